Background: an optimization exercise with open tools, aiming at small area. Do not read the settings as production practice. In this exercise RTL edits were held to simulation tests only and were not proved equivalent to the original. The runs stand in the order in which they began. Some may have run side by side, so a run need not build on the results above it, and the first need not be the original design. Not every run is shown, and edits may drop behaviour that the tests do not exercise. Power and IR drop assume default switching activity.

## run.sh

```bash
#!/bin/bash
# synth_recipe.tcl (not shown) runs the flow's synth.tcl, then flattens the netlist and writes it again
# the make line also repeats each setting of config.mk as NAME=value (left out here)
make -C /OpenROAD-flow-scripts/flow DESIGN_CONFIG=/design/flow/config.mk WORK_HOME=/design/flow/orfs CLKGATE_MAP_FILE= SYNTH_SCRIPT=/design/flow/synth_recipe.tcl finish
```

## design.v

```verilog
typedef struct packed {
    logic hsync_n;
    logic vsync_n;
    logic blank_n;           
    logic next_line_visible;     
    logic end_of_line;           
    logic end_of_visible_line;   
    logic end_of_frame;      
    logic valid;
} VGA_Timing;
`default_nettype none
module VGA_Timing_Generator #(
    CLK_DIV
)(
    clk_i,
    rst_i,
    timing_o
);
input clk_i;
input rst_i;
output VGA_Timing timing_o;
localparam H_VISIBLE = 640;
localparam H_FRONT_PORCH = 16;
localparam H_BACK_PORCH = 44;
localparam H_TOTAL = H_VISIBLE + H_FRONT_PORCH + 96 + H_BACK_PORCH;
localparam V_VISIBLE = 480;
localparam V_FRONT_PORCH = 10;
localparam V_BACK_PORCH = 31;
localparam V_TOTAL = V_VISIBLE + V_FRONT_PORCH + 2 + V_BACK_PORCH;
logic[$clog2(CLK_DIV)-1:0] prescaler;
logic clk_en;            
reg[$clog2(V_TOTAL)-1:0] scanline;
reg[$clog2(V_TOTAL)-1:0] next_scanline;      
/*verilator lint_off UNUSED*/
reg[$clog2(H_TOTAL)-1:0] i;
/*verilator lint_on UNUSED*/
reg[$clog2(H_TOTAL)-1:0] next_i;
reg is_picture_line;
always_ff @ (posedge clk_i) begin
    if (rst_i) begin
        prescaler <= '0;
        clk_en <= '0;
    end else begin
        if (prescaler == '0) begin
            prescaler <= CLK_DIV - 1;
            clk_en <= '1;
        end else begin
            prescaler <= prescaler - 1;
            clk_en <= '0;
        end
    end
end
always @ (posedge clk_i) begin
    if (rst_i) begin
        scanline <= 0;
        next_scanline <= 0;
        i <= 0;
        next_i <= 0;
        is_picture_line <= 1'b0;
    end else if (clk_en) begin
        if (next_i == 0) begin
            if (next_scanline == 0) begin
                is_picture_line <= 1'b1;
            end
            if (next_scanline == V_VISIBLE) begin
                is_picture_line <= 1'b0;
            end
        end
        i <= next_i;
        scanline <= next_scanline;
        if (next_i < H_TOTAL-1) begin
            next_i <= next_i + 1'b1;
        end else begin
            next_i <= '0;
            if (scanline < V_TOTAL-1) begin
                next_scanline <= scanline + 1'b1;
            end else begin
                next_scanline <= 0;
            end
        end
    end
end
localparam H_SYNC_BEGIN =   H_VISIBLE + H_FRONT_PORCH;
localparam H_SYNC_END =     H_TOTAL - H_BACK_PORCH;
localparam V_SYNC_BEGIN =   V_VISIBLE + V_FRONT_PORCH;
localparam V_SYNC_END =     V_TOTAL - V_BACK_PORCH;
always @ (posedge clk_i) begin
    if (rst_i) begin
        timing_o.hsync_n <= 1'b1;
        timing_o.vsync_n <= 1'b1;
    end else if (clk_en) begin
        if (next_i == H_SYNC_BEGIN) begin
            timing_o.hsync_n <= 1'b0;
        end else if (next_i == H_SYNC_END) begin
            timing_o.hsync_n <= 1'b1;
        end
        if (next_i == 0 && next_scanline == V_SYNC_BEGIN) begin
            timing_o.vsync_n <= 1'b0;
        end else if (next_i == 0 && next_scanline == V_SYNC_END) begin
            timing_o.vsync_n <= 1'b1;
        end
        if (next_i < H_VISIBLE && next_scanline < V_VISIBLE) begin
            timing_o.blank_n <= 1'b1;
        end else begin
            timing_o.blank_n <= 1'b0;
        end
    end
    timing_o.next_line_visible <= (scanline + 1'b1 < V_VISIBLE || scanline == V_TOTAL-1);
end
always @ (posedge clk_i) begin
    if (clk_en && next_i == H_VISIBLE) begin
        timing_o.end_of_line <= 1'b1;
    end else begin
        timing_o.end_of_line <= 1'b0;
    end
    if (clk_en && is_picture_line && next_i == H_VISIBLE) begin
        timing_o.end_of_visible_line <= 1'b1;
    end else begin
        timing_o.end_of_visible_line <= 1'b0;
    end
end
always @ (posedge clk_i) begin
    if (clk_en && is_picture_line && next_i == H_VISIBLE && next_scanline == V_VISIBLE - 1) begin
        timing_o.end_of_frame <= 1'b1;
    end else begin
        timing_o.end_of_frame <= 1'b0;
    end
end
always_ff @ (posedge clk_i) begin
    if (rst_i) begin
        timing_o.valid <= '0;
    end else begin
        timing_o.valid <= clk_en;
    end
end
endmodule
`default_nettype none
module Video_Ctrl(
  clk_i,
  rst_i,
  fb_en_i,
  sdram_cmd_valid,
  sdram_cmd_ready,
  sdram_rdy,
  sdram_ack,
  sdram_addr_x16,
  sdram_resp_valid,
  sdram_resp_last,
  sdram_rdata,
  timing_i,
  timing_o,
  rgb_o
);
input             clk_i;
input             rst_i;
input             fb_en_i;
output reg        sdram_cmd_valid;
input             sdram_cmd_ready;
input             sdram_rdy;
output reg        sdram_ack;
output reg[23:0]  sdram_addr_x16;      
input             sdram_resp_valid;
input             sdram_resp_last;
input[15:0]       sdram_rdata;
input VGA_Timing  timing_i;
output VGA_Timing timing_o;
output reg[23:0]  rgb_o;
wire[5:0] fb_page = 6'h20;             
reg[15:0] line_buffer[0:319];       
reg[15:0] line_read_data;
reg[9:0] line_write_ptr;
reg[9:0] line_no;
localparam DISPLAY_W = 320;
localparam DISPLAY_H = 240;
localparam BURST_LEN = 64;
localparam BURST_BITS = 6;
always @ (posedge clk_i) begin
  sdram_ack <= 1'b0;
  if (sdram_cmd_valid && sdram_cmd_ready) begin
    sdram_cmd_valid <= '0;
  end
  if (rst_i) begin
    sdram_cmd_valid <= '0;
    sdram_addr_x16 <= 0;
    line_write_ptr <= 10'd0;
    line_no <= '0;
  end else begin
    if (timing_i.end_of_visible_line) begin
    end
    if (timing_i.end_of_line && timing_i.next_line_visible) begin
      line_write_ptr <= 10'd0;
      if (fb_en_i && line_no < DISPLAY_H) begin
        sdram_cmd_valid <= '1;
      end
    end
    if (sdram_ack) begin
      sdram_ack <= 1'b0;
      if (line_write_ptr < DISPLAY_W) begin
        sdram_cmd_valid <= '1;
      end
    end else if (sdram_resp_valid) begin
      if (line_write_ptr[BURST_BITS-1:0] == BURST_LEN - 1) begin
        sdram_ack <= 1'b1;
        sdram_addr_x16[17:0] <= sdram_addr_x16[17:0] + BURST_LEN;
      end
      if (line_write_ptr < DISPLAY_W)
        line_buffer[line_write_ptr[8:0]] <= sdram_rdata;
      line_write_ptr <= line_write_ptr + 1'b1;
    end
    if (timing_i.end_of_visible_line) begin
      line_no <= line_no + 1;
    end
    if (timing_i.end_of_frame) begin
      sdram_addr_x16[17:0] <= 18'h00000;
      line_no <= '0;
    end
  end
  sdram_addr_x16[23:18] <= fb_page;
end
reg[9:0] line_read_ptr;
always_ff @ (posedge clk_i) begin
  if (rst_i) begin
    line_read_ptr <= 10'd0;
  end else begin
    if (timing_i.end_of_visible_line) begin
      line_read_ptr <= 10'd0;
    end else if (timing_i.valid && timing_i.blank_n == '1) begin
      line_read_ptr <= line_read_ptr + 1'b1;
    end
  end
end
always_comb begin
  line_read_data = (line_read_ptr < DISPLAY_W) ? line_buffer[line_read_ptr[8:0]] : 16'h0000;
end
always_ff @ (posedge clk_i) begin
  if (rst_i) begin
    rgb_o <= 24'h000000;
  end else begin
    if (fb_en_i) begin
      if (line_no < DISPLAY_H && line_read_ptr < DISPLAY_W) begin
        rgb_o <= {line_read_data[15:11], line_read_data[15:13],  
                  line_read_data[10:5], line_read_data[10:9],    
                  line_read_data[4:0], line_read_data[2:0]};     
      end else begin
        rgb_o <= 24'h000000;
      end
    end else begin
      rgb_o <= 24'hFF00FF;
    end
  end
  timing_o <= timing_i;
end
endmodule
`default_nettype none
module Poly94_Video(
    input  wire        clk_i,
    input  wire        rst_i,
    input  wire        fb_en_i,
    output wire        sdram_cmd_valid_o,
    input  wire        sdram_cmd_ready_i,
    output wire [23:0] sdram_addr_x16_o,
    input  wire        sdram_resp_valid_i,
    input  wire        sdram_resp_last_i,
    input  wire [15:0] sdram_rdata_i,
    output wire        sdram_ack_o,
    output wire        hsync_n_o,
    output wire        vsync_n_o,
    output wire        blank_n_o,
    output wire        pixel_valid_o,
    output wire        end_of_visible_line_o,
    output wire        end_of_frame_o,
    output wire [23:0] vga_color_o
);
    wire VGA_Timing timing0;
    wire VGA_Timing timing1;
    VGA_Timing_Generator #(.CLK_DIV(2)) vgatm(
        .clk_i(clk_i),
        .rst_i(rst_i),
        .timing_o(timing0)
    );
    Video_Ctrl video_inst(
        .clk_i(clk_i),
        .rst_i(rst_i),
        .fb_en_i(fb_en_i),
        .sdram_cmd_valid(sdram_cmd_valid_o),
        .sdram_cmd_ready(sdram_cmd_ready_i),
        .sdram_rdy(1'b1),
        .sdram_ack(sdram_ack_o),
        .sdram_addr_x16(sdram_addr_x16_o),
        .sdram_resp_valid(sdram_resp_valid_i),
        .sdram_resp_last(sdram_resp_last_i),
        .sdram_rdata(sdram_rdata_i),
        .timing_i(timing0),
        .timing_o(timing1),
        .rgb_o(vga_color_o)
    );
    assign hsync_n_o = timing1.hsync_n;
    assign vsync_n_o = timing1.vsync_n;
    assign blank_n_o = timing1.blank_n;
    assign pixel_valid_o = timing1.valid;
    assign end_of_visible_line_o = timing1.end_of_visible_line;
    assign end_of_frame_o = timing1.end_of_frame;
endmodule
```

## config.mk

```make
export PLATFORM = sky130hd
export DESIGN_NAME = Poly94_Video
export DESIGN_NICKNAME = Poly94_Video
export VERILOG_FILES = /design/flow/design.v
export SDC_FILE = /design/flow/constraint.sdc
export NUM_CORES = 4
export LEC_CHECK = 0
export CAP_MARGIN = 20
export CORE_MARGIN = 2
export CORE_UTILIZATION = 30
export PLACE_DENSITY = 0.42
export SLEW_MARGIN = 20
export SYNTH_MEMORY_MAX_BITS = 32768
```

## constraint.sdc

```tcl
create_clock -name core_clock -period 10.0 [get_ports {clk_i}]
set_input_delay 2.0000 -clock core_clock [delete_from_list [all_inputs] [get_ports {clk_i}]]
set_output_delay 2.0000 -clock core_clock [all_outputs]
set_load 0.01 [all_outputs]
```

==> flow_metrics.tcl, run 1 <==
set metrics [dict create \
    die_x_um 823 \
    drive_gt1_frac 0.283 \
    period_share 0.564 \
    drtPass1Iterations 5 \
    ys.flop_type "edfxtp_1" \
    yosys.area.top_type "edfxtp_1" \
    start_util 0.301 \
    setup_viol 0 \
    ys_seq_elements 5235 \
    hold_class "reg -> reg" \
    ir_drop_v 0.000168 \
    min_to "video_inst.timing_o[6]$_DFF_P_" \
    gr-total-overflow 0 \
    maxCapViolCount 0 \
    synth-xor-area-share 0.00213 \
    clkLatencyLatePin_ps 1080 \
    cts_sinks 5235 \
    synth_fa_ha_area_frac 0.000683 \
    portBuffers 64 \
    worst_pin_slew_ps 1250 \
    cts_root_buf "clkbuf_16" \
    drv_slew 0 \
    grt_usage 0.186 \
    reg2reg_slack_ps 4660 \
    post_cts_buffers 0 \
    core_area_mm2 0.668 \
    routedWlPerCell_um 34.3 \
    relSlewSlack 0.164 \
    synth_top_family_by_area "multiplexers" \
    worstPathRequired_ps 10670 \
    area_growth_pct 15.7 \
    vias_per_cell 5.18 \
    finalHoldViolations 0 \
    p_leak_nw 68.9 \
    synth_compound_area_frac 0.0217 \
    status "complete, no violations" \
    vias 98300 \
    synth_top_area_share 0.763 \
    die_height_um 823 \
    hp-start "vgatm.timing_o[6]$_SDFFE_PP1P_" \
    pin_count 78 \
    reg2reg_to "video_inst.rgb_o[13]$_SDFF_PP0_" \
    holdPathStages 0 \
    grt_max_degree 168 \
    drtIter0Drc 11600 \
    tns_ps 0 \
    syn_inst 9140 \
    synth.distinct_cells 79 \
    path_clk_slew_ps 60 \
    synthSimpleGateAreaFrac 0.0227 \
    cts_resized 0 \
    async_flop_share 0 \
    critPathMaxFanout 16 \
    cts-hold-fix-buffers 0 \
    synthTopCellsByArea "edfxtp_1 (76%), mux4_2 (15%), mux2i_1 (1.4%)" \
    rows 300 \
    place_hpwl_mm 399 \
    post-route-util 0.349 \
    syn_area_per_cell_um2 22.0 \
    gp_congestion 0.816 \
    grt_pass1_wl_mm 875 \
    seq_area_frac_synth 0.775 \
    worstSetupStartpointType "input port" \
    yosys_warnings 2 \
    synth_edf_count 5121 \
    cp_data_arrival_time_ps 6310 \
    drt.antenna.violating_nets 0 \
    dieArea_mm2 0.678 \
    skew_ps 65.5 \
    nets 9601 \
    post-route-min-period_ps 5640 \
    synthMuxAreaShare 0.163 \
    cts_tree "built" \
    synthesis.area_mm2 0.201 \
    clock.fmax_mhz 177 \
    drc 0 \
    cts_max_level 6 \
    rsz0062_at_grt "false" \
    routed_wl_mm 649 \
    cts_buffers 575 \
    antenna_found_initial 66 \
    power_density_mw_per_mm2 200 \
    path_class "in -> reg" \
    worstSetupEndpointType "register" \
    r2r_cells 8 \
    grt_pass1_vias 99800 \
    clk_path_buf_depth 4 \
]
-- Yosys cell counts (9+ instances only) --
master / count
o22ai_1: 93
ha_1: 11
clkbuf_1: 213
mux2i_1: 272
buf_4: 89
nor4_1: 22
nor2_1: 462
nor3_1: 46
a221oi_1: 29
and3_1: 20
o21ai_0: 73
o31ai_1: 17
a211oi_1: 26
a2111oi_0: 9
a21oi_1: 111
dfxtp_1: 114
inv_1: 14
xor2_1: 35
xnor2_1: 14
a22oi_1: 86
nand3_1: 80
nand2b_1: 15
nand2_1: 265
mux2_2: 24
and2_1: 19
a21o_1: 10
buf_2: 133
nor2b_1: 32
a31oi_1: 17
edfxtp_1: 5121
a22o_1: 25
mux4_2: 1321
buf_1: 46
o211ai_1: 19
nand4_1: 26
buf_6: 54
o221ai_1: 59
-- worst max-delay path, stage by stage --
cell and delay [ps]:
clkdlybuf4s50_1 510, nand2b_1 70, buf_4 180, or4_1 410, buf_4 210, nor3b_1 870
nand2_1 900, nor2_2 1140
-- flip-flops by register name, summed over array words and instances (netlist names), named ones only --
register,flops
vgatm.is_picture_line,1
video_inst.sdram_cmd_valid,1
video_inst.line_read_ptr,10
video_inst.sdram_addr_x16,12
video_inst.line_no,10
vgatm.timing_o,8
vgatm.next_scanline,10
video_inst.sdram_ack,1
vgatm.next_i,10
video_inst.line_write_ptr,10
video_inst.timing_o,6
video_inst.rgb_o,16
video_inst.line_buffer,5120
vgatm.clk_en,1
vgatm.scanline,10
-- layout make-up --
cell class / instances / area, um^2
fill: 61900 / 435000
sequential: 5235 / 156000
multi-input combinational: 3356 / 43900
clock buffer: 734 / 15400
tap: 8909 / 11100
timing repair buffer: 385 / 3630
clock inverter: 299 / 2700
inverter: 15 / 72.6
antenna: 23 / 57.6
-- how the worst max path moves through the flow --
stage | to | depth (start not counted) | startpoint | slack (ps)
floorplan | video_inst.line_buffer[63][0]$_DFFE_PP_ | 4 | rst_i | 5160
global placement | video_inst.line_buffer[75][11]$_DFFE_PP_ | 8 | sdram_resp_valid_i | 3230
detailed placement | video_inst.line_buffer[121][3]$_DFFE_PP_ | 9 | sdram_resp_valid_i | 3150
CTS | video_inst.line_buffer[121][14]$_DFFE_PP_ | 9 | sdram_resp_valid_i | 4300
global route | video_inst.line_buffer[105][4]$_DFFE_PP_ | 8 | sdram_resp_valid_i | 4180
finish | video_inst.line_buffer[96][3]$_DFFE_PP_ | 8 | sdram_resp_valid_i | 4360
-- power by group --
| part | switching, mW | internal [mW] | leakage, nW |
|---|---|---|---|
| clock | 8.80 | 11.9 | 8.84 |
| combinational | 1.14 | 0.605 | 13.1 |
| sequential | 0.0293 | 24.1 | 46.9 |
-- metal layers --
metal | part of all wire | global-route usage | vias up
met3 | 0.068 | 0.0341 | 728
met1 | 0.43 | 0.261 | 54500
li1 | - | - | 39500
met2 | 0.48 | 0.303 | 3537
met5 | 0.00014 | 0 | -
met4 | 0.025 | 0.0442 | 10
-- stage by stage --
| step | std cells | setup slack, ps | hold WS (ps) | instance area (um^2) | power (mW) |
|---|---|---|---|---|---|
| after floorplan | 9150 | 5160 | 324 | 201000 | 25.5 |
| after global placement | 17900 | 3230 | 378 | 214000 | 26.3 |
| after detailed placement | 17900 | 3150 | 372 | 214000 | 26.4 |
| after CTS | 18900 | 4300 | 388 | 233000 | 47.0 |
| after global routing | 18900 | 4180 | 399 | 233000 | 47.9 |
| final | 19000 | 4360 | 380 | 233000 | 46.5 |
-- cells in the final DEF, fill, tap and decap left out, drive strengths merged, types with 73 or more instances in the layout --
master and count:
buf 336, a22oi 86, edfxtp 5121, o21ai 73, nand3 80, a21oi 111, mux2i 272, o22ai 93
mux4 1321, nand2 265, nor2 462, dfxtp 114, clkbuf 736, clkinv 229
-- kinds of logic after synthesis --
group,Yosys count
AND/OR/NAND/NOR,1036
AO/OA/AOI/OAI,631
XOR/XNOR,49
buffers and inverters,559
multiplexers,1617
flip-flops,5235
adder cells (fa/ha/maj),11
other,2
==> inputs of run 2 (changes only) <==
==> design.v (replaced) <==
`default_nettype none
module VGA_Timing_Generator(
    input  wire       clk_i,
    input  wire       rst_i,
    output wire       hsync_n_o,
    output wire       vsync_n_o,
    output wire       blank_n_o,
    output wire       valid_o,
    output wire       end_of_visible_line_o,
    output wire       end_of_frame_o,
    output wire       left_o,        
    output wire       top_o,         
    output wire       line0_o        
);
reg       ph;            
reg [9:0] px;            
reg [9:0] v;             
always @(posedge clk_i) begin
    if (rst_i) begin
        ph <= 1'b1;
        px <= 10'd794;
        v  <= 10'd522;
    end else begin
        ph <= ~ph;
        if (ph) begin
            if (px == 10'd795) begin
                px <= 10'd0;
                v  <= (v == 10'd522) ? 10'd0 : v + 1'b1;
            end else begin
                px <= px + 1'b1;
            end
        end
    end
end
wire vis_line = (v < 10'd480);
wire eol      = ~ph & (px == 10'd640);
assign valid_o               = ~ph;
assign blank_n_o             = (px < 10'd640) & vis_line;
assign hsync_n_o             = ~((px >= 10'd656) & (px < 10'd752));
assign vsync_n_o             = ~((v == 10'd490) | (v == 10'd491));
assign end_of_visible_line_o = eol & vis_line;
assign end_of_frame_o        = eol & (v == 10'd479);
assign left_o  = (px < 10'd320);
assign top_o   = (v < 10'd240);
assign line0_o = (v == 10'd0);
endmodule
`default_nettype none
module Video_Ctrl #(
  parameter DEPTH     = 48,
  parameter REQ_LEVEL = 29
)(
  input  wire        clk_i,
  input  wire        rst_i,
  input  wire        fb_en_i,
  output wire        sdram_cmd_valid,
  input  wire        sdram_cmd_ready,
  output wire        sdram_ack,
  output wire [23:0] sdram_addr_x16,
  input  wire        sdram_resp_valid,
  input  wire        sdram_resp_last,
  input  wire [15:0] sdram_rdata,
  input  wire        valid_i,
  input  wire        left_i,
  input  wire        top_i,
  input  wire        line0_i,
  input  wire        end_of_frame_i,
  output wire [23:0] rgb_o
);
localparam LW = $clog2(DEPTH + 1);
reg [15:0]   fifo [1:DEPTH];    
reg [LW-1:0] level;
reg [16:0]   addr;
reg          first_frame;       
reg          req;               
reg          busy;              
reg          cap;               
wire show = left_i & top_i;
wire pop  = valid_i & show & ~(first_frame & line0_i);
wire full = (level == DEPTH);
wire push = sdram_resp_valid & cap & (~full | pop);
wire ack  = sdram_resp_valid & sdram_resp_last;
wire want = (level <= REQ_LEVEL);
assign sdram_cmd_valid = req;
assign sdram_ack       = ack;
assign sdram_addr_x16  = {6'h20, 1'b0, addr};
integer k;
always @(posedge clk_i) begin
  if (push) begin
    fifo[1] <= sdram_rdata;
    for (k = 2; k <= DEPTH; k = k + 1)
      fifo[k] <= fifo[k-1];
  end
end
always @(posedge clk_i) begin
  if (rst_i) begin
    level       <= '0;
    addr        <= '0;
    first_frame <= 1'b1;
    req         <= 1'b0;
    busy        <= 1'b0;
    cap         <= 1'b0;
  end else begin
    if (push & ~pop)
      level <= level + 1'b1;
    else if (pop & ~push)
      level <= level - 1'b1;
    if (push)
      addr <= addr + 1'b1;
    if (sdram_resp_valid & ~push)
      cap <= 1'b0;
    if (req) begin
      if (sdram_cmd_ready) begin
        req  <= 1'b0;
        busy <= 1'b1;
        cap  <= 1'b1;
      end
    end else if (busy) begin
      if (ack) begin
        busy <= 1'b0;
        req  <= want;
      end
    end else begin
      req <= want;
    end
    if (end_of_frame_i) begin
      level       <= '0;
      addr        <= '0;
      first_frame <= 1'b0;
    end
  end
end
wire [15:0] d = fifo[level];
assign rgb_o = ~fb_en_i ? 24'hFF00FF :
               ~show    ? 24'h000000 :
               {d[15:11], d[15:13], d[10:5], d[10:9], d[4:0], d[2:0]};
endmodule
`default_nettype none
module Poly94_Video(
    input  wire        clk_i,
    input  wire        rst_i,
    input  wire        fb_en_i,
    output wire        sdram_cmd_valid_o,
    input  wire        sdram_cmd_ready_i,
    output wire [23:0] sdram_addr_x16_o,
    input  wire        sdram_resp_valid_i,
    input  wire        sdram_resp_last_i,
    input  wire [15:0] sdram_rdata_i,
    output wire        sdram_ack_o,
    output wire        hsync_n_o,
    output wire        vsync_n_o,
    output wire        blank_n_o,
    output wire        pixel_valid_o,
    output wire        end_of_visible_line_o,
    output wire        end_of_frame_o,
    output wire [23:0] vga_color_o
);
    wire valid, left, top, line0;
    VGA_Timing_Generator vgatm(
        .clk_i(clk_i),
        .rst_i(rst_i),
        .hsync_n_o(hsync_n_o),
        .vsync_n_o(vsync_n_o),
        .blank_n_o(blank_n_o),
        .valid_o(valid),
        .end_of_visible_line_o(end_of_visible_line_o),
        .end_of_frame_o(end_of_frame_o),
        .left_o(left),
        .top_o(top),
        .line0_o(line0)
    );
    assign pixel_valid_o = valid;
    Video_Ctrl video_inst(
        .clk_i(clk_i),
        .rst_i(rst_i),
        .fb_en_i(fb_en_i),
        .sdram_cmd_valid(sdram_cmd_valid_o),
        .sdram_cmd_ready(sdram_cmd_ready_i),
        .sdram_ack(sdram_ack_o),
        .sdram_addr_x16(sdram_addr_x16_o),
        .sdram_resp_valid(sdram_resp_valid_i),
        .sdram_resp_last(sdram_resp_last_i),
        .sdram_rdata(sdram_rdata_i),
        .valid_i(valid),
        .left_i(left),
        .top_i(top),
        .line0_i(line0),
        .end_of_frame_i(end_of_frame_o),
        .rgb_o(vga_color_o)
    );
endmodule
==> run 2 against run 1 <==
Cell area fell by 84%. Global-route usage rose by 1.1 points. Area after synthesis fell by 85%. Non-clock buffer count fell by 256. Utilization rose by 0.47 points. Fmax fell by 16%. Sequential share of layout area fell by 1.2 points. Via count fell by 80%. Total power fell by 84%. Register-to-register slack improved by 360 ps. Synthesized cell count fell by 79%. Critical endpoint is now vga_color_o[5].
==> flow_metrics.tcl, run 2 <==
set metrics [dict create \
    wl_met2_mm 49.3 \
    dp_slack_ps 3380 \
    ys.flop_type "edfxtp_1" \
    post-route-min-period_ps 6720 \
    setup_viol 0 \
    finalHoldViolations 0 \
    ir_drop_v 0.000111 \
    critPathSlowestCell "nand2b_1" \
    grt_pass1_vias 18700 \
    path_class "reg -> out" \
    p_total_mw 7.67 \
    clock.fmax_mhz 149 \
    r2r_cells 14 \
    pin_count 78 \
    synth_edf_count 768 \
    antenna_found_initial 7 \
    tns_ps 0 \
    relSlewSlack 0.136 \
    drt-met1-wl_mm 46.3 \
    clkLatencyLatePin_ps 680 \
    portBuffers 70 \
    core_area_mm2 0.103 \
    maxCapViolCount 0 \
    cts_max_level 3 \
    synth_top_area_share 0.739 \
    fill_cells 9835 \
    yosys_warnings 19 \
    synthesis.area_mm2 0.0312 \
    post-route-util 0.353 \
    critPathTopFamily "compound AO/OA/AOI/OAI gates" \
    critPathMaxFanout 15 \
    path_clk_slew_ps 60 \
    cts_tree "built" \
    routedWlPerCell_um 31.4 \
    cts_buffers 90 \
    cts_root_buf "clkbuf_16" \
    gp_congestion 0.802 \
    hold_slack_ps 416 \
    place_hpwl_mm 64.4 \
    p_leak_nw 11.7 \
    ys_seq_elements 816 \
    maxUsedRoutingLayer "met5" \
    worst_slack_ps 3280 \
    gr-total-overflow 0 \
    max_stage_delay_ps 870 \
    drv_slew 0 \
    holdPathStages 0 \
    vias_per_cell 5.59 \
    worstSetupStartpointType "register" \
    final_cell_mix "edfxtp_1 (768), a22oi_1 (284), clkbuf_16 (91)" \
    dieArea_mm2 0.107 \
    worstPathRequired_ps 8000 \
    post_cts_buffers 0 \
    routed_wl_mm 108 \
    drc 0 \
    drtPass1Iterations 5 \
    cp_data_arrival_time_ps 4720 \
    postLayoutCellArea_mm2 0.0365 \
    final_common_cell "edfxtp_1" \
    drt.antenna.violating_nets 0 \
    synth.distinct_cells 83 \
    async_flop_share 0 \
    cts-hold-fix-buffers 0 \
    status "complete, no violations" \
    start_util 0.302 \
    hold_class "reg -> reg" \
    power_density_mw_per_mm2 210 \
    largest_register_ff_count 768 \
    nets 2025 \
    clk_path_buf_depth 3 \
    die_x_um 326 \
    drive_gt1_frac 0.132 \
    dr_wl_met3_mm 9.08 \
    synthTopCellsByArea "edfxtp_1 (74%), a22oi_1 (6.8%), dfxtp_1 (3.1%)" \
    syn_inst 1874 \
    synth.most_common_cell "edfxtp_1" \
    grt_pass1_wl_mm 148 \
    path_depth 7 \
    rsz0062_at_grt "false" \
    worstSetupEndpointType "output port" \
    syn_area_per_cell_um2 16.6 \
    skew_ps 55.8 \
    area_growth_pct 17.1 \
    worst_pin_slew_ps 1290 \
    postPlaceCellArea_mm2 0.0336 \
    vias 19300 \
    yosys.area.top_type "edfxtp_1" \
    crit_chain "or2_1, buf_4, o32a_2, nand2b_1, o21ai_0, a31oi_1, clkdlybuf4s50_1" \
    netlist_top_cells_count "edfxtp_1 (768), a22oi_1 (284), nand2_1 (85), nor2_1 (70), and3_1 (65)" \
    grt_usage 0.197 \
    rows 118 \
    period_share 0.672 \
    seq_area_frac_synth 0.770 \
    grt_max_degree 191 \
    cts_resized 0 \
    cts_sinks 816 \
    layout.cells.non_filler 3442 \
    dp.cells 3279 \
    worst-path-buf-inv 2 \
    die_height_um 326 \
    drtIter0Drc 2768 \
]
## run 2: final cells by class
type | count | area (um^2) | area share
Tap cell | 1380 | 1730 | 0.0473
Multi-Input combinational cell | 935 | 6570 | 0.180
Antenna cell | 1 | 2.50 | 0.0000685
Timing Repair Buffer | 129 | 1200 | 0.0328
Clock inverter | 46 | 569 | 0.0156
Sequential cell | 816 | 24000 | 0.658
Clock buffer | 116 | 2370 | 0.0649
Inverter | 19 | 71.3 | 0.00195
## run 2: path summary, 6_finish.rpt
| kind | startpoint | endpoint | slack (ps) |
|---|---|---|---|
| max | video_inst.level[4]$_SDFFE_PP0P_ | vga_color_o[5] | 3280 |
| min | video_inst.fifo[33][6]$_DFFE_PP_ | video_inst.fifo[34][6]$_DFFE_PP_ | 420 |
| max reg2reg | video_inst.level[1]$_SDFFE_PP0P_ | video_inst.level[5]$_SDFFE_PP0P_ | 5020 |
| min reg2reg | video_inst.fifo[33][6]$_DFFE_PP_ | video_inst.fifo[34][6]$_DFFE_PP_ | 420 |
## run 2: layer usage
metal	vias to the layer above	global-route usage
li1	7873	-
met1	10200	0.278
met2	999	0.304
met3	180	0.0383
met4	2	0.0716
met5	-	0
## run 2: cell families (layout without fill, tap and decap cells)
family	count (synthesis)	in the layout	share of synthesized area
DFF	816	816	0.770
other	2	8	0.000241
AOI/OAI and AO/OA	422	422	0.102
and+or+nand+nor	458	458	0.0879
adders and majority gates	12	12	0.00505
xor gates and xnor gates	35	35	0.00983
muxes	1	1	0.000321
buffers and inverters	128	310	0.0248
## run 2: power by group
| group | switching, mW | internal [mW] | leakage (nW) |
|---|---|---|---|
| clock network | 1.41 | 1.97 | 1.43 |
| logic | 0.251 | 0.106 | 2.87 |
| registers | 0.0796 | 3.86 | 7.37 |
| total | 1.74 | 5.93 | 11.7 |
==> inputs of run 3 (changes only) <==
--- a/design.v
+++ b/design.v
@@ -46,7 +46,7 @@
 endmodule
 `default_nettype none
 module Video_Ctrl #(
-  parameter DEPTH     = 48,
+  parameter DEPTH     = 47,
   parameter REQ_LEVEL = 29
 )(
   input  wire        clk_i,
@@ -129,10 +129,51 @@
     end
   end
 end
-wire [15:0] d = fifo[level];
+localparam NG = (DEPTH + 2) / 3;
+wire [DEPTH+2:1] sel;
+wire [15:0]      ent [1:DEPTH+2];
+genvar g;
+generate
+  for (g = 1; g <= DEPTH + 2; g = g + 1) begin : g_sel
+    if (g <= DEPTH) begin : g_e
+      assign sel[g] = (level == g);
+      assign ent[g] = fifo[g];
+    end else begin : g_pad
+      assign sel[g] = 1'b0;
+      assign ent[g] = 16'h0000;
+    end
+  end
+endgenerate
+wire [15:0] grp_n [0:NG-1];
+generate
+  for (g = 0; g < NG; g = g + 1) begin : g_grp
+    Sel3_N u_sel (
+      .a0(ent[3*g+1]), .a1(ent[3*g+2]), .a2(ent[3*g+3]),
+      .s0(sel[3*g+1]), .s1(sel[3*g+2]), .s2(sel[3*g+3]),
+      .y_n(grp_n[g])
+    );
+  end
+endgenerate
+reg [15:0] d;
+always @(*) begin
+  d = 16'h0000;
+  for (k = 0; k < NG; k = k + 1)
+    d = d | ~grp_n[k];
+end
 assign rgb_o = ~fb_en_i ? 24'hFF00FF :
                ~show    ? 24'h000000 :
                {d[15:11], d[15:13], d[10:5], d[10:9], d[4:0], d[2:0]};
+endmodule
+module Sel3_N(
+  input  wire [15:0] a0,
+  input  wire [15:0] a1,
+  input  wire [15:0] a2,
+  input  wire        s0,
+  input  wire        s1,
+  input  wire        s2,
+  output wire [15:0] y_n
+);
+assign y_n = ~((a0 & {16{s0}}) | (a1 & {16{s1}}) | (a2 & {16{s2}}));
 endmodule
 `default_nettype none
 module Poly94_Video(
--- a/config.mk
+++ b/config.mk
@@ -10,4 +10,5 @@
 export CORE_UTILIZATION = 30
 export PLACE_DENSITY = 0.42
 export SLEW_MARGIN = 20
+export SYNTH_HIERARCHICAL = 1
 export SYNTH_MEMORY_MAX_BITS = 32768
==> run 3 against run 2 <==
Clock power down 12%. Still clean on timing, DRC and antenna. Cell area shrank 6.7%. Fmax increased by 2.1%. Critical endpoint is now vga_color_o[0].
==> flow_metrics.tcl, run 3 <==
set metrics [dict create \
    status "complete, no violations" \
    insertedDiodeCount 0 \
    skew_ps 32.2 \
    cts-hold-fix-buffers 0 \
    syn_inst 1566 \
    worstSetupStartpointType "register" \
    die_height_um 316 \
    grt_usage 0.140 \
    post-route-min-period_ps 6590 \
    die_x_um 316 \
    place_hpwl_mm 43.0 \
    synth_edf_count 752 \
    clk_path_buf_depth 3 \
    dieArea_mm2 0.100 \
    worst_slack_ps 3410 \
    cts_max_level 3 \
    drt.antenna.violating_nets 0 \
    ys_seq_elements 800 \
    finalHoldViolations 0 \
    grt_max_degree 201 \
    hold_class "reg -> reg" \
    path_clk_slew_ps 60 \
    tns_ps 0 \
    worst_pin_slew_ps 1230 \
    synth.distinct_cells 55 \
    start_util 0.302 \
    max_stage_delay_ps 700 \
    cts_sinks 800 \
    ir_drop_v 0.000119 \
    cp_data_arrival_time_ps 4590 \
    grt_pass1_vias 16100 \
    final_common_cell "edfxtp_1" \
    vias_per_cell 5.43 \
    clock.fmax_mhz 152 \
    drv_slew 0 \
    worst-path-buf-inv 1 \
    postLayoutCellArea_mm2 0.0341 \
    area_growth_pct 16.5 \
    gr-total-overflow 0 \
    crit_chain "nand2b_1, nor2_2, a222oi_1, nand4_1, nor4_1, o21ai_0, clkdlybuf4s50_1" \
    largest_register_ff_count 752 \
    vias 16600 \
    rows 114 \
    syn_area_per_cell_um2 18.7 \
    seq_area_frac_synth 0.805 \
    cts_root_buf "clkbuf_16" \
    relSlewSlack 0.178 \
    routedWlPerCell_um 23.6 \
    portBuffers 70 \
    grt_pass1_wl_mm 106 \
    synthesis.area_mm2 0.0293 \
    nets 1743 \
    drive_gt1_frac 0.120 \
    async_flop_share 0 \
    synthTopCellsByArea "edfxtp_1 (77%), a222oi_1 (8.8%), dfxtp_1 (3.3%)" \
    maxCapViolCount 0 \
    final_cell_mix "edfxtp_1 (752), a222oi_1 (256), clkbuf_16 (87)" \
    setup_viol 0 \
    netlist_top_cells_count "edfxtp_1 (752), a222oi_1 (256), nand4_1 (74), nor2_1 (74), dfxtp_1 (48)" \
    drtIter0Drc 2866 \
    postPlaceCellArea_mm2 0.0315 \
    critPathMaxFanout 16 \
    clkLatencyLatePin_ps 630 \
    cts_buffers 85 \
    critPathTopFamily "simple AND/OR/NAND/NOR gates" \
    antenna_found_initial 0 \
    worstPathRequired_ps 8000 \
    yosys_warnings 10 \
    worstSetupEndpointType "output port" \
    drtPass1Iterations 9 \
    period_share 0.659 \
    power_density_mw_per_mm2 208 \
    critPathSlowestCell "nand2b_1" \
    core_area_mm2 0.0967 \
    p_leak_nw 10.5 \
    post_cts_buffers 0 \
    ys.flop_type "edfxtp_1" \
    cts_resized 0 \
    cts_tree "built" \
    gp_congestion 0.805 \
    dp_slack_ps 3780 \
    rsz0062_at_grt "false" \
    pin_count 78 \
    path_class "reg -> out" \
    drc 0 \
    routed_wl_mm 72.1 \
    synth_top_area_share 0.772 \
    synth.most_common_cell "edfxtp_1" \
    yosys.area.top_type "edfxtp_1" \
    post-route-util 0.353 \
]
-- run 3: changes by cell type in the layout (fill, tap and decap cells not counted), moves of 14 or more --
cell | previous run | this run
nor2_4 | 17 | 3
and3_1 | 65 | 4
a2111oi_0 | 14 | 0
nand2_1 | 84 | 37
a222oi_1 | 1 | 256
nand4_1 | 52 | 74
a22oi_1 | 284 | 0
a22o_1 | 24 | 0
nand3_1 | 36 | 19
edfxtp_1 | 768 | 752
conb_1 | 7 | 30
-- run 3: worst reg2reg max path: stages (launching register included) --
cell and delay [ps]:
dfxtp_1 350, inv_1 100, ha_1 150, or4b_2 580
nor3b_1 260, nand2_1 170, a311oi_4 700, buf_6 250
nor2_4 60, buf_12 190, buf_12 950
-- run 3: logic make-up after synthesis --
family | synth area share
flops | 0.805
compound gates | 0.105
simple gates | 0.0550
buf+inv | 0.0248
xor+xnor | 0.00389
fa+ha+maj | 0.00513
mux | 0.00141
other cells | 0.000257
-- run 3: layout make-up --
type	count	area (um^2)
clock buffer	103	2240
clock inverter	48	365
fill	9109	62600
inverter	12	45.0
multi-input combinational	691	5210
sequential	800	23500
tap	1276	1600
timing repair buffer	119	1100
-- run 3: worst paths after layout --
| check | startpoint | end | slack, ps | depth (start not counted) |
|---|---|---|---|---|
| max reg2reg | vgatm.v[0]$_SDFFE_PP0P_ | video_inst.fifo[45][8]$_DFFE_PP_ | 5540 | 10 |
| min | video_inst.fifo[40][0]$_DFFE_PP_ | video_inst.fifo[41][0]$_DFFE_PP_ | 430 | 0 |
| min reg2reg | video_inst.fifo[40][0]$_DFFE_PP_ | video_inst.fifo[41][0]$_DFFE_PP_ | 430 | 0 |
| max | video_inst.level[5]$_SDFFE_PP0P_ | vga_color_o[0] | 3410 | 7 |
-- run 3: power breakdown --
group	total [mW]	switching, mW	internal, mW
Clock	2.99	1.30	1.70
Combinational	0.257	0.176	0.0813
Sequential	3.83	0.0658	3.77
Total	7.08	1.54	5.54
-- run 3: per-module statistics from Yosys (local to each module, per instance), excerpt --
| module | cells | copies in the design | flip-flops and latches |
|---|---|---|---|
| Video_Ctrl | 1114 | 1 | 779 |
| VGA_Timing_Generator | 148 | 1 | 21 |
| Sel3_N | 19 | 16 | 0 |
-- run 3: per-layer routing --
layer	global-route usage	part of all wire
met1	0.201	0.45
met4	0.0419	0.018
met2	0.215	0.45
met3	0.0293	0.078
met5	0	0
-- run 3: metrics by stage --
| step | std cells | power [mW] | hold slack, ps |
|---|---|---|---|
| finish | 3049 | 7.08 | 426 |
| global route | 3049 | 7.35 | 446 |
| CTS | 3048 | 7.19 | 426 |
| detailed placement | 2897 | 4.16 | 432 |
| global placement | 2897 | 4.15 | 429 |
| floorplan | 1594 | 4.08 | 426 |
==> inputs of run 4 (changes only) <==
--- a/config.mk
+++ b/config.mk
@@ -7,8 +7,11 @@
 export LEC_CHECK = 0
 export CAP_MARGIN = 20
 export CORE_MARGIN = 2
-export CORE_UTILIZATION = 30
-export PLACE_DENSITY = 0.42
+export CORE_UTILIZATION = 60
+export CTS_BUF_LIST = sky130_fd_sc_hd__clkbuf_8
+export CTS_CLUSTER_DIAMETER = 60
+export CTS_CLUSTER_SIZE = 18
+export PLACE_DENSITY = 0.7
 export SLEW_MARGIN = 20
 export SYNTH_HIERARCHICAL = 1
 export SYNTH_MEMORY_MAX_BITS = 32768
==> run 4 against run 3 <==
Final cell count decreased by 25%. Critical endpoint is now vga_color_o[16]. Clock skew decreased by 0.58 ps. Clock-buffer cell count down 50. Sequential power barely moved. Clock power fell by 49%. Non-clock buffer count is 34 lower. Sequential share of layout area up 6.0 points. Largest power group unchanged. Utilization up 30 points. Critical path depth is the same. Fmax decreased by 2.7%. Global-route usage up 11 points.
==> flow_metrics.tcl, run 4 <==
set metrics [dict create \
    status "complete, no violations" \
    crit_chain "nand2b_1, nor2_2, a222oi_1, nand4_1, nor4_1, o21ai_0, clkdlybuf4s50_1" \
    cts_resized 0 \
    grt_usage 0.247 \
    post-route-util 0.654 \
    maxCapViolCount 0 \
    relSlewSlack 0.229 \
    worstSetupStartpointType "register" \
    final_common_cell "edfxtp_1" \
    synth-xor-area-share 0.00389 \
    gr-total-overflow 0 \
    power_density_mw_per_mm2 178 \
    rsz0062_at_grt "false" \
    critPathMaxFanout 18 \
    clock.fmax_mhz 148 \
    cts_tree "built" \
    cts_buffers 53 \
    period_share 0.677 \
    cp-startpoint "video_inst.level[4]$_SDFFE_PP0P_" \
    synthTopCellsByArea "edfxtp_1 (77%), a222oi_1 (8.8%), dfxtp_1 (3.3%)" \
    worstPathRequired_ps 8000 \
    hp-start "video_inst.fifo[6][15]$_DFFE_PP_" \
    drtPass1Iterations 9 \
    final_cell_mix "edfxtp_1 (752), a222oi_1 (256), nand4_1 (74)" \
    gp_congestion 0.946 \
    largest_register_ff_count 752 \
    clkLatencyLatePin_ps 700 \
    seq_area_frac_synth 0.805 \
    worstSetupEndpointType "output port" \
    vias_per_cell 7.23 \
    postLayoutCellArea_mm2 0.0314 \
    area_growth_pct 7.24 \
    synth_edf_count 752 \
    ys.flop_type "edfxtp_1" \
    cts-hold-fix-buffers 0 \
    drv_slew 0 \
    nets 1677 \
    grt_max_degree 232 \
    synth_top_family_by_area "compound AO/OA/AOI/OAI gates" \
    path_class "reg -> out" \
    syn_area_per_cell_um2 18.7 \
    dieArea_mm2 0.0505 \
    routed_wl_mm 63.0 \
    die_x_um 225 \
    grt_pass1_wl_mm 94.5 \
    rows 80 \
    synth_fa_ha_area_frac 0.00513 \
    synth.distinct_cells 55 \
    place_hpwl_mm 38.5 \
    async_flop_share 0 \
    drtIter0Drc 3443 \
    clk_path_buf_depth 3 \
    worst-path-buf-inv 1 \
    postPlaceCellArea_mm2 0.0304 \
    yosys_warnings 10 \
    post-route-min-period_ps 6770 \
    portBuffers 70 \
    cp_data_arrival_time_ps 4770 \
    antenna_found_initial 1 \
    path_clk_slew_ps 110 \
    drt.antenna.violating_nets 0 \
    core_area_mm2 0.0479 \
    synth_top_area_share 0.772 \
    rr_startpoint "vgatm.v[0]$_SDFFE_PP0P_" \
    worst_pin_slew_ps 1150 \
    reg2reg_slack_ps 5460 \
    p_leak_nw 9.53 \
    ir_drop_v 0.000124 \
    syn_inst 1566 \
    max_stage_delay_ps 850 \
    yosys.area.top_type "edfxtp_1" \
    hold_class "reg -> reg" \
    insertedDiodeCount 0 \
    vias 16500 \
    post_cts_buffers 0 \
    netlist_top_cells_count "edfxtp_1 (752), a222oi_1 (256), nand4_1 (74), nor2_1 (74), dfxtp_1 (48)" \
    drive_gt1_frac 0.0819 \
    cts_max_level 2 \
    drc 0 \
    setup_viol 0 \
    die_height_um 225 \
    synthSimpleGateAreaFrac 0.0550 \
    skew_ps 31.7 \
    pin_count 78 \
    routedWlPerCell_um 27.7 \
    critPathSlowestCell "nand2b_1" \
    grt_pass1_vias 15400 \
    synth_compound_area_frac 0.105 \
    synthMuxAreaShare 0.00141 \
    synth.most_common_cell "edfxtp_1" \
    ys_seq_elements 800 \
    cts_root_buf "clkbuf_8" \
    start_util 0.610 \
    finalHoldViolations 0 \
    cts_sinks 800 \
    critPathTopFamily "simple AND/OR/NAND/NOR gates" \
    synthesis.area_mm2 0.0293 \
]
## run 4: worst paths after layout
path | cells after the start | to
worst max register to register | 14 | video_inst.level[4]$_SDFFE_PP0P_
worst min-delay path | 0 | video_inst.fifo[7][15]$_DFFE_PP_
worst max-delay path | 7 | vga_color_o[16]
worst min register to register | 0 | video_inst.fifo[7][15]$_DFFE_PP_
## run 4: metrics by stage
stage	setup slack (ps)	instances	total power [mW]	hold slack [ps]	TNS, ps
2_1_floorplan	-5060	1594	4.08	426	-2835030
3_3_place_gp	4130	2200	4.13	428	0
3_5_place_dp	4000	2200	4.14	433	0
4_1_cts	3280	2273	5.62	449	0
5_1_grt	2940	2276	5.78	457	0
6_report	3230	2276	5.58	451	0
## run 4: cell type report
type,count,area [um^2]
clock inverter,20,156
clock buffer,53,729
sequential,800,23500
tap,615,769
fill,3215,16600
inverter,12,45.0
timing repair buffer,85,898
multi-input combinational,691,5230
## run 4: report_power, final
part           internal (mW)  total (mW)  switching, mW
combinational         0.0812       0.250          0.169
clock                  0.525        1.51          0.983
sequential              3.76        3.83         0.0679
## run 4: metal layers
metal	global-route usage	wire [um]
met5	0	0
met4	0.0562	1020
met3	0.0679	7750
met2	0.357	28300
met1	0.381	25900
## run 4: cells by family after synthesis
kind of cell    count (synthesis)
other cells                     2
fa+ha+maj                      12
xor+xnor                       13
compound gates                336
mux                             4
simple gates                  296
flops                         800
buf+inv                       103
## run 4: modules after synthesis (local to each module, per instance), a selection
module | cells inside | area (um^2) | copies in the design
VGA_Timing_Generator | 148 | 1220 | 1
Video_Ctrl | 1114 | 25000 | 1
Sel3_N | 19 | 188 | 16
==> inputs of run 5 (changes only) <==
==> flow/run.sh (new file) <==
#!/bin/bash
set -euo pipefail
export BUFFER_PORTS_ARGS="-buffer_cell sky130_fd_sc_hd__buf_1"
export CTS_ARGS="-sink_clustering_enable -repair_clock_nets -sink_clustering_size 18 -sink_clustering_max_diameter 60 -buf_list sky130_fd_sc_hd__clkbuf_8 -dont_use_dummy_load"
bash standard.sh > standard.log 2>&1
==> standard.sh (new file) <==
#!/bin/bash
# synth_recipe.tcl (not shown) runs the flow's synth.tcl, then flattens the netlist and writes it again
# the make line also repeats each setting of config.mk as NAME=value (left out here)
make -C /OpenROAD-flow-scripts/flow DESIGN_CONFIG=/design/flow/config.mk WORK_HOME=/design/flow/orfs CLKGATE_MAP_FILE= SYNTH_SCRIPT=/design/flow/synth_recipe.tcl "${@:-finish}"
--- a/config.mk
+++ b/config.mk
@@ -8,9 +8,6 @@
 export CAP_MARGIN = 20
 export CORE_MARGIN = 2
 export CORE_UTILIZATION = 60
-export CTS_BUF_LIST = sky130_fd_sc_hd__clkbuf_8
-export CTS_CLUSTER_DIAMETER = 60
-export CTS_CLUSTER_SIZE = 18
 export PLACE_DENSITY = 0.7
 export SLEW_MARGIN = 20
 export SYNTH_HIERARCHICAL = 1
removed: run.sh
==> run 5 against run 4 <==
Clock skew rose by 74 ps. Global-route usage decreased by 0.12 points. Area after synthesis stayed put. Utilization shrank 1.3 points. Clock power shrank 7%. Cell area decreased by 2.0%. Register-to-register slack worse by 80 ps. Synthesized cell count unchanged.
==> flow_metrics.tcl, run 5 <==
set metrics [dict create \
    status "complete, no violations" \
    final_common_cell "edfxtp_1" \
    cts_tree "built" \
    drtIter0Drc 3429 \
    critPathMaxFanout 18 \
    post-route-min-period_ps 6170 \
    grt_max_degree 220 \
    die_height_um 225 \
    syn_area_per_cell_um2 18.7 \
    place_hpwl_mm 38.2 \
    grt_pass1_wl_mm 93.3 \
    seq_area_frac_synth 0.805 \
    cts_buffers 53 \
    max_stage_delay_ps 1110 \
    routedWlPerCell_um 28.1 \
    async_flop_share 0 \
    synth_edf_count 752 \
    clkLatencyLatePin_ps 710 \
    largest_register_ff_count 752 \
    grt_pass1_vias 15200 \
    antenna_found_initial 0 \
    layout.cells.non_filler 2254 \
    drc 0 \
    rsz0062_at_grt "false" \
    vias_per_cell 7.24 \
    drive_gt1_frac 0.0763 \
    netlist_top_cells_count "edfxtp_1 (752), a222oi_1 (256), nand4_1 (74), nor2_1 (74), dfxtp_1 (48)" \
    insertedDiodeCount 0 \
    dp_slack_ps 4660 \
    drt.antenna.violating_nets 0 \
    routed_wl_mm 63.4 \
    finalHoldViolations 0 \
    setup_viol 0 \
    rows 80 \
    worst_pin_slew_ps 1220 \
    skew_ps 105 \
    worst-path-buf-inv 1 \
    vias 16300 \
    synth_top_area_share 0.772 \
    maxCapViolCount 0 \
    pin_count 78 \
    drtPass1Iterations 7 \
    period_share 0.617 \
    cts_sinks 800 \
    hold_class "reg -> reg" \
    critPathSlowestCell "nor2_2" \
    drv_slew 0 \
    cts_resized 0 \
    relSlewSlack 0.187 \
    holdPathStages 0 \
    path_clk_slew_ps 110 \
    syn_inst 1566 \
    synthesis.area_mm2 0.0293 \
    p_total_mw 5.47 \
    yosys_warnings 10 \
    synth.most_common_cell "edfxtp_1" \
    cts_max_level 2 \
    area_growth_pct 5.06 \
    core_area_mm2 0.0479 \
    gr-total-overflow 0 \
    yosys.area.top_type "edfxtp_1" \
    path_class "reg -> out" \
    ys.flop_type "edfxtp_1" \
    r2r_cells 9 \
    worst_slack_ps 3830 \
    synthTopCellsByArea "edfxtp_1 (77%), a222oi_1 (8.8%), dfxtp_1 (3.3%)" \
    start_util 0.610 \
    power_density_mw_per_mm2 178 \
    ir_drop_v 0.000128 \
    grt_usage 0.246 \
    worstSetupStartpointType "register" \
    dp.cells 2199 \
    critPathTopFamily "simple AND/OR/NAND/NOR gates" \
    crit_chain "nand2b_1, nor2_2, a222oi_1, nand4_1, nor4_1, o21ai_0, buf_1" \
    worstPathRequired_ps 8000 \
    clock.fmax_mhz 162 \
    post-route-util 0.641 \
    synth.distinct_cells 55 \
    portBuffers 70 \
    post_cts_buffers 0 \
    gp_congestion 0.889 \
    cts-hold-fix-buffers 0 \
    cts_root_buf "clkbuf_8" \
    die_x_um 225 \
    ys_seq_elements 800 \
    clk_path_buf_depth 3 \
    final_cell_mix "edfxtp_1 (752), a222oi_1 (256), nand4_1 (74)" \
    nets 1675 \
    dieArea_mm2 0.0505 \
    cp_data_arrival_time_ps 4170 \
    p_leak_nw 9.24 \
    worstSetupEndpointType "output port" \
    path_depth 7 \
]
==> run 5: worst reg2reg max path, delay by kind of cell, from the launching register on <==
family                 cells  cell delay [ps]
AND/OR/NAND/NOR            4             1280
flip-flops                 1              400
AO/OA/AOI/OAI              1              300
buffers and inverters      4             2160
==> run 5: cell families (layout without fill, tap and decap cells) <==
logic type / after synthesis / after routing / synth area share
flip-flops: 800 / 800 / 0.805
AO/OA/AOI/OAI: 336 / 336 / 0.105
AND/OR/NAND/NOR: 296 / 296 / 0.0550
buffers and inverters: 103 / 148 / 0.0248
XOR/XNOR: 13 / 13 / 0.00389
adder cells (fa/ha/maj): 12 / 12 / 0.00513
multiplexers: 4 / 4 / 0.00141
other: 2 / 30 / 0.000257
==> run 5: layout make-up <==
class                      instances  area [um^2]
multi-input combinational        691         5230
timing repair buffer              83          413
clock buffer                      53          729
fill                            3285        17200
sequential                       800        23500
tap                              615          769
inverter                          12         45.0
==> run 5: Yosys stat by module (local to each module, per instance), excerpt <==
module	cells inside	area [um^2]	copies in the design	flops+latches
Video_Ctrl	1114	25000	1	779
VGA_Timing_Generator	148	1220	1	21
Sel3_N	19	188	16	0
==> run 5: worst paths after layout <==
path | from | slack, ps | endpoint
max reg2reg | vgatm.v[5]$_SDFFE_PP0P_ | 5380 | video_inst.fifo[26][5]$_DFFE_PP_
max | video_inst.level[4]$_SDFFE_PP0P_ | 3830 | vga_color_o[7]
min reg2reg | video_inst.fifo[20][15]$_DFFE_PP_ | 410 | video_inst.fifo[21][15]$_DFFE_PP_
min | video_inst.fifo[20][15]$_DFFE_PP_ | 410 | video_inst.fifo[21][15]$_DFFE_PP_
==> run 5: through the flow <==
step,setup TNS (ps),hold slack [ps],area (um^2)
detailed placement,0,431,30000
finish,0,413,30700
CTS,0,423,30700
global placement,0,430,30000
floorplan,-2835030,426,29400
global route,0,434,30700
==> run 5: layer usage <==
| metal | wire [um] | vias to the layer above | track usage | share of wire |
|---|---|---|---|---|
| met5 | 0 | - | 0 | 0 |
| met1 | 25800 | 8249 | 0.376 | 0.41 |
| li1 | - | 6936 | - | - |
| met3 | 8300 | 91 | 0.0645 | 0.13 |
| met4 | 1250 | 0 | 0.0620 | 0.020 |
| met2 | 28100 | 1050 | 0.358 | 0.44 |
==> run 5: power by group <==
group | leakage (nW) | total (mW) | switching [mW] | internal (mW)
combinational | 1.62 | 0.234 | 0.166 | 0.0682
sequential | 7.24 | 3.83 | 0.0679 | 3.76
clock | 0.381 | 1.41 | 0.933 | 0.476
total | 9.24 | 5.47 | 1.17 | 4.30
==> inputs of run 6 (changes only) <==
==> flow/run.sh (replaced) <==
#!/bin/bash
set -euo pipefail
export BUFFER_PORTS_ARGS="-buffer_cell sky130_fd_sc_hd__buf_1"
export CTS_ARGS="-sink_clustering_enable -repair_clock_nets -sink_clustering_size 28 -sink_clustering_max_diameter 80 -buf_list sky130_fd_sc_hd__clkbuf_16 -dont_use_dummy_load"
bash standard.sh > standard.log 2>&1
==> run 6 against run 5 <==
Still clean. Critical path depth stayed put. Sequential share of layout area is 0.43 points lower. Sequential power hardly changed. Hold slack better by 16 ps. Total power is 3.1% higher. Clock skew is 46 ps lower. Die area stayed put.
==> flow_metrics.tcl, run 6 <==
set metrics [dict create \
    cts_resized 0 \
    ir_drop_v 0.000135 \
    post-route-min-period_ps 5980 \
    rsz0062_at_grt "false" \
    drtIter0Drc 3444 \
    status "complete, no violations" \
    ys.flop_type "edfxtp_1" \
    yosys_warnings 10 \
    power.internal_mw 4.48 \
    cts_sinks 800 \
    core_area_mm2 0.0479 \
    async_flop_share 0 \
    critPathSlowestCell "nand2b_1" \
    period_share 0.598 \
    worstSetupEndpointType "output port" \
    final_common_cell "edfxtp_1" \
    crit_chain "nand2b_1, nor2_2, a222oi_1, nand4_1, nor4_1, o21ai_0, buf_1" \
    gr-total-overflow 0 \
    drtPass1Iterations 9 \
    skew_ps 59.3 \
    nets 1658 \
    largest_register_ff_count 752 \
    final_cell_mix "edfxtp_1 (752), a222oi_1 (256), nand4_1 (74)" \
    critPathMaxFanout 18 \
    critPathTopFamily "simple AND/OR/NAND/NOR gates" \
    area_growth_pct 5.65 \
    dieArea_mm2 0.0505 \
    worst_pin_slew_ps 1210 \
    p_sw_frac 0.206 \
    synthesis.area_mm2 0.0293 \
    cp_data_arrival_time_ps 3980 \
    routedWlPerCell_um 28.1 \
    gp_congestion 0.889 \
    postLayoutCellArea_mm2 0.0309 \
    grt_pass1_wl_mm 92.9 \
    setup_viol 0 \
    clock.fmax_mhz 167 \
    start_util 0.610 \
    netlist_top_cells_count "edfxtp_1 (752), a222oi_1 (256), nand4_1 (74), nor2_1 (74), dfxtp_1 (48)" \
    antenna_found_initial 1 \
    yosys.area.top_type "edfxtp_1" \
    cts_max_level 2 \
    maxCapViolCount 0 \
    seq_area_frac_synth 0.805 \
    synth_top_area_share 0.772 \
    grt_pass1_vias 15100 \
    vias_per_cell 7.31 \
    synth.most_common_cell "edfxtp_1" \
    path_class "reg -> out" \
    routed_wl_mm 63.0 \
    worstPathRequired_ps 8000 \
    grt_max_degree 220 \
    power.switching_mw 1.16 \
    path_clk_slew_ps 100 \
    vias 16400 \
    portBuffers 70 \
    max_stage_delay_ps 760 \
    ys_seq_elements 800 \
    place_hpwl_mm 38.2 \
    p_total_mw 5.64 \
    synth_edf_count 752 \
    power_density_mw_per_mm2 183 \
    clkLatencyLatePin_ps 590 \
    rr_startpoint "vgatm.v[5]$_SDFFE_PP0P_" \
    syn_area_per_cell_um2 18.7 \
    post_cts_buffers 0 \
    relSlewSlack 0.190 \
    cts-hold-fix-buffers 0 \
    clk_path_buf_depth 3 \
    postPlaceCellArea_mm2 0.0300 \
    p_seq_frac 0.678 \
    cts_tree "built" \
    synth.distinct_cells 55 \
    cts_root_buf "clkbuf_16" \
    cts_buffers 36 \
    power_frac_comb 0.041 \
    syn_inst 1566 \
    drc 0 \
    die_x_um 225 \
    drv_slew 0 \
    drive_gt1_frac 0.0666 \
    grt_usage 0.245 \
    worstSetupStartpointType "register" \
    die_height_um 225 \
    clkPwrFrac 0.280 \
    finalHoldViolations 0 \
    drt.antenna.violating_nets 0 \
    p_leak_nw 9.30 \
    rows 80 \
    hold_class "reg -> reg" \
    pin_count 78 \
    hp-start "video_inst.fifo[31][1]$_DFFE_PP_" \
    worst-path-buf-inv 1 \
    cp-startpoint "video_inst.level[4]$_SDFFE_PP0P_" \
    synthTopCellsByArea "edfxtp_1 (77%), a222oi_1 (8.8%), dfxtp_1 (3.3%)" \
]
## run 6: area by class of cell
type	count	area [um^2]
Fill cell	3256	17000
Clock buffer	36	901
Tap cell	615	769
Timing Repair Buffer	83	413
Sequential cell	800	23500
Antenna cell	1	2.50
Inverter	12	45.0
Multi-Input combinational cell	691	5230
## run 6: logic make-up after synthesis
family,count (synthesis),synth area share
compound gates,336,0.105
xor+xnor,13,0.00389
fa+ha+maj,12,0.00513
buf+inv,103,0.0248
flops,800,0.805
mux,4,0.00141
other cells,2,0.000257
simple gates,296,0.0550
## run 6: power by group through the flow
stage | clock, mW | sequential (mW) | combinational (mW)
detailed placement | 0 | 3.90 | 0.230
CTS | 1.62 | 3.83 | 0.230
floorplan | 0 | 3.92 | 0.167
global placement | 0 | 3.89 | 0.224
global route | 1.72 | 3.84 | 0.255
finish | 1.58 | 3.83 | 0.233
## run 6: final timing paths
kind                                                          to  cells after the start  slack (ps)
worst min-delay path            video_inst.fifo[32][1]$_DFFE_PP_                      0         430
worst min register to register  video_inst.fifo[32][1]$_DFFE_PP_                      0         430
worst max register to register   video_inst.fifo[1][6]$_DFFE_PP_                      9        5440
worst max-delay path                             vga_color_o[22]                      7        4020
## run 6: Yosys stat by module, one instance, submodules excluded, a selection
module	flops+latches	copies in the design	area [um^2]	cells inside
VGA_Timing_Generator	21	1	1220	148
Sel3_N	0	16	188	19
Video_Ctrl	779	1	25000	1114
## run 6: worst reg2reg max path, delay by kind of cell, from the launching register on
| family | cells | cell delay (ps) |
|---|---|---|
| AO/OA/AOI/OAI | 1 | 290 |
| buffers and inverters | 4 | 2170 |
| flip-flops | 1 | 400 |
| AND/OR/NAND/NOR | 4 | 1280 |
## run 6: per-layer routing
layer  share of wire  track usage  up-vias
li1                -            -     6915
met1            0.40        0.374     8268
met2            0.44        0.353     1101
met3            0.13       0.0685       81
met4           0.020       0.0628        0
met5               0            0        -
## run 6: stage by stage
stage,TNS (ps),setup slack (ps),std cells,hold WS (ps),utilization
after floorplan,-2835030,-5060,1594,426,-
after global placement,0,4690,2199,430,0.625
after detailed placement,0,4660,2199,431,0.625
after CTS,0,4000,2235,434,0.644
after global routing,0,3710,2237,450,0.645
final,0,4020,2238,429,0.645
==> inputs of run 7 (changes only) <==
==> flow/run.sh (replaced) <==
#!/bin/bash
set -euo pipefail
export BUFFER_PORTS_ARGS="-buffer_cell sky130_fd_sc_hd__buf_1"
export CTS_ARGS="-sink_clustering_enable -repair_clock_nets -sink_clustering_size 18 -sink_clustering_max_diameter 60 -buf_list sky130_fd_sc_hd__clkbuf_8 -dont_use_dummy_load"
bash standard.sh > standard.log 2>&1
--- a/config.mk
+++ b/config.mk
@@ -7,8 +7,8 @@
 export LEC_CHECK = 0
 export CAP_MARGIN = 20
 export CORE_MARGIN = 2
-export CORE_UTILIZATION = 60
-export PLACE_DENSITY = 0.7
+export CORE_UTILIZATION = 75
+export PLACE_DENSITY = 0.85
 export SLEW_MARGIN = 20
 export SYNTH_HIERARCHICAL = 1
 export SYNTH_MEMORY_MAX_BITS = 32768
==> run 7 against run 6 <==
Via count increased by 2.6%. Total power is 3.5% lower. Utilization is 15 points higher. Critical path depth rose by 1. Largest cell class unchanged. Combinational power hardly changed. Global-route usage is 6.9 points higher. Worst setup slack gained 88 ps.
==> flow_metrics.tcl, run 7 <==
set metrics [dict create \
    largest_register_ff_count 752 \
    rows 72 \
    yosys.area.top_type "edfxtp_1" \
    syn_area_per_cell_um2 18.7 \
    power_density_mw_per_mm2 178 \
    period_share 0.589 \
    pin_count 78 \
    final_common_cell "edfxtp_1" \
    path_class "reg -> out" \
    start_util 0.759 \
    post-route-min-period_ps 5890 \
    rr_startpoint "vgatm.v[7]$_SDFFE_PP0P_" \
    relSlewSlack 0.198 \
    routedWlPerCell_um 29.5 \
    gr-total-overflow 0 \
    worstPathRequired_ps 8000 \
    insertedDiodeCount 0 \
    cp-startpoint "video_inst.level[4]$_SDFFE_PP0P_" \
    status "complete, no violations" \
    reg2reg_to "video_inst.fifo[47][10]$_DFFE_PP_" \
    worstSetupStartpointType "register" \
    drtIter0Drc 3682 \
    routed_wl_mm 63.8 \
    hp-start "video_inst.fifo[31][10]$_DFFE_PP_" \
    finalHoldViolations 0 \
    ir_drop_v 0.000140 \
    post_cts_buffers 0 \
    clock.fmax_mhz 170 \
    cts_max_level 2 \
    drtPass1Iterations 9 \
    postLayoutCellArea_mm2 0.0306 \
    nets 1684 \
    drv_slew 0 \
    portBuffers 70 \
    seq_area_frac_synth 0.805 \
    antenna_found_initial 0 \
    cts-hold-fix-buffers 0 \
    async_flop_share 0 \
    synth.distinct_cells 55 \
    reg2reg_slack_ps 6060 \
    area_growth_pct 4.69 \
    cts_sinks 800 \
    drive_gt1_frac 0.0752 \
    syn_inst 1566 \
    worst_pin_slew_ps 1200 \
    yosys_warnings 10 \
    critPathMaxFanout 18 \
    worstSetupEndpointType "output port" \
    p_total_mw 5.44 \
    maxCapViolCount 0 \
    gp_congestion 0.915 \
    synth_edf_count 752 \
    fill_cells 1984 \
    grt_pass1_vias 16100 \
    p_leak_nw 9.28 \
    hold_class "reg -> reg" \
    hold_slack_ps 425 \
    skew_ps 74.2 \
    final_cell_mix "edfxtp_1 (752), a222oi_1 (256), nand4_1 (74)" \
    core_area_mm2 0.0386 \
    vias_per_cell 7.75 \
    cts_tree "built" \
    ys_seq_elements 800 \
    cts_root_buf "clkbuf_8" \
    holdPathStages 0 \
    synthTopCellsByArea "edfxtp_1 (77%), a222oi_1 (8.8%), dfxtp_1 (3.3%)" \
    clk_path_buf_depth 3 \
    regArea_mm2 0.0235 \
    postPlaceCellArea_mm2 0.0299 \
    r2r_cells 8 \
    synth_top_area_share 0.772 \
    cp_data_arrival_time_ps 3890 \
    netlist_top_cells_count "edfxtp_1 (752), a222oi_1 (256), nand4_1 (74), nor2_1 (74), dfxtp_1 (48)" \
    place_hpwl_mm 39.7 \
    vias 16800 \
    grt_usage 0.314 \
    ys.flop_type "edfxtp_1" \
    dieArea_mm2 0.0406 \
    cts_buffers 52 \
    cts_resized 0 \
    die_x_um 201 \
    grt_max_degree 215 \
    synthesis.area_mm2 0.0293 \
    synth.most_common_cell "edfxtp_1" \
    min_to "video_inst.fifo[32][10]$_DFFE_PP_" \
    drc 0 \
    drt.antenna.violating_nets 0 \
    multiInputGateArea_mm2 0.00520 \
    grt_pass1_wl_mm 95.6 \
    clkLatencyLatePin_ps 670 \
    path_clk_slew_ps 100 \
    setup_viol 0 \
    die_height_um 201 \
    rsz0062_at_grt "false" \
]
-- run 7: cell counts after synthesis --
No cell type changed its count.
-- run 7: where the power goes --
part	leakage [nW]	total (mW)	internal, mW	switching (mW)
clock network	0.374	1.38	0.467	0.910
logic	1.67	0.233	0.0680	0.165
registers	7.24	3.83	3.76	0.0714
total	9.28	5.44	4.30	1.15
-- run 7: through the flow --
stage | setup TNS (ps) | setup slack, ps | instances | util
floorplan | -2835030 | -5060 | 1594 | -
finish | 0 | 4110 | 2166 | 0.794
detailed placement | 0 | 4730 | 2114 | 0.776
global route | 0 | 3850 | 2166 | 0.794
global placement | 0 | 4830 | 2114 | 0.776
CTS | 0 | 4110 | 2166 | 0.794
-- run 7: layout make-up --
| cell class | instances | share of cell area |
|---|---|---|
| inverter | 12 | 0.00147 |
| clock buffer | 52 | 0.0234 |
| sequential | 800 | 0.769 |
| timing repair buffer | 93 | 0.0156 |
| multi-input combinational | 691 | 0.170 |
| tap | 518 | 0.0212 |
-- run 7: worst max-delay path: stages (launching register included) --
cell,delay (ps)
dfxtp_1,430
nand2b_1,700
nor2_2,80
buf_4,240
a222oi_1,600
nand4_1,260
nor4_1,490
o21ai_0,220
buf_1,200
-- run 7: modules after synthesis (local to each module, per instance), a selection --
module / cells / times used
Video_Ctrl: 1114 / 1
VGA_Timing_Generator: 148 / 1
Sel3_N: 19 / 16
-- run 7: routing by layer --
| layer | share of wire | vias to the layer above | routed length (um) | GRT usage |
|---|---|---|---|---|
| li1 | - | 6951 | - | - |
| met1 | 0.36 | 8131 | 22700 | 0.461 |
| met2 | 0.46 | 1537 | 29200 | 0.468 |
| met3 | 0.15 | 176 | 9670 | 0.0808 |
| met4 | 0.034 | 0 | 2190 | 0.119 |
| met5 | 0 | - | 0 | 0 |
-- run 7: logic make-up after synthesis --
group	synth area share
compound gates	0.105
fa+ha+maj	0.00513
other cells	0.000257
simple gates	0.0550
mux	0.00141
flops	0.805
xor+xnor	0.00389
buf+inv	0.0248
-- run 7: worst max path at each step --
| stage | endpoint | slack [ps] | cells past startpoint |
|---|---|---|---|
| floorplan | video_inst.level[5]$_SDFFE_PP0P_ | -5060 | 8 |
| global placement | vga_color_o[8] | 4830 | 4 |
| detailed placement | vga_color_o[15] | 4730 | 4 |
| CTS | vga_color_o[19] | 4110 | 7 |
| global route | vga_color_o[19] | 3850 | 7 |
| finish | vga_color_o[21] | 4110 | 8 |
==> inputs of run 8 (changes only) <==
==> flow/run.sh (replaced) <==
#!/bin/bash
set -euo pipefail
export BUFFER_PORTS_ARGS="-buffer_cell sky130_fd_sc_hd__buf_1"
export CTS_ARGS="-sink_clustering_enable -repair_clock_nets -sink_clustering_size 10 -sink_clustering_max_diameter 45 -buf_list sky130_fd_sc_hd__clkbuf_4 -dont_use_dummy_load"
bash standard.sh > standard.log 2>&1
--- a/config.mk
+++ b/config.mk
@@ -7,8 +7,8 @@
 export LEC_CHECK = 0
 export CAP_MARGIN = 20
 export CORE_MARGIN = 2
-export CORE_UTILIZATION = 75
-export PLACE_DENSITY = 0.85
+export CORE_UTILIZATION = 60
+export PLACE_DENSITY = 0.7
 export SLEW_MARGIN = 20
 export SYNTH_HIERARCHICAL = 1
 export SYNTH_MEMORY_MAX_BITS = 32768
==> run 8 against run 7 <==
Highest routed layer unchanged. Total power is 0.42% higher. Sequential cell count is the same. Largest power group unchanged. Clock skew is 16 ps higher. Global-route usage shrank 6.4 points. Critical path depth down 1.
==> flow_metrics.tcl, run 8 <==
set metrics [dict create \
    start_util 0.610 \
    rows 80 \
    seq_area_frac_synth 0.805 \
    worst-path-buf-inv 1 \
    p_sw_frac 0.221 \
    area_growth_pct 5.02 \
    worstSetupEndpointType "output port" \
    worst_pin_slew_ps 1190 \
    worstPathRequired_ps 8000 \
    tns_ps 0 \
    vias 16700 \
    gp_congestion 0.889 \
    hold_class "reg -> reg" \
    cp_data_arrival_time_ps 4290 \
    worst_slack_ps 3710 \
    post-route-util 0.641 \
    synthMuxAreaShare 0.00141 \
    die_x_um 225 \
    finalHoldViolations 0 \
    reg2reg_slack_ps 5260 \
    grt_pass1_wl_mm 94.7 \
    p_seq_frac 0.700 \
    synth.most_common_cell "edfxtp_1" \
    routedWlPerCell_um 27.8 \
    ys.flop_type "edfxtp_1" \
    gr-total-overflow 0 \
    drive_gt1_frac 0.0988 \
    fill_cells 3321 \
    ir_drop_v 0.000114 \
    power.internal_mw 4.26 \
    vias_per_cell 7.24 \
    syn_inst 1566 \
    antenna_found_initial 2 \
    cts_tree "built" \
    cts_sinks 800 \
    skew_ps 90.5 \
    maxCapViolCount 0 \
    largest_register_ff_count 752 \
    portBuffers 70 \
    status "complete, no violations" \
    worstSetupStartpointType "register" \
    synth_edf_count 752 \
    place_hpwl_mm 38.2 \
    power_density_mw_per_mm2 178 \
    final_common_cell "edfxtp_1" \
    async_flop_share 0 \
    grt_pass1_vias 15600 \
    critPathSlowestCell "nand2b_1" \
    cts_buffers 94 \
    drc 0 \
    drtPass1Iterations 12 \
    core_area_mm2 0.0479 \
    p_leak_nw 9.29 \
    syn_area_per_cell_um2 18.7 \
    path_clk_slew_ps 110 \
    cts_resized 0 \
    synth_fa_ha_area_frac 0.00513 \
    dieArea_mm2 0.0505 \
    clkLatencyLatePin_ps 870 \
    synth_top_family_by_area "compound AO/OA/AOI/OAI gates" \
    cts_root_buf "clkbuf_4" \
    rsz0062_at_grt "false" \
    power_frac_comb 0.043 \
    grt_max_degree 220 \
    synth_compound_area_frac 0.105 \
    drv_slew 0 \
    power.switching_mw 1.21 \
    clkPwrFrac 0.257 \
    synthTopCellsByArea "edfxtp_1 (77%), a222oi_1 (8.8%), dfxtp_1 (3.3%)" \
    synth-xor-area-share 0.00389 \
    path_class "reg -> out" \
    post_cts_buffers 0 \
    final_cell_mix "edfxtp_1 (752), a222oi_1 (256), clkbuf_4 (94)" \
    critPathTopFamily "simple AND/OR/NAND/NOR gates" \
    die_height_um 225 \
    relSlewSlack 0.205 \
    clock.fmax_mhz 159 \
    cts_max_level 3 \
    post-route-min-period_ps 6290 \
    grt_usage 0.250 \
    dp.cells 2199 \
    yosys.area.top_type "edfxtp_1" \
    clk_path_buf_depth 3 \
    pin_count 78 \
    synth.distinct_cells 55 \
    layout.cells.non_filler 2300 \
    setup_viol 0 \
    synthesis.area_mm2 0.0293 \
    synth_top_area_share 0.772 \
    nets 1716 \
    cts-hold-fix-buffers 0 \
    max_stage_delay_ps 780 \
    netlist_top_cells_count "edfxtp_1 (752), a222oi_1 (256), nand4_1 (74), nor2_1 (74), dfxtp_1 (48)" \
    drt.antenna.violating_nets 0 \
    routed_wl_mm 63.9 \
    ys_seq_elements 800 \
    critPathMaxFanout 18 \
    period_share 0.629 \
    drtIter0Drc 3571 \
    yosys_warnings 10 \
    dp_slack_ps 4660 \
    synthSimpleGateAreaFrac 0.0550 \
    crit_chain "nand2b_1, nor2_2, a222oi_1, nand4_1, nor4_1, o21ai_0, buf_1" \
]
-- run 8: changes by cell type in the layout (fill, tap and decap cells not counted), sizes merged --
cell	change
clkbuf	+42
buf	-10
diode	+5
-- run 8: layout make-up --
| cell class | count | area (um^2) | share of cell area |
|---|---|---|---|
| diodes | 5 | 12.5 | 0.000407 |
| repair buffers | 83 | 413 | 0.0134 |
| well taps | 615 | 769 | 0.0250 |
| flip-flops and latches | 800 | 23500 | 0.766 |
| clock buffers | 94 | 706 | 0.0230 |
| inverters | 12 | 45.0 | 0.00147 |
| multi-input cells | 691 | 5230 | 0.170 |
-- run 8: power groups by stage --
stage	clock (mW)	combinational [mW]	sequential (mW)
floorplan	0	0.167	3.92
global placement	0	0.224	3.89
finish	1.40	0.234	3.83
detailed placement	0	0.230	3.90
global route	1.56	0.255	3.84
CTS	1.44	0.230	3.83
-- run 8: stage by stage --
step / power [mW] / hold WS, ps / cell area, um^2
after floorplan: 4.08 / 426 / 29400
after global placement: 4.12 / 430 / 30000
after detailed placement: 4.13 / 431 / 30000
after CTS: 5.50 / 390 / 30700
after global routing: 5.65 / 406 / 30700
final: 5.46 / 399 / 30700
-- run 8: final timing paths --
check / start / endpoint / depth (start not counted)
setup reg to reg: vgatm.v[5]$_SDFFE_PP0P_ / video_inst.fifo[26][5]$_DFFE_PP_ / 9
setup / recovery: video_inst.level[4]$_SDFFE_PP0P_ / vga_color_o[20] / 7
hold / removal: video_inst.fifo[29][10]$_DFFE_PP_ / video_inst.fifo[30][10]$_DFFE_PP_ / 0
hold reg to reg: video_inst.fifo[29][10]$_DFFE_PP_ / video_inst.fifo[30][10]$_DFFE_PP_ / 0
-- run 8: logic make-up after synthesis --
logic type | Yosys count
multiplexers | 4
other | 2
buffers and inverters | 103
adder cells (fa/ha/maj) | 12
flip-flops | 800
AND/OR/NAND/NOR | 296
XOR/XNOR | 13
AO/OA/AOI/OAI | 336
-- run 8: routing by layer --
metal / track usage / part of all wire / up-vias
met5: 0 / 0 / -
met1: 0.379 / 0.40 / 8268
met3: 0.0781 / 0.14 / 106
li1: - / - / 7062
met2: 0.356 / 0.44 / 1215
met4: 0.0679 / 0.021 / 0
-- run 8: Yosys stat by module (local to each module, per instance), a selection --
| module | cell area (um^2) | flip-flops and latches | cells inside | times used |
|---|---|---|---|---|
| Sel3_N | 188 | 0 | 19 | 16 |
| VGA_Timing_Generator | 1220 | 21 | 148 | 1 |
| Video_Ctrl | 25000 | 779 | 1114 | 1 |
==> inputs of run 9 (changes only) <==
--- a/design.v
+++ b/design.v
@@ -130,17 +130,17 @@
   end
 end
 localparam NG = (DEPTH + 2) / 3;
-wire [DEPTH+2:1] sel;
-wire [15:0]      ent [1:DEPTH+2];
+wire [3*NG:1] sel;
+wire [15:0]   ent [1:3*NG];
 genvar g;
 generate
-  for (g = 1; g <= DEPTH + 2; g = g + 1) begin : g_sel
+  for (g = 1; g <= 3 * NG; g = g + 1) begin : g_sel
     if (g <= DEPTH) begin : g_e
       assign sel[g] = (level == g);
       assign ent[g] = fifo[g];
-    end else begin : g_pad
-      assign sel[g] = 1'b0;
-      assign ent[g] = 16'h0000;
+    end else begin : g_rep
+      assign sel[g] = sel[DEPTH];
+      assign ent[g] = fifo[DEPTH];
     end
   end
 endgenerate
==> flow/run.sh (replaced) <==
#!/bin/bash
set -euo pipefail
export BUFFER_PORTS_ARGS="-buffer_cell sky130_fd_sc_hd__buf_1"
export CTS_ARGS="-sink_clustering_enable -repair_clock_nets -sink_clustering_size 18 -sink_clustering_max_diameter 60 -buf_list sky130_fd_sc_hd__clkbuf_8 -dont_use_dummy_load"
bash standard.sh > standard.log 2>&1
==> run 9 against run 8 <==
Still clean on timing, DRC and antenna. First-iteration DRC count shrank 4.3%. Sequential power is essentially flat. Global-route usage shrank 0.64 points. Via count shrank 2.8%. Clock-buffer cell count shrank 42. Largest power group unchanged.
==> flow_metrics.tcl, run 9 <==
set metrics [dict create \
    grt_pass1_wl_mm 92.8 \
    place_hpwl_mm 37.3 \
    cts_resized 0 \
    drtPass1Iterations 10 \
    drive_gt1_frac 0.0765 \
    dp_slack_ps 4430 \
    setup_viol 0 \
    async_flop_share 0 \
    post-route-util 0.640 \
    vias_per_cell 7.24 \
    cts_root_buf "clkbuf_8" \
    skew_ps 74.7 \
    worstPathRequired_ps 8000 \
    path_class "reg -> out" \
    area_growth_pct 4.92 \
    status "complete, no violations" \
    post_cts_buffers 0 \
    die_height_um 225 \
    p_leak_nw 9.19 \
    hold_class "reg -> reg" \
    cts_sinks 800 \
    routedWlPerCell_um 27.7 \
    maxCapViolCount 0 \
    yosys.area.top_type "edfxtp_1" \
    portBuffers 70 \
    cts_max_level 2 \
    drc 0 \
    rsz0062_at_grt "false" \
    seq_area_frac_synth 0.805 \
    relSlewSlack 0.217 \
    routed_wl_mm 62.1 \
    ys_seq_elements 800 \
    hold_slack_ps 427 \
    worstSetupEndpointType "output port" \
    synth.most_common_cell "edfxtp_1" \
    critPathMaxFanout 18 \
    grt_usage 0.244 \
    synth_edf_count 752 \
    syn_inst 1566 \
    gp_congestion 0.915 \
    final_cell_mix "edfxtp_1 (752), a222oi_1 (256), nand4_1 (74)" \
    grt_pass1_vias 15100 \
    cts-hold-fix-buffers 0 \
    syn_area_per_cell_um2 18.7 \
    rows 80 \
    worst_pin_slew_ps 1170 \
    netlist_top_cells_count "edfxtp_1 (752), a222oi_1 (256), nand4_1 (74), nor2_1 (74), dfxtp_1 (48)" \
    postLayoutCellArea_mm2 0.0307 \
    p_total_mw 5.46 \
    nets 1657 \
    postPlaceCellArea_mm2 0.0299 \
    dieArea_mm2 0.0505 \
    cts_buffers 52 \
    post-route-min-period_ps 6350 \
    vias 16200 \
    power_density_mw_per_mm2 178 \
    ir_drop_v 0.000125 \
    period_share 0.635 \
    clk_path_buf_depth 3 \
    grt_max_degree 212 \
    core_area_mm2 0.0479 \
    final_common_cell "edfxtp_1" \
    yosys_warnings 10 \
    drv_slew 0 \
    drtIter0Drc 3416 \
    ys.flop_type "edfxtp_1" \
    tns_ps 0 \
    gr-total-overflow 0 \
    synthTopCellsByArea "edfxtp_1 (77%), a222oi_1 (8.8%), dfxtp_1 (3.3%)" \
    cts_tree "built" \
    antenna_found_initial 2 \
    clkLatencyLatePin_ps 700 \
    path_clk_slew_ps 110 \
    worst_slack_ps 3650 \
    die_x_um 225 \
    synth.distinct_cells 55 \
    worstSetupStartpointType "register" \
    synthesis.area_mm2 0.0293 \
    cp_data_arrival_time_ps 4350 \
    synth_top_area_share 0.772 \
    finalHoldViolations 0 \
    layout.cells.non_filler 2237 \
    clock.fmax_mhz 158 \
    pin_count 78 \
    largest_register_ff_count 752 \
    start_util 0.610 \
    drt.antenna.violating_nets 0 \
    dp.cells 2182 \
]
run 9: cell count changes in the layout (fill, tap and decap cells not counted):
cell and change:
clkbuf_4 -94, clkbuf_8 +52, conb_1 -23, nor2_2 -9, nor2_1 +6, buf_4 +4, diode_2 -4, nor2_4 +3
buf_6 +2, buf_12 +1, buf_8 -1
run 9: power by group:
| group | total, mW | switching [mW] | internal (mW) | leakage (nW) |
|---|---|---|---|---|
| logic | 0.223 | 0.158 | 0.0656 | 1.58 |
| registers | 3.83 | 0.0674 | 3.76 | 7.24 |
| clock network | 1.41 | 0.940 | 0.467 | 0.374 |
run 9: worst max-delay path: stages (launching register included):
cell and delay [ps]:
dfxtp_1 460, nand2b_1 850, nor2_2 490, a222oi_1 470, nand4_1 240, nor4_1 570, o21ai_0 330, buf_1 210
run 9: path summary, 6_finish.rpt:
kind                                          from                                to  slack, ps  depth (start not counted)
setup / recovery  video_inst.level[4]$_SDFFE_PP0P_                    vga_color_o[7]       3650                          7
hold / removal     video_inst.fifo[1][2]$_DFFE_PP_   video_inst.fifo[2][2]$_DFFE_PP_        430                          0
setup reg to reg  video_inst.level[4]$_SDFFE_PP0P_  video_inst.fifo[29][9]$_DFFE_PP_       5700                          6
hold reg to reg    video_inst.fifo[1][2]$_DFFE_PP_   video_inst.fifo[2][2]$_DFFE_PP_        430                          0
run 9: layer usage:
| layer | routed length (um) | vias up | global-route usage |
|---|---|---|---|
| met5 | 11 | - | 0 |
| met4 | 1200 | 2 | 0.0577 |
| met3 | 7300 | 95 | 0.0609 |
| met2 | 27900 | 1004 | 0.359 |
| met1 | 25700 | 8156 | 0.372 |
| li1 | - | 6932 | - |
run 9: cell type report:
class	instances	area [um^2]
Inverter	12	45.0
Antenna cell	1	2.50
Fill cell	3219	17300
Sequential cell	800	23500
Multi-Input combinational cell	668	5150
Clock buffer	52	716
Timing Repair Buffer	89	470
Tap cell	615	769
run 9: logic make-up (layout without fill, tap and decap cells):
| kind of cell | Yosys count | after routing | share of synthesized area |
|---|---|---|---|
| and+or+nand+nor | 296 | 296 | 0.0550 |
| AOI/OAI and AO/OA | 336 | 336 | 0.105 |
| muxes | 4 | 4 | 0.00141 |
| xor gates and xnor gates | 13 | 13 | 0.00389 |
| other | 2 | 8 | 0.000257 |
| DFF | 800 | 800 | 0.805 |
| buffers and inverters | 103 | 153 | 0.0248 |
| adders and majority gates | 12 | 12 | 0.00513 |
run 9: modules after synthesis (local to each module, per instance), a selection:
module / flops+latches / cells
Sel3_N: 0 / 19
VGA_Timing_Generator: 21 / 148
Video_Ctrl: 779 / 1114
==> inputs of run 10 (changes only) <==
==> flow/run.sh (replaced) <==
#!/bin/bash
# The standard layout with three changes:
# - synthesis is the standard flow's own script, except that ABC maps the logic with an
#   area-oriented script (flow/abc_area_map.script: ifraig, dc2, dch, amap)
#   instead of ORFS's delay-oriented one; flip-flops are mapped as before
# - port buffers use the smallest buffer cell
# - the clock tree uses clkbuf_8 sink clusters of up to 18 flip-flops, without
#   dummy loads
set -euo pipefail
HERE=$(pwd)
{
  cat << 'EOT'
proc abc {args} {
  set i [lsearch -exact $args -script]
  if {$i >= 0} { lset args [expr {$i + 1}] $::env(AREA_ABC_SCRIPT) }
  yosys abc {*}$args
}
EOT
  cat synth_recipe.tcl
} > synth_area.tcl
export AREA_ABC_SCRIPT="$HERE/flow/abc_area_map.script"
export BUFFER_PORTS_ARGS="-buffer_cell sky130_fd_sc_hd__buf_1"
export CTS_ARGS="-sink_clustering_enable -repair_clock_nets -sink_clustering_size 18 -sink_clustering_max_diameter 60 -buf_list sky130_fd_sc_hd__clkbuf_8 -dont_use_dummy_load"
bash standard.sh SYNTH_SCRIPT="$HERE/synth_area.tcl" synth > synth.log 2>&1
bash standard.sh > standard.log 2>&1
==> flow/abc_area_map.script (new file) <==
strash
ifraig
dc2
dch -f
amap
topo
==> run 10 against run 9 <==
Cell area decreased by 0.81%. First-iteration DRC count decreased by 11%. Critical path depth increased by 1. Wire length decreased by 7.4%. Non-clock buffer count increased by 16. Critical endpoint is now vga_color_o[19]. Sequential power increased by 2%. Final cell count decreased by 0.31%. Fmax increased by 7.4%. Sequential share of layout area increased by 0.62 points. Clock power about the same.
==> flow_metrics.tcl, run 10 <==
set metrics [dict create \
    die_x_um 222 \
    skew_ps 46.5 \
    cts-hold-fix-buffers 0 \
    nets 1659 \
    status "complete, no violations" \
    critPathTopFamily "simple AND/OR/NAND/NOR gates" \
    grt_usage 0.230 \
    synth_fa_ha_area_frac 0.00529 \
    final_common_cell "edfxtp_1" \
    synth_compound_area_frac 0.110 \
    final_cell_mix "edfxtp_1 (752), a222oi_1 (256), buf_1 (70)" \
    dieArea_mm2 0.0491 \
    cts_root_buf "clkbuf_8" \
    p_total_mw 5.52 \
    cts_max_level 2 \
    insertedDiodeCount 0 \
    finalHoldViolations 0 \
    place_hpwl_mm 36.6 \
    synthesis.area_mm2 0.0284 \
    crit_chain "clkinv_1, nand2_1, nor2_2, a222oi_1, nand4_1, nor4_1, o21ai_0, buf_1" \
    path_class "reg -> out" \
    critPathSlowestCell "nand2_1" \
    synthTopCellsByArea "edfxtp_1 (80%), a222oi_1 (9.0%), dfxtp_1 (3.4%)" \
    routed_wl_mm 57.5 \
    gp_congestion 0.837 \
    yosys_warnings 10 \
    synthSimpleGateAreaFrac 0.0448 \
    vias_per_cell 7.07 \
    synth.most_common_cell "edfxtp_1" \
    synth_top_family_by_area "compound AO/OA/AOI/OAI gates" \
    largest_register_ff_count 752 \
    grt_pass1_wl_mm 86.7 \
    netlist_top_cells_count "edfxtp_1 (752), a222oi_1 (256), nor2_1 (86), nand4_1 (69), dfxtp_1 (48)" \
    path_clk_slew_ps 110 \
    worst_slack_ps 4090 \
    start_util 0.608 \
    seq_area_frac_synth 0.829 \
    rsz0062_at_grt "false" \
    clkLatencyLatePin_ps 670 \
    antenna_found_initial 0 \
    post-route-min-period_ps 5910 \
    period_share 0.591 \
    syn_inst 1475 \
    worstPathRequired_ps 8000 \
    grt_max_degree 216 \
    dp_slack_ps 4610 \
    max_stage_delay_ps 640 \
    synth_top_area_share 0.795 \
    async_flop_share 0 \
    worst-path-buf-inv 2 \
    vias 15800 \
    synth-xor-area-share 0 \
    area_growth_pct 7.24 \
    rows 79 \
    drtPass1Iterations 8 \
    portBuffers 70 \
    grt_pass1_vias 14600 \
    cp_data_arrival_time_ps 3910 \
    cts_tree "built" \
    drc 0 \
    hold_class "reg -> reg" \
    worstSetupStartpointType "register" \
    worst_pin_slew_ps 1130 \
    cts_resized 0 \
    core_area_mm2 0.0467 \
    relSlewSlack 0.248 \
    gr-total-overflow 0 \
    critPathMaxFanout 16 \
    drive_gt1_frac 0.0696 \
    ir_drop_v 0.000136 \
    clk_path_buf_depth 3 \
    cts_buffers 53 \
    syn_area_per_cell_um2 19.2 \
    synth_edf_count 752 \
    tns_ps 0 \
    routedWlPerCell_um 25.8 \
    power_density_mw_per_mm2 181 \
    drt.antenna.violating_nets 0 \
    pin_count 78 \
    worstSetupEndpointType "output port" \
    maxCapViolCount 0 \
    cts_sinks 800 \
    synth.distinct_cells 35 \
    setup_viol 0 \
    ys.flop_type "edfxtp_1" \
    die_height_um 222 \
    synthMuxAreaShare 0 \
    drtIter0Drc 3042 \
    yosys.area.top_type "edfxtp_1" \
    ys_seq_elements 800 \
    post_cts_buffers 0 \
    p_leak_nw 9.25 \
    drv_slew 0 \
    clock.fmax_mhz 169 \
]
[run 10: layout make-up]
type | instances | area [um^2]
Clock buffer | 53 | 729
Inverter | 46 | 199
Sequential cell | 800 | 23500
Multi-Input combinational cell | 619 | 4650
Tap cell | 607 | 759
Fill cell | 3119 | 16200
Timing Repair Buffer | 105 | 563
[run 10: Yosys stat by module (local to each module, per instance), excerpt]
| module | area [um^2] | copies in the design | cells inside | flip-flops and latches |
|---|---|---|---|---|
| VGA_Timing_Generator | 1070 | 1 | 143 | 21 |
| Video_Ctrl | 24800 | 1 | 1076 | 779 |
| Sel3_N | 160 | 16 | 16 | 0 |
[run 10: power by group]
part | switching, mW | total, mW | internal [mW] | leakage, nW
Clock | 0.933 | 1.41 | 0.476 | 0.381
Sequential | 0.0722 | 3.89 | 3.81 | 7.27
Combinational | 0.178 | 0.230 | 0.0520 | 1.59
Total | 1.18 | 5.52 | 4.34 | 9.25
[run 10: through the flow]
stage	util	hold slack (ps)	instance area (um^2)	instances
2_1_floorplan	-	409	28400	1480
3_3_place_gp	0.637	427	29700	2177
3_5_place_dp	0.637	432	29700	2177
4_1_cts	0.653	428	30400	2230
5_1_grt	0.653	428	30400	2230
6_report	0.653	428	30400	2230
[run 10: worst paths after layout]
path | startpoint | to | slack (ps) | cells after the start
worst max register to register | video_inst.level[4]$_SDFFE_PP0P_ | video_inst.fifo[19][15]$_DFFE_PP_ | 5460 | 8
worst max-delay path | video_inst.level[4]$_SDFFE_PP0P_ | vga_color_o[19] | 4090 | 8
worst min-delay path | video_inst.fifo[28][0]$_DFFE_PP_ | video_inst.fifo[29][0]$_DFFE_PP_ | 430 | 0
worst min register to register | video_inst.fifo[28][0]$_DFFE_PP_ | video_inst.fifo[29][0]$_DFFE_PP_ | 430 | 0
[run 10: kinds of logic (layout without fill, tap and decap cells)]
group | count (synthesis) | in the layout
adder cells (fa/ha/maj) | 12 | 12
flip-flops | 800 | 800
AO/OA/AOI/OAI | 344 | 344
AND/OR/NAND/NOR | 256 | 256
other | 2 | 7
buffers and inverters | 61 | 204
[run 10: layer usage]
layer  wire length, um  vias up  GRT usage
met3              5650       86     0.0492
met2             26200      853      0.345
met1             24400     7993      0.349
li1                  -     6836          -
met4              1140        0     0.0630
met5                 0        -          0
[run 10: worst register-to-register path: stages, from the launching register on]
cell and delay [ps]:
dfxtp_1 380, clkinv_1 160, nand2_1 640, nor2_2 100, a21oi_1 320, nand2_1 330, clkinv_16 340, buf_12 740
buf_12 980
==> inputs of run 11 (changes only) <==
==> flow/abc_area_map.script (replaced) <==
strash
dch -f
amap
topo
==> run 11 against run 10 <==
Non-clock buffer count shrank 6. Cell area grew 0.26%. Global-route usage grew 0.33 points. Sequential share of layout area shrank 0.20 points. Register-to-register slack lost 780 ps. Via count grew 0.84%.
==> flow_metrics.tcl, run 11 <==
set metrics [dict create \
    routedWlPerCell_um 26.1 \
    post_cts_buffers 0 \
    rsz0062_at_grt "false" \
    cts_tree "built" \
    yosys_warnings 10 \
    async_flop_share 0 \
    ys_seq_elements 800 \
    synthesis.area_mm2 0.0285 \
    antenna_found_initial 1 \
    start_util 0.610 \
    synth.distinct_cells 40 \
    netlist_top_cells_count "edfxtp_1 (752), a222oi_1 (256), nor2_1 (110), nand4_1 (70), dfxtp_1 (48)" \
    maxCapViolCount 0 \
    vias 15900 \
    grt_pass1_vias 14900 \
    hold_class "reg -> reg" \
    pin_count 78 \
    skew_ps 46.2 \
    relSlewSlack 0.251 \
    finalHoldViolations 0 \
    place_hpwl_mm 37.5 \
    drive_gt1_frac 0.0670 \
    p_total_mw 5.32 \
    synth.most_common_cell "edfxtp_1" \
    syn_inst 1502 \
    gp_congestion 0.926 \
    die_height_um 222 \
    die_x_um 222 \
    drtIter0Drc 2782 \
    syn_area_per_cell_um2 19.0 \
    reg2reg_slack_ps 4680 \
    cts_root_buf "clkbuf_8" \
    portBuffers 70 \
    p_leak_nw 9.14 \
    cts_max_level 2 \
    clk_path_buf_depth 3 \
    cp_data_arrival_time_ps 4010 \
    post-route-min-period_ps 6010 \
    tns_ps 0 \
    worstPathRequired_ps 8000 \
    clkLatencyLatePin_ps 680 \
    worst_pin_slew_ps 1120 \
    vias_per_cell 7.06 \
    cts_resized 0 \
    path_class "reg -> out" \
    cts_sinks 800 \
    final_common_cell "edfxtp_1" \
    drv_slew 0 \
    fill_cells 3141 \
    clock.fmax_mhz 167 \
    status "complete, no violations" \
    ys.flop_type "edfxtp_1" \
    drt.antenna.violating_nets 0 \
    cts_buffers 52 \
    largest_register_ff_count 752 \
    final_cell_mix "edfxtp_1 (752), a222oi_1 (256), nor2_1 (84)" \
    routed_wl_mm 58.7 \
    setup_viol 0 \
    grt_max_degree 237 \
    dieArea_mm2 0.0493 \
    grt_usage 0.233 \
    grt_pass1_wl_mm 88.8 \
    gr-total-overflow 0 \
    synth_edf_count 752 \
    drtPass1Iterations 10 \
    synth_top_area_share 0.792 \
    yosys.area.top_type "edfxtp_1" \
    worstSetupEndpointType "output port" \
    power_density_mw_per_mm2 174 \
    nets 1679 \
    drc 0 \
    area_growth_pct 7.05 \
    critPathMaxFanout 32 \
    cts-hold-fix-buffers 0 \
    rows 79 \
    regArea_mm2 0.0235 \
    core_area_mm2 0.0468 \
    path_clk_slew_ps 120 \
    worstSetupStartpointType "register" \
    period_share 0.601 \
    ir_drop_v 0.000130 \
    seq_area_frac_synth 0.826 \
    synthTopCellsByArea "edfxtp_1 (79%), a222oi_1 (9.0%), dfxtp_1 (3.4%)" \
    multiInputGateArea_mm2 0.00477 \
]
run 11: layout make-up:
type,count,share of cell area
well taps,607,0.0249
inverters,47,0.00664
diodes,1,0.0000820
flip-flops and latches,800,0.771
multi-input cells,645,0.156
clock buffers,52,0.0234
repair buffers,99,0.0172
run 11: power breakdown:
group / switching [mW] / internal, mW
clock: 0.924 / 0.467
combinational: 0.120 / 0.0405
sequential: 0.0449 / 3.72
total: 1.09 / 4.23
run 11: critical path, stage by stage (launching register included):
cell and delay [ps]:
dfxtp_1 350, clkinv_1 170, nand2_1 590, nor2_2 120
buf_4 270, a222oi_1 590, nand4_1 340, nor4_1 600
nor2_1 120, buf_1 150
run 11: Yosys stat by module (local to each module, per instance), a selection:
module,flip-flops and latches,times used,cells inside,area [um^2]
VGA_Timing_Generator,21,1,155,1130
Sel3_N,0,16,16,160
Video_Ctrl,779,1,1091,24800
run 11: cell families after synthesis:
logic type / count (synthesis) / share of synthesized area
simple gates: 296 / 0.0509
flops: 800 / 0.826
compound gates: 330 / 0.108
other cells: 2 / 0.000263
buf+inv: 62 / 0.0101
fa+ha+maj: 12 / 0.00527
run 11: stage by stage:
stage | hold slack, ps | setup slack, ps | utilization | cells | cell area (um^2)
after CTS | 408 | 4020 | 0.652 | 2249 | 30500
after detailed placement | 431 | 4110 | 0.637 | 2197 | 29800
final | 408 | 3990 | 0.653 | 2251 | 30500
after floorplan | 425 | 1510 | - | 1507 | 28500
after global placement | 428 | 4280 | 0.637 | 2197 | 29800
after global routing | 426 | 3720 | 0.653 | 2250 | 30500
run 11: path summary, 6_finish.rpt:
| check | startpoint | endpoint | cells past startpoint |
|---|---|---|---|
| worst max-delay path | video_inst.level[4]$_SDFFE_PP0P_ | vga_color_o[8] | 9 |
| worst min-delay path | video_inst.fifo[4][8]$_DFFE_PP_ | video_inst.fifo[5][8]$_DFFE_PP_ | 0 |
| worst max register to register | video_inst.level[4]$_SDFFE_PP0P_ | video_inst.fifo[24][14]$_DFFE_PP_ | 9 |
| worst min register to register | video_inst.fifo[4][8]$_DFFE_PP_ | video_inst.fifo[5][8]$_DFFE_PP_ | 0 |
run 11: routing by layer:
metal	vias up	global-route usage	wire length (um)
met4	0	0.0713	1290
met2	859	0.338	26100
met3	88	0.0602	6180
met1	8019	0.354	25100
li1	6934	-	-
met5	-	0	0
==> inputs of run 12 (changes only) <==
==> flow/abc_area_map.script (replaced) <==
strash
dc2
dch -f
amap
topo
==> run 12 against run 11 <==
Sequential cell count unchanged. Total power is 4.1% higher. Cell area decreased by 0.43%. Fmax shrank 2.0%. Area after synthesis fell by 0.39%. First-iteration DRC count is 6.5% higher. Final cell count is 1.2% lower. Non-clock buffer count fell by 8. Wire length rose by 2.1%. Global-route usage up 0.76 points. Critical endpoint is now vga_color_o[1]. Highest routed layer unchanged.
==> flow_metrics.tcl, run 12 <==
set metrics [dict create \
    status "complete, no violations" \
    ys.flop_type "edfxtp_1" \
    multiInputGateArea_mm2 0.00473 \
    clk_path_buf_depth 3 \
    regArea_mm2 0.0235 \
    final_common_cell "edfxtp_1" \
    core_area_mm2 0.0467 \
    path_clk_slew_ps 100 \
    place_hpwl_mm 36.9 \
    reg2reg_slack_ps 5360 \
    path_class "reg -> out" \
    drv_slew 0 \
    fill_cells 3214 \
    ir_drop_v 0.000123 \
    vias_per_cell 7.11 \
    tns_ps 0 \
    cts_sinks 800 \
    cts-hold-fix-buffers 0 \
    netlist_top_cells_count "edfxtp_1 (752), a222oi_1 (256), nor2_1 (93), nand4_1 (69), dfxtp_1 (48)" \
    hold_slack_ps 419 \
    routed_wl_mm 59.9 \
    critPathSlowestCell "nand2_1" \
    clock.fmax_mhz 163 \
    seq_area_frac_synth 0.829 \
    drc 0 \
    postPlaceCellArea_mm2 0.0297 \
    antenna_found_initial 0 \
    die_x_um 222 \
    hold_class "reg -> reg" \
    clkLatencyLatePin_ps 690 \
    rsz0062_at_grt "false" \
    largest_register_ff_count 752 \
    cts_tree "built" \
    period_share 0.613 \
    nets 1652 \
    yosys_warnings 10 \
    final_cell_mix "edfxtp_1 (752), a222oi_1 (256), buf_1 (70)" \
    worstSetupEndpointType "output port" \
    gr-total-overflow 0 \
    syn_area_per_cell_um2 19.2 \
    grt_max_degree 219 \
    synthTopCellsByArea "edfxtp_1 (80%), a222oi_1 (9.0%), dfxtp_1 (3.4%)" \
    grt_usage 0.241 \
    dieArea_mm2 0.0491 \
    post-route-min-period_ps 6130 \
    start_util 0.609 \
    pin_count 78 \
    drtPass1Iterations 10 \
    worstSetupStartpointType "register" \
    syn_inst 1482 \
    routedWlPerCell_um 26.9 \
    setup_viol 0 \
    synth_edf_count 752 \
    ys_seq_elements 800 \
    async_flop_share 0 \
    worst_pin_slew_ps 1250 \
    synth_top_area_share 0.795 \
    relSlewSlack 0.168 \
    synth.most_common_cell "edfxtp_1" \
    maxCapViolCount 0 \
    finalHoldViolations 0 \
    crit_chain "clkinv_1, nand2_1, nor2_2, a222oi_1, nand4_1, nor4_1, o21ai_0, buf_1" \
    yosys.area.top_type "edfxtp_1" \
    skew_ps 66.5 \
    cp_data_arrival_time_ps 4130 \
    critPathMaxFanout 16 \
    drtIter0Drc 2962 \
    cts_resized 0 \
    gp_congestion 0.883 \
    cts_root_buf "clkbuf_8" \
    worstPathRequired_ps 8000 \
    grt_pass1_vias 14900 \
    max_stage_delay_ps 670 \
    postLayoutCellArea_mm2 0.0304 \
    synthesis.area_mm2 0.0284 \
    die_height_um 222 \
    area_growth_pct 7.00 \
    power_density_mw_per_mm2 182 \
    drive_gt1_frac 0.0736 \
    synth.distinct_cells 34 \
    grt_pass1_wl_mm 90.5 \
    insertedDiodeCount 0 \
    drt.antenna.violating_nets 0 \
    rows 79 \
    cts_buffers 53 \
    p_leak_nw 9.19 \
    post_cts_buffers 0 \
    vias 15800 \
    portBuffers 70 \
    cts_max_level 2 \
]
-- run 12: cell types whose count changed in the layout (fill, tap and decap cells not counted), sizes merged, moves of 3 or more --
cell	change
nand3	-7
clkinv	-3
and3	+8
buf	-8
a211oi	-6
o41a	+6
o21ai	+11
nor2	-17
nand2	+3
nor4	-12
a21oi	+10
-- run 12: stage by stage --
step	setup slack [ps]	total power [mW]	std cells	util
6_report	3870	5.53	2223	0.651
5_1_grt	3640	5.73	2223	0.651
4_1_cts	3880	5.57	2223	0.651
3_5_place_dp	4620	4.20	2170	0.636
3_3_place_gp	4530	4.18	2170	0.636
2_1_floorplan	1970	4.11	1487	-
-- run 12: area by class of cell --
type	count	share of cell area
multi-input combinational	628	0.156
timing repair buffer	91	0.0145
sequential	800	0.775
tap	607	0.0250
inverter	44	0.00630
clock buffer	53	0.0240
-- run 12: path summary, 6_finish.rpt --
path	cells after the start	from	endpoint
setup reg to reg	21	video_inst.level[4]$_SDFFE_PP0P_	video_inst.addr[16]$_SDFFE_PP0P_
hold / removal	0	video_inst.fifo[8][13]$_DFFE_PP_	video_inst.fifo[9][13]$_DFFE_PP_
hold reg to reg	0	video_inst.fifo[8][13]$_DFFE_PP_	video_inst.fifo[9][13]$_DFFE_PP_
setup / recovery	8	video_inst.level[4]$_SDFFE_PP0P_	vga_color_o[1]
-- run 12: metal layers --
metal  track usage  routed length [um]
met5             0                   0
met4        0.0619                1310
met3        0.0526                6210
met2         0.368               27700
met1         0.360               24700
-- run 12: critical path: cells and delay by family (launching register included) --
family / cells / cell delay, ps
simple gates: 4 / 1930
compound gates: 2 / 790
buf+inv: 2 / 390
flops: 1 / 370
-- run 12: cells by family after synthesis --
kind of cell,synth area share
and+or+nand+nor,0.0464
DFF,0.829
buffers and inverters,0.00978
adders and majority gates,0.00529
AOI/OAI and AO/OA,0.109
other,0.000264
-- run 12: modules after synthesis (local to each module, per instance), a selection --
module                area [um^2]  cells  flip-flops and latches  times used
Sel3_N                        160     16                       0          16
VGA_Timing_Generator         1080    150                      21           1
Video_Ctrl                  24800   1076                     779           1
-- run 12: where the power goes --
part	switching, mW	total (mW)	internal (mW)
Clock	0.933	1.41	0.476
Sequential	0.0741	3.89	3.81
Combinational	0.183	0.235	0.0521
Total	1.19	5.53	4.34
==> inputs of run 13 (changes only) <==
--- a/config.mk
+++ b/config.mk
@@ -5,10 +5,10 @@
 export SDC_FILE = /design/flow/constraint.sdc
 export NUM_CORES = 4
 export LEC_CHECK = 0
-export CAP_MARGIN = 20
+export CAP_MARGIN = 5
 export CORE_MARGIN = 2
 export CORE_UTILIZATION = 60
 export PLACE_DENSITY = 0.7
-export SLEW_MARGIN = 20
+export SLEW_MARGIN = 5
 export SYNTH_HIERARCHICAL = 1
 export SYNTH_MEMORY_MAX_BITS = 32768
==> run 13 against run 12 <==
Fmax barely moved. Largest cell class unchanged. Clock skew shrank 1.4 ps. Critical endpoint unchanged. Total power about the same. Clock power about the same. Combinational power barely moved. Highest routed layer unchanged. Register-to-register slack got worse by 240 ps. Synthesized cell count did not move.
==> flow_metrics.tcl, run 13 <==
set metrics [dict create \
    status "complete, no violations" \
    clkPwrFrac 0.254 \
    rsz0062_at_grt "false" \
    cts_resized 0 \
    rows 79 \
    power.switching_mw 1.19 \
    async_flop_share 0 \
    vias 15800 \
    p_sw_frac 0.215 \
    path_clk_slew_ps 100 \
    pin_count 78 \
    drtPass1Iterations 13 \
    relSlewSlack 0.183 \
    p_seq_frac 0.703 \
    ir_drop_v 0.000123 \
    place_hpwl_mm 36.9 \
    power.internal_mw 4.34 \
    multiInputGateArea_mm2 0.00473 \
    antenna_found_initial 0 \
    critPathTopFamily "simple AND/OR/NAND/NOR gates" \
    worst_pin_slew_ps 1220 \
    vias_per_cell 7.10 \
    critPathMaxFanout 16 \
    cts_tree "built" \
    grt_max_degree 219 \
    synthesis.area_mm2 0.0284 \
    start_util 0.609 \
    period_share 0.613 \
    synth_top_area_share 0.795 \
    core_area_mm2 0.0467 \
    nets 1652 \
    postPlaceCellArea_mm2 0.0297 \
    grt_pass1_vias 14900 \
    post_cts_buffers 0 \
    insertedDiodeCount 0 \
    cts_max_level 2 \
    drt.antenna.violating_nets 0 \
    final_cell_mix "edfxtp_1 (752), a222oi_1 (256), buf_1 (70)" \
    setup_viol 0 \
    max_stage_delay_ps 670 \
    synthTopCellsByArea "edfxtp_1 (80%), a222oi_1 (9.0%), dfxtp_1 (3.4%)" \
    grt_pass1_wl_mm 90.5 \
    cts_buffers 53 \
    cts_sinks 800 \
    synth_edf_count 752 \
    fill_cells 3217 \
    routed_wl_mm 59.9 \
    seq_area_frac_synth 0.829 \
    ys.flop_type "edfxtp_1" \
    worstSetupStartpointType "register" \
    gr-total-overflow 0 \
    clock.fmax_mhz 163 \
    drive_gt1_frac 0.0736 \
    synth.most_common_cell "edfxtp_1" \
    crit_chain "clkinv_1, nand2_1, nor2_2, a222oi_1, nand4_1, nor4_1, o21ai_0, buf_1" \
    post-route-min-period_ps 6130 \
    gp_congestion 0.883 \
    worstPathRequired_ps 8000 \
    final_common_cell "edfxtp_1" \
    drc 0 \
    postLayoutCellArea_mm2 0.0304 \
    routedWlPerCell_um 26.9 \
    dieArea_mm2 0.0491 \
    worstSetupEndpointType "output port" \
    path_class "reg -> out" \
    largest_register_ff_count 752 \
    maxCapViolCount 0 \
    hold_class "reg -> reg" \
    tns_ps 0 \
    cp_data_arrival_time_ps 4130 \
    yosys.area.top_type "edfxtp_1" \
    clk_path_buf_depth 3 \
    yosys_warnings 10 \
    cts_root_buf "clkbuf_8" \
    finalHoldViolations 0 \
    drtIter0Drc 2966 \
    p_leak_nw 9.19 \
    power_frac_comb 0.042 \
    critPathSlowestCell "nand2_1" \
    clkLatencyLatePin_ps 690 \
    regArea_mm2 0.0235 \
    synth.distinct_cells 34 \
    netlist_top_cells_count "edfxtp_1 (752), a222oi_1 (256), nor2_1 (93), nand4_1 (69), dfxtp_1 (48)" \
    hold_slack_ps 420 \
    die_height_um 222 \
    syn_area_per_cell_um2 19.2 \
    area_growth_pct 6.97 \
    portBuffers 70 \
    syn_inst 1482 \
    skew_ps 65.1 \
    cts-hold-fix-buffers 0 \
    grt_usage 0.241 \
    drv_slew 0 \
    worst-path-buf-inv 2 \
    power_density_mw_per_mm2 182 \
    ys_seq_elements 800 \
    die_x_um 222 \
]
==> run 13: cells by family after synthesis <==
kind of cell / share of synthesized area
AND/OR/NAND/NOR: 0.0464
adder cells (fa/ha/maj): 0.00529
flip-flops: 0.829
buffers and inverters: 0.00978
AO/OA/AOI/OAI: 0.109
other: 0.000264
==> run 13: power groups by stage <==
| stage | registers (mW) | logic, mW | clock network (mW) |
|---|---|---|---|
| finish | 3.89 | 0.235 | 1.41 |
| global route | 3.90 | 0.256 | 1.57 |
| CTS | 3.89 | 0.233 | 1.45 |
| detailed placement | 3.96 | 0.233 | 0 |
| global placement | 3.95 | 0.228 | 0 |
| floorplan | 3.97 | 0.148 | 0 |
==> run 13: path summary, 6_finish.rpt <==
path	start	to	slack, ps	cells past startpoint
max	video_inst.level[4]$_SDFFE_PP0P_	vga_color_o[1]	3870	8
min	video_inst.fifo[8][13]$_DFFE_PP_	video_inst.fifo[9][13]$_DFFE_PP_	420	0
max reg2reg	video_inst.level[4]$_SDFFE_PP0P_	video_inst.fifo[30][8]$_DFFE_PP_	5120	8
min reg2reg	video_inst.fifo[8][13]$_DFFE_PP_	video_inst.fifo[9][13]$_DFFE_PP_	420	0
==> run 13: through the flow <==
stage / power (mW) / instances / util / worst slack (ps)
final: 5.53 / 2223 / 0.651 / 3870
after global routing: 5.73 / 2223 / 0.651 / 3640
after floorplan: 4.11 / 1487 / - / 1970
after detailed placement: 4.20 / 2170 / 0.636 / 4620
after CTS: 5.57 / 2223 / 0.651 / 3880
after global placement: 4.18 / 2170 / 0.636 / 4530
==> run 13: layout make-up <==
type,count,share of cell area
sequential,800,0.775
inverter,44,0.00630
tap,607,0.0250
clock buffer,53,0.0240
timing repair buffer,91,0.0142
multi-input combinational,628,0.156
==> run 13: metal layers <==
metal,track usage,part of all wire,vias up
met5,0,0,-
met4,0.0619,0.022,0
li1,-,-,6823
met2,0.368,0.46,894
met1,0.360,0.41,7977
met3,0.0526,0.10,83
==> run 13: modules after synthesis (local to each module, per instance), excerpt <==
| module | cell area, um^2 | cells inside |
|---|---|---|
| Sel3_N | 160 | 16 |
| VGA_Timing_Generator | 1080 | 150 |
| Video_Ctrl | 24800 | 1076 |
==> inputs of run 14 (changes only) <==
==> flow/run.sh (replaced) <==
#!/bin/bash
# The standard layout with three changes:
# - synthesis is the standard flow's own script, except that ABC maps the logic with an
#   area-oriented script (flow/abc_area_map.script: ifraig, dc2, dch, amap)
#   instead of ORFS's delay-oriented one; flip-flops are mapped as before
# - port buffers use the smallest buffer cell
# - the clock tree uses clkbuf_4 sink clusters of up to 10 flip-flops, without
#   dummy loads
set -euo pipefail
HERE=$(pwd)
{
  cat << 'EOT'
proc abc {args} {
  set i [lsearch -exact $args -script]
  if {$i >= 0} { lset args [expr {$i + 1}] $::env(AREA_ABC_SCRIPT) }
  yosys abc {*}$args
}
EOT
  cat synth_recipe.tcl
} > synth_area.tcl
export AREA_ABC_SCRIPT="$HERE/flow/abc_area_map.script"
export BUFFER_PORTS_ARGS="-buffer_cell sky130_fd_sc_hd__buf_1"
export CTS_ARGS="-sink_clustering_enable -repair_clock_nets -sink_clustering_size 10 -sink_clustering_max_diameter 45 -buf_list sky130_fd_sc_hd__clkbuf_4 -dont_use_dummy_load"
bash standard.sh SYNTH_SCRIPT="$HERE/synth_area.tcl" synth > synth.log 2>&1
bash standard.sh > standard.log 2>&1
--- a/config.mk
+++ b/config.mk
@@ -5,10 +5,10 @@
 export SDC_FILE = /design/flow/constraint.sdc
 export NUM_CORES = 4
 export LEC_CHECK = 0
-export CAP_MARGIN = 5
+export CAP_MARGIN = 20
 export CORE_MARGIN = 2
 export CORE_UTILIZATION = 60
 export PLACE_DENSITY = 0.7
-export SLEW_MARGIN = 5
+export SLEW_MARGIN = 20
 export SYNTH_HIERARCHICAL = 1
 export SYNTH_MEMORY_MAX_BITS = 32768
==> run 14 against run 13 <==
Still clean on timing, DRC and antenna. Final cell count rose by 1.9%. Wire length rose by 1.2%. Worst setup slack got worse by 200 ps. Total power fell by 0.23%. Cell area barely moved. Sequential cell count did not move. Non-clock buffer count did not move. Synthesized cell count did not move. Critical path type unchanged. Critical endpoint is now vga_color_o[4].
==> flow_metrics.tcl, run 14 <==
set metrics [dict create \
    status "complete, no violations" \
    tns_ps 0 \
    synth.most_common_cell "edfxtp_1" \
    vias_per_cell 7.08 \
    nets 1692 \
    drt.antenna.violating_nets 0 \
    synth-xor-area-share 0 \
    syn_inst 1482 \
    clock.fmax_mhz 158 \
    drtIter0Drc 3240 \
    critPathMaxFanout 16 \
    ir_drop_v 0.000119 \
    power.switching_mw 1.22 \
    vias 16000 \
    gp_congestion 0.883 \
    reg2reg_slack_ps 5310 \
    max_stage_delay_ps 660 \
    cts_buffers 93 \
    skew_ps 56.6 \
    start_util 0.609 \
    synth_compound_area_frac 0.109 \
    die_height_um 222 \
    reg2reg_to "video_inst.fifo[36][7]$_DFFE_PP_" \
    critPathSlowestCell "nand2_1" \
    p_leak_nw 9.24 \
    maxCapViolCount 0 \
    final_common_cell "edfxtp_1" \
    setup_viol 0 \
    r2r_cells 8 \
    cp_data_arrival_time_ps 4330 \
    pin_count 78 \
    netlist_top_cells_count "edfxtp_1 (752), a222oi_1 (256), nor2_1 (93), nand4_1 (69), dfxtp_1 (48)" \
    yosys_warnings 10 \
    p_total_mw 5.52 \
    drtPass1Iterations 10 \
    die_x_um 222 \
    worst_pin_slew_ps 1210 \
    synth_top_area_share 0.795 \
    synthTopCellsByArea "edfxtp_1 (80%), a222oi_1 (9.0%), dfxtp_1 (3.4%)" \
    gr-total-overflow 0 \
    power_frac_comb 0.043 \
    worstSetupStartpointType "register" \
    rsz0062_at_grt "false" \
    hold_slack_ps 413 \
    largest_register_ff_count 752 \
    fill_cells 3228 \
    post-route-min-period_ps 6330 \
    path_clk_slew_ps 100 \
    final_cell_mix "edfxtp_1 (752), a222oi_1 (256), clkbuf_4 (93)" \
    cts_sinks 800 \
    core_area_mm2 0.0467 \
    layout.cells.non_filler 2265 \
    multiInputGateArea_mm2 0.00473 \
    finalHoldViolations 0 \
    ys.flop_type "edfxtp_1" \
    clkPwrFrac 0.253 \
    p_sw_frac 0.222 \
    clk_path_buf_depth 3 \
    grt_max_degree 219 \
    regArea_mm2 0.0235 \
    critPathTopFamily "simple AND/OR/NAND/NOR gates" \
    dieArea_mm2 0.0491 \
    antenna_found_initial 2 \
    ys_seq_elements 800 \
    path_depth 8 \
    cts_resized 0 \
    grt_pass1_wl_mm 91.9 \
    routedWlPerCell_um 26.8 \
    yosys.area.top_type "edfxtp_1" \
    seq_area_frac_synth 0.829 \
    dp.cells 2170 \
    hold_class "reg -> reg" \
    worstPathRequired_ps 8000 \
    area_growth_pct 6.91 \
    routed_wl_mm 60.6 \
    cts-hold-fix-buffers 0 \
    period_share 0.633 \
    syn_area_per_cell_um2 19.2 \
    power.internal_mw 4.29 \
    async_flop_share 0 \
    synth_fa_ha_area_frac 0.00529 \
    cts_root_buf "clkbuf_4" \
    crit_end "vga_color_o[4]" \
    post_cts_buffers 0 \
    crit_chain "clkinv_1, nand2_1, nor2_2, a222oi_1, nand4_1, nor4_1, o21ai_0, buf_1" \
    place_hpwl_mm 36.9 \
    post-route-util 0.651 \
    relSlewSlack 0.190 \
    clkLatencyLatePin_ps 820 \
    p_seq_frac 0.705 \
    synthSimpleGateAreaFrac 0.0464 \
    portBuffers 70 \
    grt_pass1_vias 15200 \
    synth_top_family_by_area "compound AO/OA/AOI/OAI gates" \
    cts_tree "built" \
    synth.distinct_cells 34 \
    synthesis.area_mm2 0.0284 \
    drv_slew 0 \
    rr_startpoint "video_inst.level[4]$_SDFFE_PP0P_" \
    synthMuxAreaShare 0 \
    drive_gt1_frac 0.0960 \
    worst-path-buf-inv 2 \
    rows 79 \
    worstSetupEndpointType "output port" \
    power_density_mw_per_mm2 182 \
    drc 0 \
    cp-startpoint "video_inst.level[4]$_SDFFE_PP0P_" \
    grt_usage 0.246 \
    synth_edf_count 752 \
    path_class "reg -> out" \
    cts_max_level 3 \
]
run 14: how the worst min path moves through the flow:
stage,start,end,cells after the start
after global placement,vgatm.ph$_SDFF_PP1_,vgatm.ph$_SDFF_PP1_,1
after floorplan,vgatm.ph$_SDFF_PP1_,vgatm.ph$_SDFF_PP1_,1
after CTS,video_inst.fifo[31][11]$_DFFE_PP_,video_inst.fifo[32][11]$_DFFE_PP_,0
after detailed placement,vgatm.ph$_SDFF_PP1_,vgatm.ph$_SDFF_PP1_,1
after global routing,video_inst.fifo[31][11]$_DFFE_PP_,video_inst.fifo[32][11]$_DFFE_PP_,0
final,video_inst.fifo[31][11]$_DFFE_PP_,video_inst.fifo[32][11]$_DFFE_PP_,0
run 14: cell families after synthesis:
| kind of cell | Yosys count |
|---|---|
| other cells | 2 |
| buf+inv | 59 |
| compound gates | 341 |
| simple gates | 268 |
| fa+ha+maj | 12 |
| flops | 800 |
run 14: routing by layer:
metal / up-vias / part of all wire / GRT usage / wire, um
met3: 120 / 0.11 / 0.0526 / 6400
met4: 0 / 0.027 / 0.0822 / 1640
met5: - / 0 / 0 / 0
li1: 6940 / - / - / -
met1: 8004 / 0.41 / 0.369 / 25100
met2: 976 / 0.45 / 0.365 / 27500
run 14: layout make-up:
class                      count  share of cell area
multi-input combinational    628               0.156
antenna                        2            0.000165
clock buffer                  93              0.0230
timing repair buffer          91              0.0145
inverter                      44             0.00630
tap                          607              0.0250
sequential                   800               0.775
run 14: worst register-to-register path: cells and delay by family, from the launching register on:
| family | cells | cell delay, ps |
|---|---|---|
| buf+inv | 4 | 2320 |
| flops | 1 | 360 |
| simple gates | 3 | 1320 |
| compound gates | 1 | 270 |
run 14: per-stage QoR:
stage	setup slack, ps	area, um^2
6_report	3670	30400
5_1_grt	3410	30400
4_1_cts	3680	30400
3_5_place_dp	4620	29700
3_3_place_gp	4530	29700
2_1_floorplan	1970	28400
run 14: power groups by stage:
stage / combinational [mW] / clock [mW] / sequential [mW]
CTS: 0.233 / 1.45 / 3.89
detailed placement: 0.233 / 0 / 3.96
global route: 0.256 / 1.57 / 3.90
global placement: 0.228 / 0 / 3.95
floorplan: 0.148 / 0 / 3.97
finish: 0.236 / 1.39 / 3.89
run 14: modules after synthesis, one instance, submodules excluded, a selection:
module	flops+latches	copies in the design	cell area, um^2	cells
Sel3_N	0	16	160	16
VGA_Timing_Generator	21	1	1080	150
Video_Ctrl	779	1	24800	1076
==> inputs of run 15 (changes only) <==
--- a/design.v
+++ b/design.v
@@ -71,9 +71,10 @@
 reg [LW-1:0] level;
 reg [16:0]   addr;
 reg          first_frame;       
-reg          req;               
 reg          busy;              
-reg          cap;               
+reg          st0;               
+wire         req = ~busy & st0;
+wire         cap = busy & st0;
 wire show = left_i & top_i;
 wire pop  = valid_i & show & ~(first_frame & line0_i);
 wire full = (level == DEPTH);
@@ -96,9 +97,8 @@
     level       <= '0;
     addr        <= '0;
     first_frame <= 1'b1;
-    req         <= 1'b0;
     busy        <= 1'b0;
-    cap         <= 1'b0;
+    st0         <= 1'b0;
   end else begin
     if (push & ~pop)
       level <= level + 1'b1;
@@ -106,21 +106,18 @@
       level <= level - 1'b1;
     if (push)
       addr <= addr + 1'b1;
-    if (sdram_resp_valid & ~push)
-      cap <= 1'b0;
-    if (req) begin
-      if (sdram_cmd_ready) begin
-        req  <= 1'b0;
-        busy <= 1'b1;
-        cap  <= 1'b1;
-      end
-    end else if (busy) begin
+    if (busy) begin
       if (ack) begin
         busy <= 1'b0;
-        req  <= want;
+        st0  <= want;
+      end else if (sdram_resp_valid & ~push) begin
+        st0  <= 1'b0;
       end
+    end else if (st0) begin
+      if (sdram_cmd_ready)
+        busy <= 1'b1;
     end else begin
-      req <= want;
+      st0 <= want;
     end
     if (end_of_frame_i) begin
       level       <= '0;
==> flow/run.sh (replaced) <==
#!/bin/bash
# The standard layout with three changes:
# - synthesis is the standard flow's own script, except that ABC maps the logic with an
#   area-oriented script (flow/abc_area_map.script: ifraig, dc2, dch, amap)
#   instead of ORFS's delay-oriented one; flip-flops are mapped as before
# - port buffers use the smallest buffer cell
# - the clock tree uses clkbuf_8 sink clusters of up to 18 flip-flops, without
#   dummy loads
set -euo pipefail
HERE=$(pwd)
{
  cat << 'EOT'
proc abc {args} {
  set i [lsearch -exact $args -script]
  if {$i >= 0} { lset args [expr {$i + 1}] $::env(AREA_ABC_SCRIPT) }
  yosys abc {*}$args
}
EOT
  cat synth_recipe.tcl
} > synth_area.tcl
export AREA_ABC_SCRIPT="$HERE/flow/abc_area_map.script"
export BUFFER_PORTS_ARGS="-buffer_cell sky130_fd_sc_hd__buf_1"
export CTS_ARGS="-sink_clustering_enable -repair_clock_nets -sink_clustering_size 18 -sink_clustering_max_diameter 60 -buf_list sky130_fd_sc_hd__clkbuf_8 -dont_use_dummy_load"
bash standard.sh SYNTH_SCRIPT="$HERE/synth_area.tcl" synth > synth.log 2>&1
bash standard.sh > standard.log 2>&1
==> run 15 against run 14 <==
First-iteration DRC count shrank 5.4%. Clock skew grew 58 ps. Utilization grew 0.47 points. Critical path type unchanged. Sequential power shrank 5%. Critical endpoint is now vga_color_o[3]. Via count shrank 2.7%. Largest cell class unchanged. Hold slack lost 9.0 ps.
==> flow_metrics.tcl, run 15 <==
set metrics [dict create \
    regArea_mm2 0.0235 \
    p_total_mw 5.24 \
    cts-hold-fix-buffers 0 \
    cts_root_buf "clkbuf_8" \
    vias 15600 \
    yosys.area.top_type "edfxtp_1" \
    dp_slack_ps 4300 \
    hold_slack_ps 404 \
    path_clk_slew_ps 110 \
    portBuffers 70 \
    async_flop_share 0 \
    period_share 0.575 \
    grt_usage 0.227 \
    core_area_mm2 0.0466 \
    power_density_mw_per_mm2 172 \
    clk_path_buf_depth 3 \
    reg2reg_to "video_inst.fifo[17][11]$_DFFE_PP_" \
    ir_drop_v 0.000138 \
    reg2reg_slack_ps 5660 \
    synthesis.area_mm2 0.0284 \
    ys.flop_type "edfxtp_1" \
    cts_sinks 799 \
    seq_area_frac_synth 0.829 \
    dieArea_mm2 0.0490 \
    skew_ps 114 \
    cts_max_level 2 \
    hp-start "video_inst.fifo[28][0]$_DFFE_PP_" \
    grt_pass1_wl_mm 86.4 \
    final_common_cell "edfxtp_1" \
    clkLatencyLatePin_ps 710 \
    drv_slew 0 \
    antenna_found_initial 0 \
    setup_viol 0 \
    post-route-min-period_ps 5750 \
    final_cell_mix "edfxtp_1 (752), a222oi_1 (256), nor2_1 (81)" \
    synth_top_area_share 0.796 \
    grt_max_degree 221 \
    relSlewSlack 0.285 \
    synth.most_common_cell "edfxtp_1" \
    drc 0 \
    place_hpwl_mm 36.4 \
    fill_cells 3145 \
    largest_register_ff_count 752 \
    gp_congestion 0.896 \
    cts_buffers 53 \
    die_x_um 221 \
    start_util 0.609 \
    drive_gt1_frac 0.0715 \
    syn_area_per_cell_um2 19.2 \
    grt_pass1_vias 14700 \
    holdPathStages 0 \
    nets 1672 \
    die_height_um 221 \
    netlist_top_cells_count "edfxtp_1 (752), a222oi_1 (256), nor2_1 (90), nand4_1 (70), dfxtp_1 (47)" \
    p_leak_nw 9.29 \
    ys_seq_elements 799 \
    synthTopCellsByArea "edfxtp_1 (80%), a222oi_1 (9.0%), dfxtp_1 (3.3%)" \
    gr-total-overflow 0 \
    worstSetupEndpointType "output port" \
    synth_edf_count 752 \
    drt.antenna.violating_nets 0 \
    clock.fmax_mhz 174 \
    insertedDiodeCount 0 \
    worstPathRequired_ps 8000 \
    path_class "reg -> out" \
    cts_resized 0 \
    drtIter0Drc 3065 \
    maxCapViolCount 0 \
    rsz0062_at_grt "false" \
    pin_count 78 \
    yosys_warnings 10 \
    finalHoldViolations 0 \
    rows 79 \
    post_cts_buffers 0 \
    synth.distinct_cells 33 \
    min_to "video_inst.fifo[29][0]$_DFFE_PP_" \
    r2r_cells 9 \
    routedWlPerCell_um 25.5 \
    critPathMaxFanout 33 \
    cts_tree "built" \
    worst_pin_slew_ps 1070 \
    syn_inst 1474 \
    rr_startpoint "video_inst.level[4]$_SDFFE_PP0P_" \
    cp_data_arrival_time_ps 3750 \
    worstSetupStartpointType "register" \
    multiInputGateArea_mm2 0.00466 \
    hold_class "reg -> reg" \
    status "complete, no violations" \
    worst_slack_ps 4250 \
    routed_wl_mm 57.2 \
    drtPass1Iterations 12 \
    area_growth_pct 7.62 \
    vias_per_cell 6.96 \
]
## run 15: worst max path at each step
stage	from	endpoint	slack (ps)
floorplan	sdram_resp_valid_i	video_inst.addr[16]$_SDFFE_PP0P_	-7830
global placement	fb_en_i	vga_color_o[10]	4520
detailed placement	sdram_resp_valid_i	video_inst.fifo[26][0]$_DFFE_PP_	4300
CTS	video_inst.level[3]$_SDFFE_PP0P_	vga_color_o[3]	4300
global route	video_inst.level[3]$_SDFFE_PP0P_	vga_color_o[3]	4010
finish	video_inst.level[3]$_SDFFE_PP0P_	vga_color_o[3]	4250
## run 15: per-stage QoR
stage | TNS, ps | cells | area, um^2 | utilization
3_3_place_gp | 0 | 2188 | 29700 | 0.639
2_1_floorplan | -3810210 | 1479 | 28400 | -
3_5_place_dp | 0 | 2188 | 29700 | 0.639
6_report | 0 | 2243 | 30500 | 0.656
5_1_grt | 0 | 2243 | 30500 | 0.656
4_1_cts | 0 | 2241 | 30500 | 0.654
## run 15: logic make-up (layout without fill, tap and decap cells)
kind of cell,after synthesis,in the layout,share of synthesized area
flops,799,799,0.829
other cells,2,7,0.000265
buf+inv,53,210,0.00900
simple gates,264,264,0.0461
fa+ha+maj,12,12,0.00529
compound gates,344,344,0.110
## run 15: layer usage
layer	global-route usage	part of all wire	vias to the layer above
li1	-	-	6861
met1	0.352	0.44	7892
met2	0.328	0.44	767
met3	0.0543	0.098	91
met4	0.0598	0.023	0
met5	0	0	-
## run 15: final cells by class
cell class              instances  area share
clock buffers                  53      0.0239
inverters                      38     0.00471
multi-input cells             627       0.153
flip-flops and latches        799       0.771
well taps                     607      0.0249
repair buffers                119      0.0230
## run 15: worst max-delay path, stage by stage, from the launching register on
cell	delay, ps
dfxtp_1	470
clkinv_1	280
nor2_1	360
nand2_1	230
nor2_2	120
buf_4	360
a222oi_1	200
nand4_1	250
nor4_1	80
o21ai_0	540
buf_1	220
## run 15: per-module statistics from Yosys, one instance, submodules excluded, excerpt
module,cells inside,copies in the design,flops+latches
VGA_Timing_Generator,150,1,21
Video_Ctrl,1068,1,778
Sel3_N,16,16,0
## run 15: power breakdown
| group | switching [mW] | internal [mW] | total (mW) |
|---|---|---|---|
| clock network | 0.931 | 0.475 | 1.41 |
| logic | 0.0920 | 0.0337 | 0.126 |
| registers | 0.0321 | 3.68 | 3.71 |
| total | 1.06 | 4.19 | 5.24 |
==> inputs of run 16 (changes only) <==
==> flow/run.sh (replaced) <==
#!/bin/bash
# The standard layout with three changes:
# - synthesis is the standard flow's own script, except that ABC maps the logic with an
#   area-oriented script (flow/abc_area_map.script: ifraig, dc2, dch, amap)
#   instead of ORFS's delay-oriented one; flip-flops are mapped as before
# - port buffers use the smallest buffer cell
# - the clock tree uses clkbuf_4 sink clusters of up to 10 flip-flops, without
#   dummy loads
set -euo pipefail
HERE=$(pwd)
{
  cat << 'EOT'
proc abc {args} {
  set i [lsearch -exact $args -script]
  if {$i >= 0} { lset args [expr {$i + 1}] $::env(AREA_ABC_SCRIPT) }
  yosys abc {*}$args
}
EOT
  cat synth_recipe.tcl
} > synth_area.tcl
export AREA_ABC_SCRIPT="$HERE/flow/abc_area_map.script"
export BUFFER_PORTS_ARGS="-buffer_cell sky130_fd_sc_hd__buf_1"
export CTS_ARGS="-sink_clustering_enable -repair_clock_nets -sink_clustering_size 10 -sink_clustering_max_diameter 45 -buf_list sky130_fd_sc_hd__clkbuf_4 -dont_use_dummy_load"
bash standard.sh SYNTH_SCRIPT="$HERE/synth_area.tcl" synth > synth.log 2>&1
bash standard.sh > standard.log 2>&1
==> run 16 against run 15 <==
Critical path type unchanged. Highest routed layer is now met5. Clock skew fell by 23 ps. Cell area about the same. Critical path depth unchanged. Clock-buffer cell count up 43. Register-to-register slack got worse by 60 ps. Sequential power is essentially flat.
==> flow_metrics.tcl, run 16 <==
set metrics [dict create \
    status "complete, no violations" \
    area_growth_pct 7.60 \
    antenna_found_initial 1 \
    synthTopCellsByArea "edfxtp_1 (80%), a222oi_1 (9.0%), dfxtp_1 (3.3%)" \
    grt_max_degree 221 \
    hp-start "video_inst.fifo[25][13]$_DFFE_PP_" \
    reg2reg_to "video_inst.fifo[24][4]$_DFFE_PP_" \
    p_sw_frac 0.207 \
    grt_usage 0.233 \
    worst_pin_slew_ps 1070 \
    dp_slack_ps 4300 \
    clk_path_buf_depth 3 \
    drt.antenna.violating_nets 0 \
    power_frac_comb 0.024 \
    portBuffers 70 \
    grt_pass1_wl_mm 88.2 \
    dp.cells 2188 \
    rows 79 \
    place_hpwl_mm 36.4 \
    regArea_mm2 0.0235 \
    multiInputGateArea_mm2 0.00466 \
    drv_slew 0 \
    syn_area_per_cell_um2 19.2 \
    clkPwrFrac 0.268 \
    synth.most_common_cell "edfxtp_1" \
    yosys_warnings 10 \
    pin_count 78 \
    drtIter0Drc 2894 \
    worstSetupStartpointType "register" \
    p_total_mw 5.24 \
    clock.fmax_mhz 167 \
    worstSetupEndpointType "output port" \
    post_cts_buffers 0 \
    drive_gt1_frac 0.0953 \
    path_class "reg -> out" \
    vias_per_cell 6.93 \
    worst_slack_ps 4030 \
    netlist_top_cells_count "edfxtp_1 (752), a222oi_1 (256), nor2_1 (90), nand4_1 (70), dfxtp_1 (47)" \
    setup_viol 0 \
    cts_resized 0 \
    ir_drop_v 0.000111 \
    final_cell_mix "edfxtp_1 (752), a222oi_1 (256), clkbuf_4 (96)" \
    clkLatencyLatePin_ps 840 \
    cts_root_buf "clkbuf_4" \
    reg2reg_slack_ps 5600 \
    routedWlPerCell_um 25.2 \
    core_area_mm2 0.0466 \
    die_height_um 221 \
    power.internal_mw 4.15 \
    maxCapViolCount 0 \
    yosys.area.top_type "edfxtp_1" \
    path_clk_slew_ps 100 \
    die_x_um 221 \
    start_util 0.609 \
    cts_tree "built" \
    hold_slack_ps 369 \
    synth_edf_count 752 \
    fill_cells 3183 \
    finalHoldViolations 0 \
    relSlewSlack 0.288 \
    power_density_mw_per_mm2 172 \
    period_share 0.597 \
    skew_ps 91.6 \
    largest_register_ff_count 752 \
    dieArea_mm2 0.0490 \
    drtPass1Iterations 13 \
    final_common_cell "edfxtp_1" \
    p_leak_nw 9.35 \
    cts_sinks 799 \
    synth.distinct_cells 33 \
    async_flop_share 0 \
    gr-total-overflow 0 \
    drc 0 \
    vias 15900 \
    cts_max_level 3 \
    min_to "video_inst.fifo[26][13]$_DFFE_PP_" \
    r2r_cells 9 \
    synth_top_area_share 0.796 \
    post-route-min-period_ps 5970 \
    grt_pass1_vias 15200 \
    syn_inst 1474 \
    cts-hold-fix-buffers 0 \
    synthesis.area_mm2 0.0284 \
    ys.flop_type "edfxtp_1" \
    seq_area_frac_synth 0.829 \
    routed_wl_mm 57.7 \
    nets 1715 \
    hold_class "reg -> reg" \
    power.switching_mw 1.09 \
    worstPathRequired_ps 8000 \
    cts_buffers 96 \
    holdPathStages 0 \
    cp_data_arrival_time_ps 3970 \
    tns_ps 0 \
    rr_startpoint "video_inst.level[4]$_SDFFE_PP0P_" \
    p_seq_frac 0.708 \
    ys_seq_elements 799 \
    critPathMaxFanout 33 \
    rsz0062_at_grt "false" \
    gp_congestion 0.896 \
    layout.cells.non_filler 2287 \
]
run 16: worst max path at each step:
stage                                             to                              from  slack, ps  depth (start not counted)
floorplan           video_inst.addr[16]$_SDFFE_PP0P_                sdram_resp_valid_i      -7830                         13
global placement                     vga_color_o[10]                           fb_en_i       4520                          4
detailed placement  video_inst.fifo[26][0]$_DFFE_PP_                sdram_resp_valid_i       4300                          5
CTS                                   vga_color_o[3]  video_inst.level[3]$_SDFFE_PP0P_       4090                         10
global route                          vga_color_o[3]  video_inst.level[3]$_SDFFE_PP0P_       3820                         10
finish                                vga_color_o[3]  video_inst.level[3]$_SDFFE_PP0P_       4030                         10
run 16: critical path, stage by stage (launching register included):
cell      delay, ps
dfxtp_1         460
clkinv_1        280
nor2_1          350
nand2_1         230
nor2_2          120
buf_4           360
a222oi_1        190
nand4_1         240
nor4_1           80
o21ai_0         600
buf_1           220
run 16: per-module statistics from Yosys, one instance, submodules excluded, excerpt:
module | copies in the design | flip-flops and latches
Sel3_N | 16 | 0
Video_Ctrl | 1 | 778
VGA_Timing_Generator | 1 | 21
run 16: power groups by stage:
stage	Clock (mW)	Sequential (mW)	Combinational, mW
CTS	1.46	3.71	0.124
floorplan	0	3.81	0.0828
global route	1.58	3.72	0.139
detailed placement	0	3.79	0.123
finish	1.40	3.71	0.126
global placement	0	3.78	0.120
run 16: final cells by class:
type / instances / share of cell area
timing repair buffer: 119 / 0.0230
clock buffer: 96 / 0.0236
tap: 607 / 0.0249
multi-input combinational: 627 / 0.153
antenna: 1 / 0.0000820
sequential: 799 / 0.771
inverter: 38 / 0.00472
run 16: per-stage QoR:
stage / utilization / cell area [um^2]
after floorplan: - / 28400
after global routing: 0.655 / 30500
final: 0.655 / 30500
after CTS: 0.654 / 30400
after detailed placement: 0.639 / 29700
after global placement: 0.639 / 29700
run 16: kinds of logic (layout without fill, tap and decap cells):
kind of cell    count (synthesis)  after routing  synth area share
flops                         799            799             0.829
compound gates                344            344             0.110
simple gates                  264            264            0.0461
buf+inv                        53            253           0.00900
fa+ha+maj                      12             12           0.00529
other cells                     2              8          0.000265
run 16: per-layer routing:
| layer | GRT usage | vias to the layer above | wire length (um) |
|---|---|---|---|
| met4 | 0.0816 | 2 | 1350 |
| met5 | 0.00684 | - | 41 |
| li1 | - | 6980 | - |
| met1 | 0.358 | 8004 | 25200 |
| met2 | 0.330 | 767 | 25600 |
| met3 | 0.0546 | 100 | 5490 |

==> afterwards: timing with drivers on the ports <==
Ports are ideal in the flow. The routed layouts listed here were re-timed in OpenROAD. Step 1: set_driving_cell puts a clkbuf_16 on clk_i and a buf_2 on each other input, an assumption about the parent block. Step 2, shift: input delay + t, output delay - t, t = (earliest + latest rising clock arrival at the registers) / 2. This alone moves slack from input paths to output paths. a / b / c = ideal ports / drivers / drivers and shift; a / b = the first two.
| run | shift t [ns] | setup slack, ns | cell pins on the clock port's net |
|---|---|---|---|
| run 1 | 1.177 | 4.364 / 4.467 / 3.290 | 1 |
| run 2 | 0.716 | 3.280 / 3.216 / 3.308 | 1 |
| run 3 | 0.670 | 3.415 / 3.356 / 3.827 | 1 |
| run 4 | 0.741 | 3.233 / 3.177 / 3.918 | 1 |
| run 5 | 0.717 | 3.833 / 3.776 / 4.492 | 1 |
| run 6 | 0.623 | 4.017 / 3.954 / 4.577 | 1 |
| run 7 | 0.687 | 4.106 / 4.055 / 4.653 | 1 |
| run 8 | 0.882 | 3.714 / 3.653 / 4.535 | 1 |
| run 9 | 0.716 | 3.655 / 3.604 / 4.319 | 1 |
| run 10 | 0.705 | 4.093 / 4.037 / 4.597 | 1 |
| run 11 | 0.709 | 3.994 / 3.942 / 3.959 | 1 |
| run 12 | 0.706 | 3.874 / 3.821 / 4.527 | 1 |
| run 13 | 0.704 | 3.871 / 3.819 / 4.523 | 1 |
| run 14 | 0.856 | 3.670 / 3.616 / 4.472 | 1 |
| run 15 | 0.703 | 4.252 / 4.200 / 4.404 | 1 |
| run 16 | 0.864 | 4.026 / 3.968 / 4.382 | 1 |
After both steps setup and hold are still met in every run listed. The setup slack of run 1, which loses most, moves by +0.103 ns with the drivers and by -1.074 ns with both steps.
